From an optimization exercise on the open Yosys and OpenROAD flow, aimed at small area, a short achievable clock period and few clock cycles per item; shortcuts taken in it are not production practice.
At most, simulation tests tie the RTL to the original design; equivalence was not proved.
The runs stand in the order in which they began. Some may have run side by side, so a run need not build on the results above it, and the first need not be the original design.
Some runs may be left out. An edit can pass the tests and still lose a function that they never use.
Only the layout flow was run in run 2; the RTL was not checked for function there.
Power and IR drop assume default switching activity.

==> flow/design.v <==
module Cfu (
    input               cmd_valid,
    output              cmd_ready,
    input      [9:0]    cmd_payload_function_id,
    input      [31:0]   cmd_payload_inputs_0,
    input      [31:0]   cmd_payload_inputs_1,
    output reg          rsp_valid,
    input               rsp_ready,
    output reg [31:0]   rsp_payload_outputs_0,
    input               reset,
    input               clk
);
    reg [8:0] InputOffset;
    wire signed [15:0] prod_0, prod_1, prod_2, prod_3;
    assign prod_0 =  ($signed(cmd_payload_inputs_0[7 : 0]) + $signed(InputOffset))
                    * $signed(cmd_payload_inputs_1[7 : 0]);
    assign prod_1 =  ($signed(cmd_payload_inputs_0[15: 8]) + $signed(InputOffset))
                    * $signed(cmd_payload_inputs_1[15: 8]);
    assign prod_2 =  ($signed(cmd_payload_inputs_0[23:16]) + $signed(InputOffset))
                    * $signed(cmd_payload_inputs_1[23:16]);
    assign prod_3 =  ($signed(cmd_payload_inputs_0[31:24]) + $signed(InputOffset))
                    * $signed(cmd_payload_inputs_1[31:24]);
    wire signed [31:0] sum_prods;
    assign sum_prods = prod_0 + prod_1 + prod_2 + prod_3;
    assign cmd_ready = ~rsp_valid & ~calculating;
    reg [31:0] exp_input, exp_integer_bits;
    reg exp_input_valid;
    wire exp_finish;
    wire [31:0] exp_result;
    exp EXP (
        .clk(clk),
        .rst(reset),
        .x(exp_input),
        .integer_bits(exp_integer_bits[3:0]),
        .input_valid(exp_input_valid),
        .exp_x(exp_result),
        .output_valid(exp_finish)
    );
    reg [31:0] re_input;
    reg re_input_valid;
    wire [31:0] re_result;
    wire re_finish;
    reciprocal RECIPROCAL (
        .clk(clk),
        .rst(reset),
        .x(re_input),
        .input_valid(re_input_valid),
        .reciprocal(re_result),
        .output_valid(re_finish)
    );
    wire signed [31:0] quantized_result;
    reg [31:0] quantized_multiplier, quantized_shift, quantized_x;
    reg quan_input_valid;
    wire quan_finish;
    MultiplyByQuantizedMultiplier MBQM (
        .clk(clk),
        .x(quantized_x),
        .quantized_multiplier(quantized_multiplier),
        .shift(quantized_shift),
        .reset(reset),
        .result(quantized_result),
        .input_valid(quan_input_valid),
        .output_valid(quan_finish)
    );
    reg calculating;
    always @(posedge clk) begin
        if (reset) begin
            rsp_payload_outputs_0 <= 32'b0;
            rsp_valid <= 1'b0;
            calculating <= 0;
            exp_input <= 0;
            exp_input_valid <= 0;
            re_input <= 0;
            re_input_valid <= 0;
            quan_input_valid <= 0;
            InputOffset <= 0;
        end else if (rsp_valid) begin
            rsp_valid <= ~rsp_ready;
        end else if (cmd_valid && cmd_ready) begin
            if (cmd_payload_function_id[9:3] == 0) begin
                rsp_payload_outputs_0 <= 32'b0;
                InputOffset <= cmd_payload_inputs_0[8:0];
                rsp_valid <= 1'b1;
            end 
            else if (cmd_payload_function_id[9:3] == 1) begin
                rsp_payload_outputs_0 <= rsp_payload_outputs_0 + sum_prods;
                rsp_valid <= 1'b1;
            end 
            else if (cmd_payload_function_id[9:3] == 10) begin
                quantized_x <= cmd_payload_inputs_0;
                quantized_multiplier <= cmd_payload_inputs_1;
                rsp_valid <= 1'b1;
            end
            else if (cmd_payload_function_id[9:3] == 11) begin
                quantized_shift <= cmd_payload_inputs_0;
                quan_input_valid <= 1;
                calculating <= 1;
            end
            else if (cmd_payload_function_id[9:3] == 12) begin
                exp_input <= cmd_payload_inputs_0;
                exp_integer_bits <= cmd_payload_inputs_1;
                exp_input_valid <= 1;
                calculating <= 1;
            end
            else if (cmd_payload_function_id[9:3] == 13) begin
                re_input <= cmd_payload_inputs_0;
                re_input_valid <= 1;
                calculating <= 1;
            end
        end
        else if (exp_input_valid || re_input_valid || quan_input_valid) begin
            exp_input_valid <= 0;
            re_input_valid <= 0;
            quan_input_valid <= 0;
        end
        else if (exp_finish == 1) begin
            calculating <= 0;
            rsp_valid <= 1'b1;
            rsp_payload_outputs_0 <= exp_result;
        end
        else if (re_finish == 1) begin
            calculating <= 0;
            rsp_valid <= 1'b1;
            rsp_payload_outputs_0 <= re_result;
        end
        else if (quan_finish == 1) begin
            calculating <= 0;
            rsp_valid <= 1'b1;
            rsp_payload_outputs_0 <= quantized_result;
        end
    end
endmodule
module exp(
    input wire clk,
    input wire rst,
    input wire [31:0] x,
    input wire [3:0] integer_bits,
    input wire input_valid,
    output reg [31:0] exp_x,
    output reg output_valid
);
    localparam IDLE = 0, CALC = 1, DONE = 2, INIT = 3;
    reg [1:0] state;
    reg [2:0] i;
    reg [36:0] x_extention;
    reg [36:0] temp;  
    reg [73:0] x_power;
    reg [73:0] term;
    reg [15:0] multiplier [0:5];
    always @(posedge clk) begin
        if (rst) begin
            state <= IDLE;
            temp <= 37'd0;
            x_power <= 74'd0;
            term <= 74'd0;
            i <= 0;
            x_extention <= 37'd0;
            output_valid <= 0;
            multiplier[0] <= 16'b1000000000000000;
            multiplier[1] <= 16'b0010101010101010;
            multiplier[2] <= 16'b0000101010101010;
            multiplier[3] <= 16'b0000001000100010;
            multiplier[4] <= 0;
            multiplier[5] <= 0;
        end 
        else begin
            case(state)
                IDLE: begin
                    output_valid <= 0;
                    if (input_valid) begin
                        x_extention <= {6'b0, x[30:0]} << integer_bits;  
                        temp <= 64'd1 << 31;  
                        i <= 1;
                        state <= INIT;
                    end
                end
                INIT: begin
                    x_power <= (x_extention * x_extention) >> 31;
                    term <= x_extention;
                    i <= i + 1;
                    state <= CALC;
                end
                CALC: begin
                    if (i <= 6) begin
                        term <= (x_power * multiplier[i-2]) >> 16;
                        temp <= (i % 2 == 1) ? temp + term : temp - term;
                        x_power <= (x_power * x_extention) >> 31;
                        i <= i + 1;
                    end else begin
                        state <= DONE;
                    end
                end
                DONE: begin
                    state <= IDLE;
                    exp_x <= temp[31] == 1 ? temp[31:0] - 1 : temp[31:0];
                    output_valid <= 1;
                end
            endcase
        end
    end
endmodule
module reciprocal(
    input wire clk,
    input wire rst,
    input wire [31:0] x,
    input wire input_valid,
    output reg [31:0] reciprocal,
    output reg output_valid
);
    localparam [33:0] CONSTANT_48_OVER_17 = 34'b0_10_1101001011010010110100101101001;  
    localparam [33:0] CONSTANT_32_OVER_17 = 34'b0_01_1110000111100001111000011110000;  
    localparam IDLE = 0, INIT = 1, CALC1 = 2, CALC2 = 3, CALC3 = 4, CALC4 = 5, DONE = 6;
    reg [2:0] state; 
    reg [33:0] half_denominator;
    reg [33:0] xi;
    reg [33:0] half_denominator_times_xi;
    reg [33:0] one_minus_half_denominator_times_xi;
    reg [33:0] correction;
    wire [67:0] temp0 = CONSTANT_48_OVER_17 - ((half_denominator * CONSTANT_32_OVER_17) >> 31);
    wire [67:0] temp1 = (half_denominator * xi) >> 31;
    wire [67:0] temp2 = (xi * one_minus_half_denominator_times_xi) >> 31;
    integer iteration_count;
    always @(posedge clk) begin
        if (rst) begin
            state <= IDLE;
            half_denominator <= 0;
            xi <= 0;
            half_denominator_times_xi <= 0;
            one_minus_half_denominator_times_xi <= 0;
            correction <= 0;
            iteration_count <= 0;
            output_valid <= 0;
        end
        else begin
            case (state)
            IDLE: begin
                output_valid <= 0;
                reciprocal <= 0;
                if (input_valid) begin
                    state <= INIT;
                end
                half_denominator <= (x + (34'h1 << 31)) >> 1;
            end
            INIT: begin
                xi <= temp0[33:0];
                iteration_count <= 0;
                state <= CALC1;
            end
            CALC1: begin
                half_denominator_times_xi <= temp1[33:0];
                state <= CALC2;
            end
            CALC2: begin
                if (half_denominator_times_xi > (34'h1 << 31)) begin
                    one_minus_half_denominator_times_xi <= half_denominator_times_xi - (34'h1 << 31);
                end else begin
                    one_minus_half_denominator_times_xi <= (34'h1 << 31) - half_denominator_times_xi;
                end
                state <= CALC3;
            end
            CALC3: begin
                correction <= temp2[33:0];
                state <= CALC4;
            end
            CALC4: begin
                if (half_denominator_times_xi > (34'h1 << 31)) begin
                    xi <= xi - correction;
                end else begin
                    xi <= xi + correction;
                end
                iteration_count <= iteration_count + 1;
                if (iteration_count >= 3) begin
                    state <= DONE;
                end else begin
                    state <= CALC1;   
                end
            end
            DONE: begin
                reciprocal <= {xi[33], xi[31:1]};   
                output_valid <= 1;
                state <= IDLE;
            end
            endcase
        end
    end
endmodule
module MultiplyByQuantizedMultiplier
(
    input clk,
    input reset,
    input [31:0] x,
    input [31:0] quantized_multiplier,
    input [31:0] shift,
    output reg [31:0] result,
    input input_valid,
    output reg output_valid
);
    wire [31:0] left_shifted;
    wire [31:0] right_shift;
    wire [63:0] mul_result;
    assign left_shifted = x << (shift[31] ? 0 : shift);
    assign right_shift = (shift[31] ? -shift : 0);
    assign mul_result = $signed(left_shifted) * $signed(quantized_multiplier);
    reg valid_1;
    reg [63:0] mul_result_reg;
    reg [31:0] left_shifted_reg, right_shift_reg, quantized_multiplier_reg;
    always @(posedge clk) begin
        if (reset) begin
            valid_1 <= 0;
        end
        else if (input_valid) begin
            valid_1 <= 1;
            mul_result_reg <= mul_result;
            left_shifted_reg <= left_shifted;
            right_shift_reg <= right_shift;
            quantized_multiplier_reg <= quantized_multiplier;
        end 
        else begin
            valid_1 <= 0;
        end
    end
    wire [63:0] adjusted_mul_result;
    wire [31:0] nudge;
    wire overflow;
    wire [31:0] mul_high;
    assign overflow = (left_shifted_reg == quantized_multiplier_reg) && (left_shifted_reg == 32'h80000000);
    assign nudge = mul_result_reg[63] ? 32'hbfffffff : 32'h40000000;
    assign adjusted_mul_result = mul_result_reg + nudge;
    assign mul_high = overflow ? 32'h7fffffff : adjusted_mul_result[62:31];
    reg valid_2;
    reg [31:0] right_shift_reg2;
    reg [31:0] mul_high_reg2;
    always @(posedge clk) begin
        if (reset) begin
            valid_2 <= 0;
        end
        else if (valid_1) begin
            valid_2 <= 1;
            right_shift_reg2 <= right_shift_reg;
            mul_high_reg2 <= mul_high;
        end 
        else begin
            valid_2 <= 0;
        end
    end
    wire [31:0] remainder, threshold, mask;
    wire [31:0] x_shifted;
    assign mask = (32'h1 << right_shift_reg2) - 32'h1;
    assign remainder = mul_high_reg2 & mask;
    assign threshold = (mask >> 1) + (mul_high_reg2[31] ? 1 : 0);
    assign x_shifted = $signed(mul_high_reg2) >>> right_shift_reg2;
    reg valid_3;
    reg [31:0] remainder_reg3, threshold_reg3;
    reg [31:0] x_shifted_reg3;
    always @(posedge clk) begin
        if (reset) begin
            valid_3 <= 0;
        end
        else if (valid_2) begin
            valid_3 <= 1;
            remainder_reg3 <= remainder;
            threshold_reg3 <= threshold;
            x_shifted_reg3 <= x_shifted;
        end 
        else begin
            valid_3 <= 0;
        end
    end
    wire [31:0] x_rounded;
    assign x_rounded = x_shifted_reg3 + (remainder_reg3 > threshold_reg3 ? 1 : 0);
    always @(posedge clk) begin
        if (reset) begin
            output_valid <= 0;
        end
        else if (valid_3) begin
            output_valid <= 1;
            result <= x_rounded;
        end 
        else begin
            output_valid <= 0;
        end
    end
endmodule
==> flow/run.sh <==
#!/bin/bash
# synth_recipe.tcl (not shown) runs the flow's synth.tcl, then flattens the netlist and writes it again
# the make line also repeats each setting of config.mk as NAME=value (left out here)
make -C /OpenROAD-flow-scripts/flow DESIGN_CONFIG=/design/flow/config.mk WORK_HOME=/design/flow/orfs CLKGATE_MAP_FILE= SYNTH_SCRIPT=/design/flow/synth_recipe.tcl finish
==> flow/config.mk <==
export PLATFORM = sky130hd
export DESIGN_NAME = Cfu
export DESIGN_NICKNAME = Cfu
export VERILOG_FILES = /design/flow/design.v
export SDC_FILE = /design/flow/constraint.sdc
export NUM_CORES = 4
export LEC_CHECK = 0
export CAP_MARGIN = 20
export CORE_MARGIN = 2
export CORE_UTILIZATION = 45
export PLACE_DENSITY = 0.6
export SLEW_MARGIN = 20
==> flow/constraint.sdc <==
create_clock -name core_clock -period 15.0 [get_ports {clk}]
set_input_delay 3.0000 -clock core_clock [delete_from_list [all_inputs] [get_ports {clk}]]
set_output_delay 3.0000 -clock core_clock [all_outputs]
set_load 0.01 [all_outputs]
==> results of run 1 <==
routing by layer:
| metal | up-vias | global-route usage [%] | routed length, um |
|---|---|---|---|
| met1 | 105000 | 38.30 | 356600 |
| met3 | 1363 | 4.815 | 68310 |
| met4 | 22 | 8.624 | 31400 |
| li1 | 88320 | - | - |
| met5 | - | 0 | 138 |
| met2 | 7179 | 45.00 | 391600 |
final timing paths:
kind / startpoint / endpoint / slack (ns) / cells past startpoint
setup / recovery: cmd_payload_inputs_0[0] / rsp_payload_outputs_0[30] / 1.44 / 46
hold / removal: MBQM.right_shift_reg[11] / MBQM.right_shift_reg2[11] / 0.42 / 0
setup reg to reg: quantized_shift[12] / MBQM.mul_result_reg[63] / 1.88 / 39
hold reg to reg: MBQM.right_shift_reg[11] / MBQM.right_shift_reg2[11] / 0.42 / 0
through the flow:
step	hold slack [ns]	worst slack (ns)	total power (uW)
after global routing	0.4232	0.8728	31120
final	0.4174	1.437	28780
after global placement	0.4024	0.4822	25310
after detailed placement	0.4045	0.6793	25140
after floorplan	0.4003	2.417	18220
after CTS	0.4182	1.558	28710
cells by family (layout without fill, tap and decap cells):
family                   count (synthesis)  after routing
buffers and inverters                 8843           8135
adder cells (fa/ha/maj)               8648           8648
AND/OR/NAND/NOR                       8566           8566
AO/OA/AOI/OAI                         2260           2260
flip-flops                             982            982
XOR/XNOR                               776            776
multiplexers                           271            271
other                                    0             17
layout make-up:
cell class	instances	area share (%)
diodes	17	0.01457
clock buffers	182	1.330
clock inverters	62	0.2095
inverters	7301	9.384
multi-input cells	20520	75.34
flip-flops and latches	982	8.598
well taps	8120	3.479
repair buffers	590	1.640
worst max-delay path, delay by kind of cell:
kind / cells / cell delay (ns)
AO/OA/AOI/OAI: 22 / 4.16
XOR/XNOR: 2 / 0.68
adder cells (fa/ha/maj): 11 / 4.52
buffers and inverters: 5 / 0.67
AND/OR/NAND/NOR: 6 / 1.29
cell usage in the layout, fill, tap and decap left out, types with 201 or more instances in the layout:
| cell type | n |
|---|---|
| fa_1 | 6399 |
| buf_4 | 476 |
| dfxtp_1 | 327 |
| nor2_1 | 792 |
| inv_1 | 7283 |
| and2_1 | 1836 |
| o21ai_0 | 395 |
| nor3_1 | 201 |
| a21o_1 | 218 |
| xnor2_1 | 510 |
| ha_1 | 2248 |
| xor2_1 | 263 |
| a21oi_1 | 810 |
| edfxtp_1 | 516 |
| nand2_1 | 4845 |
| mux2i_1 | 212 |
report_power, final:
part | total (uW) | leakage [uW] | switching, uW | internal, uW
logic | 22100 | 0.130 | 12900 | 9180
registers | 3310 | 0.00854 | 357 | 2950
clock network | 3390 | 0.00217 | 1440 | 1960
==> summary.txt, run 1 <==
Route
  • Initial DRC Count: 14940
  • WL/cell: 22.45 um
  • Vias after detailed routing: 201800
  • Routed WL: 848100 um
  • Via density per instance: 5.343
  • Antenna Nets Post-Route: 0
  • Drt first pass iters: 7
  • Drt drc: 0

Setup path
  • Critical Path Sink Type: flop
  • CP Launch Type: input port
  • Cell repeated most along the worst path: fa_1
  • Data arrival, critical path: 14.37 ns
  • Critical path fanouts, max: 8
  • Worst EP required: 15.80 ns
  • Worst stage delay on the critical path: 0.53 ns
  • CP max-delay cell: fa_1
  • WS Path Type: in2reg

Floorplanning
  • Die ar.: 623500 um^2
  • Die height: 789.6 um
  • Total core area: 615100 um^2
  • # rows: 288
  • I/O pins: 112
  • Die W: 789.6 um
  • Initial Util: 45.15%

Outcome
  • Status: no timing/DRC/antenna violations

Run
  • Max-cap viol count: 0

Pwr
  • P_leak: 0.1405 uW
  • Peak supply drop: 1.071 mV
  • Pwr dens: 98.54 nW/um^2

Global routing
  • First-pass GRT wire length: 1326000 um
  • GRT Resource Usage Total: 27.80%
  • Vias in the first global route: 218600
  • Total grt overflow: 0
  • Initial antenna violation count: 55
  • Pin count of the biggest net entering global routing: 99

Yosys
  • Area contributors post-synth: fa_1 (46%), ha_1 (10%), inv_1 (9.8%), nand2_1 (6.6%), edfxtp_1 (5.6%)
  • Sequential area share after synthesis: 8.937%
  • Mapped Avg Cell Area: 9.153 um^2
  • Synth unique cells: 111
  • Synth area leader: fa_1
  • Top-count cell post-synth: inv_1
  • Asr flop ratio synth: 0%
  • Synthesized net count: 39070
  • Largest family of logic cells by synthesized area: adder cells
  • Post-synthesis mux area share: 1.117%
  • Post-Syn Area: 277800 um^2
  • Simple-Gate Fraction of Synth Area: 14.12%
  • Synth Area in Compound Gates: 5.140%
  • Area share of fa/ha/maj cells after synthesis: 56.25%
  • Post-Synthesis Cells: 30350
  • Most common library cells after synthesis: inv_1 (7283), fa_1 (6399), nand2_1 (4847), ha_1 (2249), and2_1 (1836)
  • Area fraction of the dominant cell type after synthesis: 46.12%
  • Synth Area in XOR/XNOR: 2.459%
  • Post-synth EDFFs: 516
  • Synth Warn #: 5
  • Most used DFF post-synth: edfxtp_1
  • Yosys reg bits: 982

Timing
  • Final Hold Vio Count: 0
  • Finish-stage setup viols: 0
  • RSZ-0062 raised after global routing: no
  • Fin crit share: 90.42%
  • Min cycle time layout: 13.56 ns
  • Maximum clock rate: 73.73 MHz
  • Relative slew margins: 15.57%
  • Final slew viol count: 0
  • Setup TNS: 0 ns
  • Clk_skew: 0.08978 ns
  • Worst-margin pin slew: 1.253 ns

Finish
  • Ratio of cells with drive above 1 in the final layout: 3.576%
  • Final core occ: 47.48%
  • Final Cell Area: 292000 um^2
  • Area of the multi-input gates: 220000 um^2
  • Final Instance Count excl. Fillers: 37780
  • Nets@finish: 38260
  • Fill cell count: 58520
  • Area growth, synth to finish: 5.146%
  • Register Area: 25110 um^2
  • Max reg flops: 64

Placement
  • Placed inst area: 287400 um^2
  • Placed Cells: 37510
  • I/O Buffers: 108
  • Routability Congestion: 0.9368
  • Post-DP HPWL: 664800 um

Clock tree
  • Clk sink count: 982
  • Clk buf depth: 4
  • CTS tree: done
  • Post-CTS sizing: 0
  • Postcts setup bufs: 0
  • Num CTS Buffers: 135
  • CTS Hold Bufs: 0
  • Clock Latency Late Sink: 0.89 ns
  • H-tree depth: 4
  • Clock root cell: clkbuf_16
  • Clk pin slew, worst setup/hold paths: 0.06 ns

Hold path
  • Worst hold path class: reg2reg
Testbench counts, summed over its fixed seeds: cycles 15,804, items 3,342.
==> run 2: too many edits to list; what changed since run 1 <==
flow/design.v: 383 -> 2959 lines; modules unchanged: 0
  Cfu: edited, 132 -> 2959 lines, shown in part
  removed: exp, reciprocal, MultiplyByQuantizedMultiplier
==> module Cfu as of run 2, first 49 of 2959 lines <==
module Cfu (
    input               cmd_valid,
    output              cmd_ready,
    input      [9:0]    cmd_payload_function_id,
    input      [31:0]   cmd_payload_inputs_0,
    input      [31:0]   cmd_payload_inputs_1,
    output              rsp_valid,
    input               rsp_ready,
    output     [31:0]   rsp_payload_outputs_0,
    input               reset,
    input               clk
);
    localparam [4:0] LQ = 5'd4, LE = 5'd10, LR = 5'd20;
    localparam [37:0] C32 = 38'hF0F0F0F0;
    reg        a_v;
    reg [31:0] a_a, a_b;
    reg        a_f0, a_f1, a_f10, a_f11, a_f12, a_f13;
    wire [6:0] fin = cmd_payload_function_id[9:3];
    reg [2:0]  oc;       
    reg [4:0]  cnt;      
    reg        r1_v, r2_v, r2_last;
    wire       ring_free = ~(r2_v & ~r2_last);
    wire a_simple = a_f0 | a_f1 | a_f10;
    wire a_long = a_f11 | a_f12 | a_f13;
    wire a_none = ~(a_simple | a_long);
    wire disp = a_v & ((a_simple & (cnt == 5'd0)) |
                       (a_f11 & (cnt < LQ) & ring_free) |
                       (a_f12 & (cnt < LE) & ring_free) |
                       (a_f13 & (cnt < LR) & ring_free) |
                       a_none);
    wire disp_long = disp & a_long;
    assign cmd_ready = ~oc[2] & (~a_v | disp);
    wire take = cmd_valid & cmd_ready;
    reg        rv;
    wire       ho = rv & rsp_ready;
    always @(posedge clk) begin
        if (cmd_ready) begin
            a_a <= cmd_payload_inputs_0;
            a_b <= cmd_payload_inputs_1;
            a_f0 <= fin == 7'd0;
            a_f1 <= fin == 7'd1;
            a_f10 <= fin == 7'd10;
            a_f11 <= fin == 7'd11;
            a_f12 <= fin == 7'd12;
            a_f13 <= fin == 7'd13;
        end
        if (reset) begin
            a_v <= 1'b0;
            oc <= 3'd0;
==> summary.txt, run 2 <==
Outcome
  • Status: no timing/DRC/antenna violations

Setup path
  • Worst reg2reg setup slack: 5.48 ns
  • WP depth: 27
  • CP max-delay cell: nor4bb_1
  • Critical path fanouts, max: 42
  • CP Launch Type: flop
  • R2R Path Start: r1_pass[0]
  • CP Buf/Inv Count: 7
  • Critical path's top delay family: simple AND/OR/NAND/NOR gates
  • WS Path Type: reg2reg
  • Cell repeated most along the worst path: fa_1
  • Worst stage delay on the critical path: 0.76 ns
  • Setup crit start: r1_pass[0]
  • Reg2reg end: r2_T[31]
  • Data arrival, critical path: 10.10 ns
  • Worst reg2reg path depth: 27
  • Critical Path Sink Type: flop
  • Worst EP required: 15.58 ns

Floorplanning
  • Initial Util: 45.18%
  • Die ar.: 231600 um^2
  • I/O pins: 112
  • Die height: 481.3 um
  • # rows: 175
  • Die W: 481.3 um
  • Total core area: 226800 um^2

Clock tree
  • Clock root cell: clkbuf_16
  • Clk sink count: 801
  • Post-CTS sizing: 0
  • CTS Hold Bufs: 0
  • Clk pin slew, worst setup/hold paths: 0.06 ns
  • Clk buf depth: 3
  • Num CTS Buffers: 95
  • H-tree depth: 3
  • Postcts setup bufs: 0
  • Clock Latency Late Sink: 0.76 ns
  • CTS tree: done

Global routing
  • Total grt overflow: 0
  • GR Layer Usage met3: 10.68%
  • GRT Resource Usage Total: 33.59%
  • Pin count of the biggest net entering global routing: 75
  • First-pass GRT wire length: 578100 um
  • Vias in the first global route: 86990
  • Initial antenna violation count: 23
  • Met2 Resource Use GR: 49.15%
  • Grt peak-use layer: met2
  • Grt met1 use: 45.07%

Finish
  • Most frequent cells in the layout: inv_1 (1757), fa_1 (1365), a22oi_1 (797)
  • Nets@finish: 12920
  • Commonest non-fill, non-tap cell in the layout: inv_1
  • Final Instance Count excl. Fillers: 13990
  • Ratio of cells with drive above 1 in the final layout: 5.789%
  • Area growth, synth to finish: 7.233%

Hold path
  • Hold path endpoint: r2_B[36]
  • Hold Startpoint: r1_B[36]
  • Worst hold path class: reg2reg
  • Hold path depth: 0

Route
  • Vias after detailed routing: 85970
  • Drt first pass iters: 6
  • Via density per instance: 6.146
  • Drt drc: 0
  • Antenna Nets Post-Route: 0
  • Routed WL: 392200 um
  • Initial DRC Count: 10410
  • WL/cell: 28.04 um

Timing
  • Finish-stage setup viols: 0
  • Worst-margin pin slew: 1.288 ns
  • Final slew viol count: 0
  • Final Hold Vio Count: 0
  • Relative slew margins: 13.50%
  • Clk_skew: 0.04153 ns
  • Setup TNS: 0 ns
  • RSZ-0062 raised after global routing: no
  • Min cycle time layout: 9.520 ns
  • Fin crit share: 63.47%
  • Maximum clock rate: 105.0 MHz

Placement
  • I/O Buffers: 108
  • Post-DP HPWL: 275600 um
  • Placed Cells: 13800
  • Routability Congestion: 1.010

Yosys
  • Post-synth EDFFs: 262
  • Top-count cell post-synth: inv_1
  • Yosys reg bits: 801
  • Most used DFF post-synth: dfxtp_1
  • Synth unique cells: 92
  • Synth Warn #: 1
  • Area contributors post-synth: fa_1 (27%), dfxtp_1 (11%), edfxtp_1 (7.7%), ha_1 (7.1%), inv_1 (6.4%)
  • Area fraction of the dominant cell type after synthesis: 26.66%
  • Asr flop ratio synth: 0%
  • Post-Syn Area: 102500 um^2
  • Synth area leader: fa_1
  • Mapped Avg Cell Area: 9.130 um^2
  • Most common library cells after synthesis: inv_1 (1757), fa_1 (1365), a22oi_1 (797), nand2_1 (715), clkbuf_1 (625)
  • Synthesized net count: 13260
  • Post-Synthesis Cells: 11230
  • Sequential area share after synthesis: 18.20%

Run
  • Max-cap viol count: 0
run 2: changes by cell type in the layout (fill, tap and decap cells not counted), sizes merged, moves of 121 or more:
cell	delta
ha	-1664
fa	-5034
inv	-5527
xor2	+342
nand2	-4132
a22oi	+754
and2	-1598
buf	-250
a21oi	-346
and3	-121
edfxtp	-254
nor2	-321
run 2: metrics by stage:
step                setup WS (ns)  hold WS (ns)  util (%)  area [um^2]
global route                4.882        0.4042     48.44       109900
CTS                         5.295        0.3896     48.41       109800
detailed placement          5.313        0.3862     46.97       106500
floorplan                   7.154        0.3393         -       102500
global placement            5.466        0.3798     46.97       106500
finish                      5.480        0.3895     48.45       109900
run 2: cell type report:
class	instances	area, um^2
flip-flops and latches	801	18760
multi-input cells	7880	74620
fillers	21560	116900
inverters	1772	6653
well taps	3009	3765
diodes	9	22.52
clock inverters	59	604.3
repair buffers	340	2828
clock buffers	118	2660
run 2: routing by layer:
layer  vias up  part of all wire, %
met5         -                0.023
met3      1309                   12
met4        14                  5.7
met1     42870                   40
met2      5313                   42
li1      36460                    -
run 2: how the worst max path moves through the flow:
stage,endpoint
final,r2_T[31]
after global routing,r2_T[31]
after CTS,r2_T[31]
after detailed placement,r2_T[31]
after global placement,r2_T[31]
after floorplan,s_val[17]
run 2: cell families after synthesis:
kind of cell	count (synthesis)	synth area share (%)
xor+xnor	1168	9.980
mux	209	2.792
buf+inv	2546	9.379
other cells	1	0.003659
simple gates	2040	9.435
fa+ha+maj	1950	33.80
compound gates	2512	16.41
flops	801	18.20
Power of run 2 is left out: the tool's default activity adds up to more than one toggle a clock period on the data nets, which glitch-free logic cannot reach.
--- run 3: outline of the changes from run 2 ---
flow/design.v: 2959 -> 4480 lines; modules unchanged: 0
  Cfu: edited, 2959 -> 4480 lines, shown in part
==> module Cfu, changes in run 3, first 39 of 2024 lines <==
@@ -17,31 +17,50 @@
     reg        a_f0, a_f1, a_f10, a_f11, a_f12, a_f13;
     wire [6:0] fin = cmd_payload_function_id[9:3];
+    wire       n_f0 = fin == 7'd0, n_f1 = fin == 7'd1, n_f10 = fin == 7'd10;
+    wire       n_f11 = fin == 7'd11, n_f12 = fin == 7'd12, n_f13 = fin == 7'd13;
     reg [2:0]  oc;       
     reg [4:0]  cnt;      
-    reg        r1_v, r2_v, r2_last;
-    wire       ring_free = ~(r2_v & ~r2_last);
+    reg        ok_s, ok_q, ok_e, ok_r;   
+    reg        rdy;      
     wire a_simple = a_f0 | a_f1 | a_f10;
     wire a_long = a_f11 | a_f12 | a_f13;
     wire a_none = ~(a_simple | a_long);
-    wire disp = a_v & ((a_simple & (cnt == 5'd0)) |
-                       (a_f11 & (cnt < LQ) & ring_free) |
-                       (a_f12 & (cnt < LE) & ring_free) |
-                       (a_f13 & (cnt < LR) & ring_free) |
-                       a_none);
+    wire disp = a_v & ((a_simple & ok_s) | (a_f11 & ok_q) | (a_f12 & ok_e) |
+                       (a_f13 & ok_r) | a_none);
     wire disp_long = disp & a_long;
-    assign cmd_ready = ~oc[2] & (~a_v | disp);
-    wire take = cmd_valid & cmd_ready;
+    assign cmd_ready = rdy;
+    wire take = cmd_valid & rdy;
     reg        rv;
     wire       ho = rv & rsp_ready;
+    reg        r1_v, r1_last;
+    wire [4:0] cnt_n = (disp & a_simple) ? 5'd0 :
+                       (disp & a_f11) ? LQ - 5'd1 :
+                       (disp & a_f12) ? LE - 5'd1 :
+                       (disp & a_f13) ? LR - 5'd1 :
+                       (cnt != 5'd0) ? cnt - 5'd1 : 5'd0;
+    wire       rf_n = ~(r1_v & ~r1_last);    
+    wire       ok_s_n = cnt_n == 5'd0;
+    wire       ok_q_n = (cnt_n < LQ) & rf_n;
+    wire       ok_e_n = (cnt_n < LE) & rf_n;
+    wire       ok_r_n = (cnt_n < LR) & rf_n;
--- a/flow/config.mk
+++ b/flow/config.mk
@@ -8,5 +8,5 @@
 export CAP_MARGIN = 20
 export CORE_MARGIN = 2
-export CORE_UTILIZATION = 45
+export CORE_UTILIZATION = 40
 export PLACE_DENSITY = 0.6
 export SLEW_MARGIN = 20
==> summary.txt, run 3 <==
Clock tree
  • CTS tree: done
  • Post-CTS sizing: 0
  • Clock Latency Late Sink: 0.83 ns
  • CTS Hold Bufs: 0
  • Clock root cell: clkbuf_16
  • Clk sink count: 1022
  • Postcts setup bufs: 0
  • Num CTS Buffers: 117
  • Clk pin slew, worst setup/hold paths: 0.07 ns
  • H-tree depth: 3
  • Clk buf depth: 3

Setup path
  • Worst reg2reg path depth: 18
  • Critical Path Sink Type: flop
  • Data arrival, critical path: 6.69 ns
  • R2R Path Start: pr_V[10]
  • Cell repeated most along the worst path: inv_1
  • CP Capture Point: lr[29]
  • CP Buf/Inv Count: 3
  • Critical path fanouts, max: 9
  • Worst EP required: 15.64 ns
  • Crit path cell chain: inv_1 > fa_1 > inv_1 > fa_1 > inv_1 > ha_1 > ha_1 > and3_1 > a221o_1 > a31o_4 > a2111oi_4 > nor4_2 > o31a_1 > or2_1 > a21oi_1 > a21oi_1 > xnor2_1 > o311ai_1
  • CP max-delay cell: dfxtp_1
  • Worst stage delay on the critical path: 0.81 ns
  • Worst reg2reg setup slack: 8.95 ns
  • WS Path Type: reg2reg
  • Setup crit start: pr_V[10]
  • CP Launch Type: flop
  • WP depth: 18
  • Reg2reg end: lr[29]
  • Critical path's top delay family: compound AO/OA/AOI/OAI gates

Finish
  • Fill cell count: 24420
  • Nets@finish: 12300
  • Ratio of cells with drive above 1 in the final layout: 6.303%
  • Area growth, synth to finish: 8.082%
  • Commonest non-fill, non-tap cell in the layout: inv_1
  • Most frequent cells in the layout: inv_1 (1579), fa_1 (1195), a22oi_1 (1007)

Floorplanning
  • # rows: 185
  • Total core area: 254200 um^2
  • Die ar.: 259900 um^2
  • Die W: 509.8 um
  • Initial Util: 40.26%
  • I/O pins: 112
  • Die height: 509.8 um

Yosys
  • Yosys reg bits: 1022
  • Asr flop ratio synth: 0%
  • Post-Syn Area: 102300 um^2
  • Synth Warn #: 1
  • Synth Area in XOR/XNOR: 10.82%
  • Post-synthesis mux area share: 2.478%
  • Most used DFF post-synth: dfxtp_1
  • Area share of fa/ha/maj cells after synthesis: 30.27%
  • Post-Synthesis Cells: 10840
  • Simple-Gate Fraction of Synth Area: 7.245%
  • Most common library cells after synthesis: inv_1 (1582), fa_1 (1195), a22oi_1 (1007), dfxtp_1 (720), clkbuf_1 (669)
  • Top-count cell post-synth: inv_1
  • Synth unique cells: 109
  • Synthesized net count: 12670
  • Mapped Avg Cell Area: 9.441 um^2
  • Sequential area share after synthesis: 22.95%
  • Post-synth EDFFs: 302
  • Synth area leader: fa_1
  • Synth Area in Compound Gates: 17.41%
  • Largest family of logic cells by synthesized area: adder cells
  • Area contributors post-synth: fa_1 (23%), dfxtp_1 (14%), edfxtp_1 (8.9%), a22oi_1 (7.4%), ha_1 (6.9%)
  • Area fraction of the dominant cell type after synthesis: 23.38%

Timing
  • Relative slew margins: 11.03%
  • Final slew viol count: 0
  • Fin crit share: 40.35%
  • Finish-stage setup viols: 0
  • Min cycle time layout: 6.052 ns
  • Clk_skew: 0.08306 ns
  • Final hold slack: 0.2923 ns
  • RSZ-0062 raised after global routing: no
  • Final Hold Vio Count: 0
  • Setup TNS: 0 ns
  • Maximum clock rate: 165.2 MHz
  • Worst-margin pin slew: 1.325 ns

Global routing
  • Met2 Resource Use GR: 44.17%
  • Total grt overflow: 0
  • GR Layer Usage met3: 8.296%
  • Initial antenna violation count: 26
  • GRT Resource Usage Total: 29.60%
  • Grt met1 use: 39.95%
  • Pin count of the biggest net entering global routing: 69
  • Grt peak-use layer: met2
  • First-pass GRT wire length: 570700 um
  • Vias in the first global route: 85170

Run
  • Max-cap viol count: 0

Route
  • Initial DRC Count: 10350
  • Routed WL: 391300 um
  • Via density per instance: 6.023
  • Antenna Nets Post-Route: 0
  • Vias after detailed routing: 83940
  • WL/cell: 28.08 um
  • Drt first pass iters: 9
  • Drt drc: 0

Outcome
  • Status: no timing/DRC/antenna violations

Placement
  • Routability Congestion: 0.9885
  • Post-DP HPWL: 272200 um
  • I/O Buffers: 108

Hold path
  • Worst hold path class: reg2reg
-- run 3: cell families (layout without fill, tap and decap cells) --
logic type,after synthesis,in the layout
adder cells (fa/ha/maj),1759,1759
buffers and inverters,2401,2128
other,1,6
AND/OR/NAND/NOR,1605,1605
multiplexers,183,183
AO/OA/AOI/OAI,2606,2606
XOR/XNOR,1262,1262
flip-flops,1022,1022
-- run 3: area by class of cell --
cell class | instances | area [um^2] | share of cell area, %
inverters | 1600 | 6007 | 5.431
repair buffers | 307 | 2570 | 2.324
well taps | 3366 | 4212 | 3.808
clock buffers | 156 | 3297 | 2.981
flip-flops and latches | 1022 | 23620 | 21.36
diodes | 5 | 12.51 | 0.01131
multi-input cells | 7416 | 69940 | 63.23
clock inverters | 65 | 945.9 | 0.8552
-- run 3: worst min path at each step --
| stage | startpoint | end | slack, ns | cells after the start |
|---|---|---|---|---|
| 3_5_place_dp | r1_pass[0] | r2_pass[0] | 0.31 | 0 |
| 4_1_cts | r1_op[1] | r2_op[1] | 0.31 | 0 |
| 6_report | r1_op[1] | r2_op[1] | 0.29 | 0 |
| 3_3_place_gp | r1_pass[2] | r2_pass[2] | 0.31 | 0 |
| 5_1_grt | r1_op[1] | r2_op[1] | 0.33 | 0 |
| 2_1_floorplan | r1_B[34] | r2_B[34] | 0.31 | 0 |
-- run 3: per-layer routing --
layer / vias up / wire [um]
li1: 35580 / -
met1: 41730 / 156600
met2: 5392 / 166800
met3: 1212 / 47100
met4: 28 / 20400
met5: - / 356
-- run 3: through the flow --
| step | utilization (%) | instance area [um^2] | worst slack, ns | instances |
|---|---|---|---|---|
| finish | 43.52 | 110600 | 8.948 | 13940 |
| global route | 43.52 | 110600 | 8.735 | 13930 |
| floorplan | - | 102300 | 9.230 | 10840 |
| CTS | 43.50 | 110600 | 9.101 | 13930 |
| global placement | 41.81 | 106300 | 9.134 | 13710 |
| detailed placement | 41.83 | 106300 | 9.103 | 13710 |
Testbench counts for the RTL of run 3, summed over its fixed seeds: cycles 6,876, items 3,342.
Power of run 3 is left out for the same reason.
==> inputs of run 4 (changes only) <==
==> flow/flow/run.sh (new file) <==
#!/bin/bash
set -euo pipefail
bash standard.sh synth > synth.log 2>&1
bash standard.sh SETUP_SLACK_MARGIN=10 finish > layout.log 2>&1
==> flow/standard.sh (new file) <==
#!/bin/bash
# synth_recipe.tcl (not shown) runs the flow's synth.tcl, then flattens the netlist and writes it again
# the make line also repeats each setting of config.mk as NAME=value (left out here)
make -C /OpenROAD-flow-scripts/flow DESIGN_CONFIG=/design/flow/config.mk WORK_HOME=/design/flow/orfs CLKGATE_MAP_FILE= SYNTH_SCRIPT=/design/flow/synth_recipe.tcl "${@:-finish}"
removed: flow/run.sh
==> summary.txt, run 4 <==
Setup path
  • Critical Path Sink Type: flop
  • Critical path fanouts, max: 38
  • Setup crit start: r1_A[14]
  • R2R Path Start: r1_A[14]
  • Worst EP required: 15.60 ns
  • CP Launch Type: flop
  • Worst reg2reg setup slack: 9.98 ns
  • Data arrival, critical path: 5.63 ns
  • CP Capture Point: r2_S[32]
  • WS Path Type: reg2reg
  • Worst reg2reg path depth: 12
  • Reg2reg end: r2_S[32]

Yosys
  • Synth unique cells: 109
  • Synth Warn #: 1
  • Post-Synthesis Cells: 10840
  • Yosys reg bits: 1022
  • Area contributors post-synth: fa_1 (23%), dfxtp_1 (14%), edfxtp_1 (8.9%), a22oi_1 (7.4%), ha_1 (6.9%)
  • Post-Syn Area: 102300 um^2
  • Area fraction of the dominant cell type after synthesis: 23.38%
  • Asr flop ratio synth: 0%
  • Mapped Avg Cell Area: 9.441 um^2
  • Top-count cell post-synth: inv_1
  • Sequential area share after synthesis: 22.95%
  • Most common library cells after synthesis: inv_1 (1582), fa_1 (1195), a22oi_1 (1007), dfxtp_1 (720), clkbuf_1 (669)
  • Most used DFF post-synth: dfxtp_1
  • Synthesized net count: 12670
  • Post-synth EDFFs: 302
  • Synth area leader: fa_1

Hold path
  • Worst hold path class: reg2reg

Placement
  • Routability Congestion: 0.9924
  • Post-DP HPWL: 273000 um
  • Placed Cells: 13720
  • I/O Buffers: 108

Timing
  • Clk_skew: 0.1158 ns
  • Finish-stage setup viols: 0
  • Final slew viol count: 0
  • Worst-margin pin slew: 1.203 ns
  • Min cycle time layout: 5.023 ns
  • Relative slew margins: 19.51%
  • RSZ-0062 raised after global routing: yes
  • Fin crit share: 33.49%
  • Setup TNS: 0 ns
  • Final Hold Vio Count: 0
  • Maximum clock rate: 199.1 MHz

Route
  • Via density per instance: 5.975
  • Initial DRC Count: 10100
  • Routed WL: 390200 um
  • Antenna Nets Post-Route: 0
  • WL/cell: 27.76 um
  • Drt drc: 0
  • Drt first pass iters: 7
  • Vias after detailed routing: 84000

Finish
  • Commonest non-fill, non-tap cell in the layout: inv_1
  • Nets@finish: 12420
  • Most frequent cells in the layout: inv_1 (1567), fa_1 (1194), a22oi_1 (998)
  • Ratio of cells with drive above 1 in the final layout: 8.778%
  • Final Instance Count excl. Fillers: 14060
  • Area growth, synth to finish: 10.36%

Floorplanning
  • Die ar.: 259900 um^2
  • Initial Util: 40.26%
  • Die height: 509.8 um
  • Die W: 509.8 um
  • I/O pins: 112
  • Total core area: 254200 um^2
  • # rows: 185

Global routing
  • Vias in the first global route: 85570
  • First-pass GRT wire length: 569500 um
  • Pin count of the biggest net entering global routing: 65
  • Initial antenna violation count: 32
  • Total grt overflow: 0
  • GRT Resource Usage Total: 29.53%

Clock tree
  • Clk pin slew, worst setup/hold paths: 0.07 ns
  • Clk sink count: 1022
  • CTS tree: done
  • CTS Hold Bufs: 0
  • Clock root cell: clkbuf_16
  • Clk buf depth: 3
  • Clock Latency Late Sink: 0.83 ns
  • Num CTS Buffers: 118
  • H-tree depth: 3

Outcome
  • Status: no timing/DRC/antenna violations

Run
  • Max-cap viol count: 0
-- run 4: cell counts after synthesis --
No cell type changed its count.
-- run 4: final cells by class --
cell class | count | area, um^2
Multi-Input combinational cell | 7416 | 70570
Clock buffer | 166 | 3440
Sequential cell | 1022 | 23750
Clock inverter | 59 | 753.2
Antenna cell | 7 | 17.52
Tap cell | 3366 | 4212
Timing Repair Buffer | 423 | 4118
Fill cell | 24290 | 141200
Inverter | 1600 | 6083
-- run 4: repair_timing --
item / 4_1_cts / 5_1_grt
setup endpoints to repair: 185 / 132
buffers inserted: 49 / 52
resized for setup: 251 / 256
pin swaps: 21 / 34
gates cloned: 1 / 2
-- run 4: through the flow --
step                      utilization (%)  cell area (um^2)  setup WS (ns)  hold slack [ns]
final                               44.44            112900          9.977           0.2359
after global routing                44.43            112900          9.833           0.2474
after CTS                           43.88            111500          9.840           0.2330
after detailed placement            41.87            106400          9.026           0.3143
after global placement              41.86            106400          9.040           0.3110
after floorplan                         -            102400          10.01           0.3096
-- run 4: logic make-up after synthesis --
group / count (synthesis) / synth area share [%]
compound gates: 2606 / 17.41
xor+xnor: 1262 / 10.82
fa+ha+maj: 1759 / 30.27
buf+inv: 2401 / 8.821
flops: 1022 / 22.95
mux: 183 / 2.478
other cells: 1 / 0.003664
simple gates: 1605 / 7.245
-- run 4: routing by layer --
layer / vias to the layer above / global-route usage, % / share of wire [%]
met1: 41760 / 39.06 / 40
met3: 1363 / 9.419 / 12
li1: 35800 / - / -
met4: 19 / 14.83 / 6.0
met2: 5058 / 43.28 / 42
met5: - / 0.09137 / 0.039
-- run 4: worst min-delay path by stage --
stage	slack, ns	cells after the start	startpoint	end
floorplan	0.31	0	r1_B[34]	r2_B[34]
global placement	0.31	0	r1_op[0]	r2_op[0]
detailed placement	0.31	0	r1_pass[0]	r2_pass[0]
CTS	0.23	0	r1_op[1]	r2_op[1]
global route	0.25	0	r1_op[1]	r2_op[1]
finish	0.24	0	r1_op[1]	r2_op[1]
-- run 4: worst max-delay path, stage by stage (launching register included) --
cell     delay [ns]
dfxtp_2        0.53
buf_6          0.57
a22oi_1        0.18
xor2_1         0.21
fa_1           0.57
fa_1           0.58
inv_1          0.06
fa_1           0.47
inv_1          0.05
fa_1           0.48
inv_1          0.07
fa_1           0.44
fa_1           0.57
Power of run 4 is left out for the same reason.
==> inputs of run 5 (changes only) <==
--- a/flow/design.v
+++ b/flow/design.v
@@ -4308,6 +4308,11 @@
     reg [31:0] lr;
     always @(posedge clk) begin
-        if (reset) lr_v <= 1'b0;
-        else lr_v <= pr_v;
+        if (reset) begin
+            lr_v <= 1'b0;
+            cv <= 1'b0;
+        end else begin
+            lr_v <= pr_v;
+            cv <= pr_v | (disp & a_simple);
+        end
         lr_dec <= pr_op == 2'd0 & esum[47];
         lr_inc <= pr_op == 2'd1 & qround;
@@ -4450,5 +4455,5 @@
     wire [31:0] simple_res = s_f0 ? 32'd0 : macc;
     wire [31:0] long_res = lr + {{31{lr_dec}}, lr_dec | lr_inc};
-    wire        cv = s_v | lr_v;
+    reg         cv;      
     wire [31:0] cval = s_v ? simple_res : long_res;
     reg [2:0]  q;
==> flow/flow/run.sh (replaced) <==
#!/bin/bash
set -euo pipefail
sed 's/yosys synth -nofsm -noshare {\*}\$args/yosys synth -nofsm -noshare -noabc {*}$args/' \
    synth_recipe.tcl > nabc_synth.tcl
grep -q -- '-noabc' nabc_synth.tcl
bash standard.sh SYNTH_SCRIPT="$PWD/nabc_synth.tcl" synth > synth.log 2>&1
bash standard.sh SYNTH_SCRIPT="$PWD/nabc_synth.tcl" SETUP_SLACK_MARGIN=10 finish > layout.log 2>&1
--- a/flow/config.mk
+++ b/flow/config.mk
@@ -9,4 +9,4 @@
 export CORE_MARGIN = 2
 export CORE_UTILIZATION = 40
-export PLACE_DENSITY = 0.6
+export PLACE_DENSITY = 0.5
 export SLEW_MARGIN = 20
==> summary.txt, run 5 <==
Setup path
  • CP Launch Type: flop
  • Setup crit start: r1_bn[7]
  • Reg2reg end: r2_S[41]
  • Worst EP required: 15.67 ns
  • WS Path Type: reg2reg
  • Critical path fanouts, max: 31
  • Critical Path Sink Type: flop
  • Data arrival, critical path: 5.69 ns
  • Worst reg2reg setup slack: 9.98 ns
  • R2R Path Start: r1_bn[7]
  • Worst reg2reg path depth: 8

Yosys
  • Area fraction of the dominant cell type after synthesis: 24.60%
  • Sequential area share after synthesis: 23.87%
  • Synthesized net count: 11560
  • Most used DFF post-synth: dfxtp_1
  • Synth unique cells: 103
  • Most common library cells after synthesis: fa_1 (1209), xnor2_1 (1056), a22oi_1 (991), dfxtp_1 (720), clkbuf_1 (678)
  • Top-count cell post-synth: fa_1
  • Synth Warn #: 1
  • Post-synth EDFFs: 302
  • Mapped Avg Cell Area: 10.16 um^2
  • Post-Synthesis Cells: 9687
  • Post-Syn Area: 98400 um^2
  • Asr flop ratio synth: 0%
  • Yosys reg bits: 1022
  • Area contributors post-synth: fa_1 (25%), dfxtp_1 (15%), xnor2_1 (9.4%), edfxtp_1 (9.2%), a22oi_1 (7.6%)
  • Synth area leader: fa_1

Timing
  • Final slew viol count: 0
  • Setup TNS: 0 ns
  • Fin crit share: 33.44%
  • Relative slew margins: 17.07%
  • Worst-margin pin slew: 1.238 ns
  • Finish-stage setup viols: 0
  • RSZ-0062 raised after global routing: yes
  • Maximum clock rate: 199.4 MHz
  • Clk_skew: 0.07670 ns
  • Final worst slack: 9.985 ns
  • Min cycle time layout: 5.015 ns
  • Final Hold Vio Count: 0

Clock tree
  • Clock root cell: clkbuf_16
  • CTS tree: done
  • Clk sink count: 1022
  • H-tree depth: 3
  • Clock Latency Late Sink: 0.86 ns
  • Num CTS Buffers: 121
  • CTS Hold Bufs: 0
  • Clk buf depth: 3
  • Clk pin slew, worst setup/hold paths: 0.07 ns

Finish
  • Register Area: 23830 um^2
  • Nets@finish: 11280
  • Most frequent cells in the layout: fa_1 (1208), xnor2_1 (1046), a22oi_1 (979)
  • Ratio of cells with drive above 1 in the final layout: 9.468%
  • Commonest non-fill, non-tap cell in the layout: fa_1
  • Area growth, synth to finish: 10.42%
  • Area of the multi-input gates: 70800 um^2
  • Fill cell count: 23190

Global routing
  • Vias in the first global route: 80690
  • First-pass GRT wire length: 588300 um
  • Initial antenna violation count: 17
  • GRT Resource Usage Total: 32.37%
  • Pin count of the biggest net entering global routing: 76
  • Total grt overflow: 0

Hold path
  • Worst hold path class: reg2reg
  • Hold path endpoint: r2_B[4]
  • Hold path depth: 0
  • Hold Startpoint: r1_B[4]

Placement
  • Routability Congestion: 0.9650
  • Post-place setup slack: 8.788 ns
  • Post-DP HPWL: 279000 um
  • I/O Buffers: 108

Route
  • Via density per instance: 6.276
  • Routed WL: 412600 um
  • Vias after detailed routing: 80040
  • Drt drc: 0
  • Initial DRC Count: 9449
  • Drt first pass iters: 9
  • Antenna Nets Post-Route: 0
  • WL/cell: 32.35 um

Floorplanning
  • Total core area: 245300 um^2
  • Die W: 500.0 um
  • Die height: 500.0 um
  • I/O pins: 112
  • Initial Util: 40.12%
  • # rows: 182
  • Die ar.: 250000 um^2

Run
  • Max-cap viol count: 0

Outcome
  • Status: no timing/DRC/antenna violations
-- run 5: repair_timing --
item | in CTS | in global routing
gates resized for setup | 161 | 191
setup buffers | 37 | 40
endpoints found under the setup margin | 182 | 146
cloned | 3 | 3
pin swaps | 9 | 42
-- run 5: cells by family (layout without fill, tap and decap cells) --
group	Yosys count	after routing	share of synthesized area (%)
fa+ha+maj	1795	1795	32.05
buf+inv	1266	1095	4.884
other cells	0	17	0
simple gates	1669	1669	7.958
flops	1022	1022	23.87
xor+xnor	1213	1213	10.83
compound gates	2535	2535	17.88
mux	187	187	2.530
-- run 5: how the worst max path moves through the flow --
stage | to | slack [ns] | depth (start not counted)
5_1_grt | R[15] | 9.95 | 15
2_1_floorplan | s_p0[15] | 10.07 | 18
4_1_cts | s_p2[15] | 9.82 | 14
3_5_place_dp | s_p0[15] | 8.79 | 17
3_3_place_gp | s_p0[15] | 8.78 | 17
6_report | r2_S[41] | 9.98 | 8
-- run 5: stage by stage --
step	util (%)	hold WS, ns	std cells	instance area [um^2]
2_1_floorplan	-	0.3096	9687	98400
3_3_place_gp	41.73	0.3109	12420	102400
3_5_place_dp	41.74	0.3121	12420	102400
4_1_cts	43.86	0.3175	12690	107600
5_1_grt	44.29	0.3296	12740	108600
6_report	44.30	0.3104	12750	108700
-- run 5: final cells by class --
cell class	count	area share, %
inverter	466	1.635
timing repair inverter	1	0.004606
timing repair buffer	398	3.592
tap	3220	3.708
multi-input combinational	7399	65.16
clock inverter	80	0.8003
sequential	1022	21.93
clock buffer	150	3.135
antenna	17	0.03915
-- run 5: metal layers --
metal	up-vias	wire length [um]	track usage [%]
li1	33500	-	-
met1	40670	177200	45.58
met2	4753	171300	46.38
met3	1108	43250	9.036
met4	16	20530	13.56
met5	-	200	0.3666
-- run 5: worst max-delay path, cell delays in order (launching register included) --
cell and delay, ns:
dfxtp_2 0.85, buf_6 0.57, xnor2_1 0.22, fa_1 0.58, fa_1 0.46, fa_1 0.54
fa_1 0.56, fa_1 0.59, fa_1 0.45
Testbench counts for the RTL of run 5, summed over its fixed seeds: cycles 6,876, items 3,342.
Power of run 5 is left out for the same reason.
==> inputs of run 6 (changes only) <==
--- a/flow/design.v
+++ b/flow/design.v
@@ -607,9 +607,9 @@
     reg [3:0]  r2_pass;
     reg [73:0] r2_S, r2_C;
-    reg [47:0] r2_tS, r2_tC;
+    reg [31:0] r2_tS, r2_tC;
+    reg        r2_tc;        
     reg [37:0] r2_B;
     wire [73:0] V = r2_S + r2_C;
-    wire [47:0] TV = r2_tS + r2_tC;
-    wire [31:0] r2_T = TV[47:16];
+    wire [31:0] r2_T = r2_tS + r2_tC + {31'b0, r2_tc};
     wire [33:0] pv = V[64:31];
     wire        ps = |pv[33:31];
@@ -3387,4 +3387,5 @@
 assign mC = {mt_1714, mt_1712, mt_1710, mt_1708, mt_1706, mt_1704, mt_1702, mt_1700, mt_1698, mt_1696, mt_1694, mt_1692, mt_1690, mt_1688, mt_1686, mt_1684, mt_1682, mt_1680, mt_1678, mt_1676, mt_1674, mt_1672, mt_1670, mt_1668, mt_1666, mt_1664, mt_1662, mt_1660, mt_1658, mt_1656, mt_1654, mt_1652, mt_1650, mt_1648, mt_1646, mt_1644, mt_1642, mt_1640, mt_1638, mt_1636, mt_1634, mt_1632, mt_1630, mt_1628, mt_1626, mt_1624, mt_1622, mt_1620, mt_1618, mt_1616, mt_1614, mt_1612, mt_1610, mt_1608, mt_1606, mt_1604, mt_1602, mt_1600, mt_1598, mt_1596, mt_1594, mt_1592, mt_1590, mt_1588, mt_1586, mt_1584, mt_1582, mt_1580, mt_1578, mt_1576, mt_1574, mt_1572, mt_1570, z3_0};
     wire [47:0] tS, tC;
+    wire [16:0] tlow = {1'b0, tS[15:0]} + {1'b0, tC[15:0]};
 wire ts0_11 = (tp4 & r1_A[0]);
 wire ts0_12 = (tp4 & r1_A[1]);
@@ -4281,6 +4282,7 @@
         r2_S <= mS;
         r2_C <= mC;
-        r2_tS <= tS;
-        r2_tC <= tC;
+        r2_tS <= tS[47:16];
+        r2_tC <= tC[47:16];
+        r2_tc <= tlow[16];
         r2_B <= r1_B;
     end
@@ -4320,5 +4322,8 @@
               (pr_op == 2'd1) ? qsh : {pr_V[33], pr_V[31:1]};
     end
-    reg [31:0] R;
+    reg [3:0]  wp, rp;
+    reg [31:0] e0, e1, e2, e3;
+    wire [31:0] R = ({32{wp[1]}} & e0) | ({32{wp[2]}} & e1) |
+                    ({32{wp[3]}} & e2) | ({32{wp[0]}} & e3);
     wire [31:0] cS, cC;
 wire ct_1 = R[0] ^ s_p0[0];
@@ -4458,10 +4463,7 @@
     wire [31:0] cval = s_v ? simple_res : long_res;
     reg [2:0]  q;
-    reg [3:0]  wp, rp;
-    reg [31:0] e0, e1, e2, e3;
     wire [2:0] qc = q + {2'b0, cv};
     always @(posedge clk) begin
         if (reset) begin
-            R <= 32'd0;
             q <= 3'd0;
             rv <= 1'b0;
@@ -4469,5 +4471,4 @@
             rp <= 4'b0001;
         end else begin
-            if (cv) R <= cval;
             q <= qc - {2'b0, ho};
             rv <= ho ? (qc != 3'd1) : (qc != 3'd0);
@@ -4478,5 +4479,6 @@
         if (cv & wp[1]) e1 <= cval;
         if (cv & wp[2]) e2 <= cval;
-        if (cv & wp[3]) e3 <= cval;
+        if (reset) e3 <= 32'd0;
+        else if (cv & wp[3]) e3 <= cval;
     end
     assign rsp_valid = rv;
==> summary.txt, run 6 <==
Clock tree
  • Clock root cell: clkbuf_16
  • H-tree depth: 3
  • Clock Latency Late Sink: 0.85 ns
  • CTS tree: done
  • Num CTS Buffers: 116
  • Clk sink count: 961
  • Clk buf depth: 3
  • CTS Hold Bufs: 0
  • Clk pin slew, worst setup/hold paths: 0.06 ns

Placement
  • I/O Buffers: 108
  • Placed inst area: 101400 um^2
  • Routability Congestion: 0.9495
  • Post-DP HPWL: 273400 um
  • Post-place setup slack: 8.661 ns

Setup path
  • WP depth: 19
  • WS Path Type: reg2reg
  • CP Buf/Inv Count: 2
  • Worst reg2reg path depth: 19
  • Worst reg2reg setup slack: 9.93 ns
  • Worst EP required: 15.74 ns
  • Crit path cell chain: buf_12 > a22oi_2 > nand2_2 > fa_1 > fa_1 > fa_1 > buf_4 > fa_2 > a211oi_4 > o21a_1 > o21bai_4 > o2111ai_4 > a21oi_4 > o21ai_2 > a31oi_4 > a21o_1 > a31oi_4 > o221ai_4 > a22o_1
  • CP Launch Type: flop
  • Worst stage delay on the critical path: 0.51 ns
  • Reg2reg end: e3[30]
  • Critical path's top delay family: compound AO/OA/AOI/OAI gates
  • Critical path fanouts, max: 7
  • R2R Path Start: wp[0]
  • Cell repeated most along the worst path: fa_1
  • Data arrival, critical path: 5.81 ns
  • CP max-delay cell: fa_1
  • Critical Path Sink Type: flop

Timing
  • Min cycle time layout: 5.073 ns
  • Final slew viol count: 0
  • Finish-stage setup viols: 0
  • Final worst slack: 9.927 ns
  • Fin crit share: 33.82%
  • Clk_skew: 0.07436 ns
  • Final Hold Vio Count: 0
  • RSZ-0062 raised after global routing: yes
  • Worst-margin pin slew: 1.274 ns
  • Setup TNS: 0 ns
  • Relative slew margins: 14.49%
  • Maximum clock rate: 197.1 MHz
  • Final hold slack: 0.3268 ns

Yosys
  • Synth unique cells: 107
  • Post-Syn Area: 97890 um^2
  • Most used DFF post-synth: dfxtp_1
  • Post-synth EDFFs: 270
  • Most common library cells after synthesis: fa_1 (1211), xnor2_1 (1066), a22oi_1 (1058), dfxtp_1 (691), clkbuf_1 (680)
  • Top-count cell post-synth: fa_1
  • Synth area leader: fa_1
  • Sequential area share after synthesis: 22.41%
  • Mapped Avg Cell Area: 10.13 um^2
  • Yosys reg bits: 961
  • Synth Warn #: 1
  • Post-Synthesis Cells: 9664
  • Area contributors post-synth: fa_1 (25%), dfxtp_1 (14%), xnor2_1 (9.5%), edfxtp_1 (8.3%), a22oi_1 (8.1%)
  • Asr flop ratio synth: 0%
  • Area fraction of the dominant cell type after synthesis: 24.77%
  • Synthesized net count: 11540

Floorplanning
  • I/O pins: 112
  • Initial Util: 40.25%
  • # rows: 181
  • Die W: 498.7 um
  • Die height: 498.7 um
  • Total core area: 243200 um^2
  • Die ar.: 248700 um^2

Global routing
  • GRT Resource Usage Total: 31.83%
  • Vias in the first global route: 80950
  • Pin count of the biggest net entering global routing: 67
  • First-pass GRT wire length: 581200 um
  • Total grt overflow: 0
  • Initial antenna violation count: 34

Finish
  • Area growth, synth to finish: 10.26%
  • Nets@finish: 11230
  • Register Area: 22270 um^2
  • Final Cell Area: 107900 um^2
  • Most frequent cells in the layout: fa_1 (1209), xnor2_1 (1058), a22oi_1 (1024)
  • Ratio of cells with drive above 1 in the final layout: 9.966%
  • Commonest non-fill, non-tap cell in the layout: fa_1
  • Area of the multi-input gates: 71880 um^2
  • Fill cell count: 23030

Route
  • Via density per instance: 6.298
  • Routed WL: 408400 um
  • Antenna Nets Post-Route: 0
  • Drt drc: 0
  • WL/cell: 32.23 um
  • Initial DRC Count: 9502
  • Vias after detailed routing: 79800
  • Drt first pass iters: 8

Hold path
  • Hold path depth: 0
  • Hold path endpoint: r2_B[35]
  • Hold Startpoint: r1_B[35]
  • Worst hold path class: reg2reg

Outcome
  • Status: no timing/DRC/antenna violations

Run
  • Max-cap viol count: 0
[run 6: cell count changes after synthesis, moves of 32 or more]
cell      before   now
o21ai_0      303   341
a21oi_1      433   394
nor2_1       410   344
a22oi_1      991  1058
edfxtp_1     302   270
and2_1        74   138
[run 6: how the worst max path moves through the flow]
stage	start	end
after floorplan	wp[3]	e3[30]
after global placement	a_b[2]	s_p0[15]
after detailed placement	a_b[2]	s_p0[15]
after CTS	a_b[2]	s_p0[15]
after global routing	wp[2]	e3[30]
final	wp[0]	e3[30]
[run 6: layer usage]
| layer | up-vias | global-route usage, % | wire [um] |
|---|---|---|---|
| met5 | - | 0 | 37 |
| met3 | 1028 | 8.465 | 43860 |
| met4 | 6 | 12.07 | 18140 |
| met2 | 4689 | 46.65 | 172300 |
| li1 | 33440 | - | - |
| met1 | 40640 | 44.70 | 174100 |
[run 6: stage by stage]
stage          utilization, %  cells
6_report                44.38  12670
5_1_grt                 44.37  12670
4_1_cts                 43.82  12620
3_5_place_dp            41.70  12350
3_3_place_gp            41.70  12350
2_1_floorplan               -   9664
[run 6: layout make-up]
cell class / count / share of cell area [%]
Inverter: 475 / 1.676
Timing Repair Buffer: 383 / 3.508
Clock buffer: 149 / 3.011
Multi-Input combinational cell: 7422 / 66.60
Antenna cell: 7 / 0.01623
Sequential cell: 961 / 20.63
Clock inverter: 72 / 0.8416
Tap cell: 3202 / 3.712
[run 6: cells by family (layout without fill, tap and decap cells)]
| family | Yosys count | in the layout | synth area share, % |
|---|---|---|---|
| compound gates | 2608 | 2608 | 18.55 |
| fa+ha+maj | 1797 | 1797 | 32.25 |
| simple gates | 1598 | 1598 | 7.805 |
| buf+inv | 1281 | 1079 | 5.091 |
| xor+xnor | 1214 | 1214 | 10.88 |
| flops | 961 | 961 | 22.41 |
| mux | 205 | 205 | 3.014 |
| other cells | 0 | 7 | 0 |
[run 6: worst reg2reg max path, cell delays in order (launching register included)]
cell	delay, ns
dfxtp_4	0.38
buf_12	0.15
a22oi_2	0.18
nand2_2	0.11
fa_1	0.46
fa_1	0.51
fa_1	0.43
buf_4	0.16
fa_2	0.41
a211oi_4	0.29
o21a_1	0.22
o21bai_4	0.11
o2111ai_4	0.29
a21oi_4	0.11
o21ai_2	0.22
a31oi_4	0.14
a21o_1	0.23
a31oi_4	0.17
o221ai_4	0.15
a22o_1	0.26
[run 6: what timing repair did]
item / CTS / global route
resized for setup: 253 / 191
setup buffers: 42 / 43
endpoints found under the setup margin: 211 / 127
pin swaps: 33 / 38
gates cloned: 4 / 3
Testbench counts for the RTL of run 6, summed over its fixed seeds: cycles 6,876, items 3,342.
Power of run 6 is left out for the same reason.
==> inputs of run 7 (changes only) <==
--- a/flow/design.v
+++ b/flow/design.v
@@ -11,5 +11,5 @@
     input               clk
 );
-    localparam [4:0] LQ = 5'd4, LE = 5'd10, LR = 5'd20;
+    localparam [4:0] LQ = 5'd4, LE = 5'd10, LR = 5'd19;
     localparam [37:0] C32 = 38'hF0F0F0F0;
     reg        a_v;
@@ -4293,5 +4293,5 @@
     always @(posedge clk) begin
         if (reset) pr_v <= 1'b0;
-        else pr_v <= r2_v & r2_last;
+        else pr_v <= r2_v & r2_last & (r2_op != 2'd2);
         pr_op <= r2_op;
         pr_V <= V[73:31];
@@ -4307,4 +4307,5 @@
     wire        qround = (rsa != 6'd0) & mh[rb] & (~mh[31] | (|(mh & lowm)));
     wire [31:0] qsh = $signed(mh) >>> rsm;
+    wire       rec_done = r2_v & r2_last & (r2_op == 2'd2);
     reg        lr_v, lr_dec, lr_inc;
     reg [31:0] lr;
@@ -4314,11 +4315,11 @@
             cv <= 1'b0;
         end else begin
-            lr_v <= pr_v;
-            cv <= pr_v | (disp & a_simple);
+            lr_v <= pr_v | rec_done;
+            cv <= pr_v | rec_done | (disp & a_simple);
         end
-        lr_dec <= pr_op == 2'd0 & esum[47];
-        lr_inc <= pr_op == 2'd1 & qround;
-        lr <= (pr_op == 2'd0) ? esum[47:16] :
-              (pr_op == 2'd1) ? qsh : {pr_V[33], pr_V[31:1]};
+        lr_dec <= ~rec_done & pr_op == 2'd0 & esum[47];
+        lr_inc <= ~rec_done & pr_op == 2'd1 & qround;
+        lr <= rec_done ? {V[64], V[62:32]} :
+              (pr_op == 2'd0) ? esum[47:16] : qsh;
     end
     reg [3:0]  wp, rp;
==> summary.txt, run 7 <==
Setup path
  • CP max-delay cell: fa_2
  • Reg2reg end: e0[30]
  • WS Path Type: reg2reg
  • Worst reg2reg setup slack: 9.78 ns
  • Setup crit start: wp[1]
  • Critical path fanouts, max: 15
  • CP Launch Type: flop
  • CP Buf/Inv Count: 1
  • R2R Path Start: wp[1]
  • Critical Path Sink Type: flop
  • WP depth: 19
  • Worst stage delay on the critical path: 0.59 ns
  • Data arrival, critical path: 5.71 ns
  • Critical path's top delay family: compound AO/OA/AOI/OAI gates
  • Worst EP required: 15.49 ns
  • Worst reg2reg path depth: 19
  • Crit path cell chain: buf_12 > a22oi_2 > nand2_2 > fa_1 > fa_2 > fa_1 > fa_2 > a21o_1 > a21o_1 > a21oi_4 > o31ai_4 > a21oi_2 > a31o_4 > a2111oi_4 > o21ai_1 > nand2b_1 > a211oi_2 > xor2_1 > o22ai_2
  • CP Capture Point: e0[30]

Finish
  • Fill cell count: 22720
  • Area of the multi-input gates: 71320 um^2
  • Commonest non-fill, non-tap cell in the layout: fa_1
  • Final core occ: 44.41%
  • Ratio of cells with drive above 1 in the final layout: 9.854%
  • Area growth, synth to finish: 10.28%
  • Most frequent cells in the layout: fa_1 (1209), xnor2_1 (1061), a22oi_1 (1029)
  • Register Area: 22270 um^2
  • Nets@finish: 11150

Global routing
  • GR Layer Usage met3: 8.708%
  • Grt met1 use: 45.36%
  • Grt peak-use layer: met2
  • Vias in the first global route: 79780
  • Total grt overflow: 0
  • First-pass GRT wire length: 576000 um
  • Met2 Resource Use GR: 46.47%
  • Pin count of the biggest net entering global routing: 70
  • GRT Resource Usage Total: 32.19%
  • Initial antenna violation count: 52

Clock tree
  • CTS Hold Bufs: 0
  • Clk buf depth: 3
  • Clock Latency Late Sink: 0.81 ns
  • Num CTS Buffers: 116
  • Clk sink count: 961
  • H-tree depth: 3
  • CTS tree: done
  • Clock root cell: clkbuf_16
  • Clk pin slew, worst setup/hold paths: 0.06 ns

Yosys
  • Top-count cell post-synth: fa_1
  • Yosys reg bits: 961
  • Post-Syn Area: 97040 um^2
  • Area contributors post-synth: fa_1 (25%), dfxtp_1 (14%), xnor2_1 (9.8%), edfxtp_1 (8.4%), a22oi_1 (8.2%)
  • Area fraction of the dominant cell type after synthesis: 24.98%
  • Synth Warn #: 1
  • Synthesized net count: 11460
  • Synth unique cells: 105
  • Most used DFF post-synth: dfxtp_1
  • Asr flop ratio synth: 0%
  • Sequential area share after synthesis: 22.61%
  • Most common library cells after synthesis: fa_1 (1211), xnor2_1 (1081), a22oi_1 (1059), dfxtp_1 (691), clkbuf_1 (678)
  • Synth area leader: fa_1
  • Post-synth EDFFs: 270
  • Post-Synthesis Cells: 9587
  • Mapped Avg Cell Area: 10.12 um^2

Timing
  • Final hold slack: 0.3223 ns
  • Setup TNS: 0 ns
  • Relative slew margins: 10.04%
  • Clk_skew: 0.06360 ns
  • Finish-stage setup viols: 0
  • RSZ-0062 raised after global routing: yes
  • Min cycle time layout: 5.219 ns
  • Final Hold Vio Count: 0
  • Maximum clock rate: 191.6 MHz
  • Final slew viol count: 0
  • Worst-margin pin slew: 1.345 ns
  • Fin crit share: 34.80%

Floorplanning
  • Initial Util: 40.27%
  • Total core area: 241000 um^2
  • Die W: 496.5 um
  • Die ar.: 246600 um^2
  • # rows: 180
  • Die height: 496.5 um
  • I/O pins: 112

Route
  • Routed WL: 404500 um
  • Initial DRC Count: 9479
  • Drt drc: 0
  • Drt first pass iters: 10
  • Vias after detailed routing: 79170
  • WL/cell: 32.16 um
  • Antenna Nets Post-Route: 0
  • Via density per instance: 6.295

Placement
  • Post-DP HPWL: 270300 um
  • Routability Congestion: 0.9629
  • I/O Buffers: 108

Outcome
  • Status: no timing/DRC/antenna violations

Run
  • Max-cap viol count: 0

Hold path
  • Worst hold path class: reg2reg
## run 7: logic make-up after synthesis
kind of cell | count (synthesis) | share of synthesized area [%]
AO/OA/AOI/OAI | 2552 | 18.19
adder cells (fa/ha/maj) | 1796 | 32.53
AND/OR/NAND/NOR | 1570 | 7.776
buffers and inverters | 1277 | 4.976
XOR/XNOR | 1224 | 11.07
flip-flops | 961 | 22.61
multiplexers | 207 | 2.851
## run 7: layout make-up
| type | instances | share of cell area (%) |
|---|---|---|
| clock buffers | 164 | 3.199 |
| well taps | 3185 | 3.724 |
| flip-flops and latches | 961 | 20.81 |
| repair buffers | 366 | 3.329 |
| diodes | 14 | 0.03274 |
| multi-input cells | 7349 | 66.64 |
| clock inverters | 56 | 0.5484 |
| inverters | 481 | 1.714 |
## run 7: through the flow
stage                     area, um^2  instances  worst slack, ns
after floorplan                97080       9587            10.00
after global placement        100800      12260            9.001
after detailed placement      100900      12260            8.983
after CTS                     106100      12540            9.817
after global routing          107000      12560            9.631
final                         107000      12580            9.781
## run 7: worst min path at each step
stage | from | endpoint | slack [ns] | depth (start not counted)
4_1_cts | r1_B[34] | r2_B[34] | 0.32 | 0
3_5_place_dp | r1_B[35] | r2_B[35] | 0.31 | 0
5_1_grt | r1_pass[3] | r2_pass[3] | 0.33 | 0
3_3_place_gp | r1_B[37] | r2_B[37] | 0.31 | 0
2_1_floorplan | r1_B[34] | r2_B[34] | 0.31 | 0
6_report | r1_B[34] | r2_B[34] | 0.32 | 0
## run 7: layer usage
layer,routed length (um),vias to the layer above,share of wire (%)
li1,-,33050,-
met1,172000,40320,43
met2,169800,4781,42
met3,43950,1005,11
met4,18650,18,4.6
met5,119,-,0.029
## run 7: timing repair
item / in CTS / in global routing
pin swaps: 44 / 48
buffers inserted: 52 / 22
cloned: 4 / 2
setup endpoints to repair: 212 / 192
gates resized for setup: 198 / 186
Testbench counts for the RTL of run 7, summed over its fixed seeds: cycles 6,824, items 3,342.
Power of run 7 is left out for the same reason.
==> inputs of run 8 (changes only) <==
--- a/flow/config.mk
+++ b/flow/config.mk
@@ -8,5 +8,5 @@
 export CAP_MARGIN = 20
 export CORE_MARGIN = 2
-export CORE_UTILIZATION = 40
-export PLACE_DENSITY = 0.5
+export CORE_UTILIZATION = 45
+export PLACE_DENSITY = 0.65
 export SLEW_MARGIN = 20
==> summary.txt, run 8 <==
Yosys
  • Yosys reg bits: 961
  • Post-synth EDFFs: 270
  • Area contributors post-synth: fa_1 (25%), dfxtp_1 (14%), xnor2_1 (9.8%), edfxtp_1 (8.4%), a22oi_1 (8.2%)
  • Synth unique cells: 105
  • Asr flop ratio synth: 0%
  • Post-Synthesis Cells: 9587
  • Synth Warn #: 1
  • Synthesized net count: 11460
  • Area fraction of the dominant cell type after synthesis: 24.98%
  • Synth area leader: fa_1
  • Most common library cells after synthesis: fa_1 (1211), xnor2_1 (1081), a22oi_1 (1059), dfxtp_1 (691), clkbuf_1 (678)
  • Sequential area share after synthesis: 22.61%
  • Most used DFF post-synth: dfxtp_1
  • Mapped Avg Cell Area: 10.12 um^2
  • Post-Syn Area: 97040 um^2
  • Top-count cell post-synth: fa_1

Finish
  • Area growth, synth to finish: 9.630%
  • Most frequent cells in the layout: fa_1 (1207), xnor2_1 (1072), a22oi_1 (1027)
  • Nets@finish: 11160
  • Fill cell count: 19280
  • Commonest non-fill, non-tap cell in the layout: fa_1
  • Ratio of cells with drive above 1 in the final layout: 9.638%

Timing
  • Final slew viol count: 0
  • Maximum clock rate: 190.7 MHz
  • RSZ-0062 raised after global routing: yes
  • Setup TNS: 0 ns
  • Fin crit share: 34.96%
  • Finish-stage setup viols: 0
  • Clk_skew: 0.1066 ns
  • Worst-margin pin slew: 1.245 ns
  • Final Hold Vio Count: 0
  • Min cycle time layout: 5.245 ns
  • Relative slew margins: 17.02%

Setup path
  • Crit path cell chain: buf_12 > a22oi_2 > nand2_2 > fa_1 > fa_1 > fa_1 > ha_4 > or2_2 > a21oi_2 > a21oi_2 > nor3b_1 > o31a_1 > buf_4 > o21a_1 > o21ai_1 > nand2b_1 > a221oi_2 > xnor2_1 > a31o_2 > a22o_1
  • Reg2reg end: e3[21]
  • CP max-delay cell: fa_1
  • CP Launch Type: flop
  • CP Capture Point: e3[21]
  • CP Buf/Inv Count: 2
  • Worst reg2reg path depth: 20
  • Data arrival, critical path: 5.96 ns
  • Critical path's top delay family: compound AO/OA/AOI/OAI gates
  • Cell repeated most along the worst path: fa_1
  • Critical path fanouts, max: 18
  • Setup crit start: wp[3]
  • Worst stage delay on the critical path: 0.57 ns
  • WS Path Type: reg2reg
  • Critical Path Sink Type: flop
  • WP depth: 20
  • R2R Path Start: wp[3]
  • Worst EP required: 15.72 ns
  • Worst reg2reg setup slack: 9.76 ns

Run
  • Max-cap viol count: 0

Global routing
  • Pin count of the biggest net entering global routing: 68
  • GRT Resource Usage Total: 34.17%
  • Initial antenna violation count: 39
  • Vias in the first global route: 81070
  • Total grt overflow: 0
  • First-pass GRT wire length: 552000 um

Floorplanning
  • # rows: 170
  • I/O pins: 112
  • Die height: 468.4 um
  • Die W: 468.4 um
  • Initial Util: 45.26%
  • Die ar.: 219400 um^2
  • Total core area: 214400 um^2

Clock tree
  • Clock root cell: clkbuf_16
  • CTS Hold Bufs: 0
  • CTS tree: done
  • Num CTS Buffers: 111
  • H-tree depth: 3
  • Clk sink count: 961
  • Clk pin slew, worst setup/hold paths: 0.06 ns
  • Clock Latency Late Sink: 0.83 ns
  • Clk buf depth: 3

Route
  • Vias after detailed routing: 81440
  • Routed WL: 384700 um
  • Drt first pass iters: 10
  • Antenna Nets Post-Route: 0
  • Via density per instance: 6.657
  • WL/cell: 31.44 um
  • Drt drc: 0
  • Initial DRC Count: 11680

Hold path
  • Worst hold path class: reg2reg

Placement
  • I/O Buffers: 108
  • Routability Congestion: 0.9742
  • Post-DP HPWL: 253400 um

Outcome
  • Status: no timing/DRC/antenna violations
## run 8: cell counts after synthesis
No cell type changed its count.
## run 8: per-layer routing
layer	part of all wire (%)	vias to the layer above	global-route usage (%)	wire (um)
met4	6.1	20	16.39	23290
met5	0.063	-	0.7359	241
li1	-	33040	-	-
met2	42	6425	49.51	159800
met3	14	1674	11.26	52420
met1	39	40280	45.84	149000
## run 8: cells by family (layout without fill, tap and decap cells)
kind of cell / Yosys count / in the layout / synth area share, %
mux: 207 / 207 / 2.851
simple gates: 1570 / 1570 / 7.776
flops: 961 / 961 / 22.61
other cells: 0 / 15 / 0
xor+xnor: 1224 / 1224 / 11.07
fa+ha+maj: 1796 / 1796 / 32.53
compound gates: 2552 / 2552 / 18.19
buf+inv: 1277 / 1070 / 4.976
## run 8: through the flow
stage               setup WS, ns  hold WS (ns)  instance area, um^2  util [%]  instances
floorplan                  10.00        0.3096                97080         -       9587
global placement           8.992        0.3110               100400     46.82      11930
detailed placement         8.995        0.3121               100400     46.83      11930
CTS                        9.932        0.3262               105500     49.21      12200
global route               9.637        0.3299               106300     49.60      12220
finish                     9.756        0.3263               106400     49.62      12230
## run 8: final cells by class
| type | count | area [um^2] | area share, % |
|---|---|---|---|
| timing repair buffer | 378 | 3717 | 3.494 |
| antenna | 15 | 37.54 | 0.03528 |
| clock inverter | 73 | 842.1 | 0.7915 |
| inverter | 481 | 1832 | 1.722 |
| multi-input combinational | 7349 | 71140 | 66.87 |
| sequential | 961 | 22170 | 20.84 |
| clock buffer | 138 | 3098 | 2.912 |
| tap | 2838 | 3551 | 3.338 |
## run 8: worst min path at each step
stage / startpoint / end / slack (ns) / depth (start not counted)
floorplan: r1_B[34] / r2_B[34] / 0.31 / 0
global placement: r1_pass[2] / r2_pass[2] / 0.31 / 0
detailed placement: r1_B[34] / r2_B[34] / 0.31 / 0
CTS: r1_B[34] / r2_B[34] / 0.33 / 0
global route: r1_B[37] / r2_B[37] / 0.33 / 0
finish: r1_B[36] / r2_B[36] / 0.33 / 0
## run 8: what timing repair did
item / CTS / global route
resized for setup: 257 / 145
buffers inserted: 48 / 19
cloned: 5 / 1
pin swaps: 52 / 41
endpoints found under the setup margin: 212 / 165
Power of run 8 is left out for the same reason.
==> inputs of run 9 (changes only) <==
--- a/flow/design.v
+++ b/flow/design.v
@@ -4323,8 +4323,5 @@
               (pr_op == 2'd0) ? esum[47:16] : qsh;
     end
-    reg [3:0]  wp, rp;
-    reg [31:0] e0, e1, e2, e3;
-    wire [31:0] R = ({32{wp[1]}} & e0) | ({32{wp[2]}} & e1) |
-                    ({32{wp[3]}} & e2) | ({32{wp[0]}} & e3);
+    reg [31:0] R;        
     wire [31:0] cS, cC;
 wire ct_1 = R[0] ^ s_p0[0];
@@ -4464,4 +4461,6 @@
     wire [31:0] cval = s_v ? simple_res : long_res;
     reg [2:0]  q;
+    reg [3:0]  wp, rp;
+    reg [31:0] e0, e1, e2, e3;
     wire [2:0] qc = q + {2'b0, cv};
     always @(posedge clk) begin
@@ -4469,7 +4468,9 @@
             q <= 3'd0;
             rv <= 1'b0;
+            R <= 32'd0;
             wp <= 4'b0001;
             rp <= 4'b0001;
         end else begin
+            if (cv) R <= cval;
             q <= qc - {2'b0, ho};
             rv <= ho ? (qc != 3'd1) : (qc != 3'd0);
@@ -4480,6 +4481,5 @@
         if (cv & wp[1]) e1 <= cval;
         if (cv & wp[2]) e2 <= cval;
-        if (reset) e3 <= 32'd0;
-        else if (cv & wp[3]) e3 <= cval;
+        if (cv & wp[3]) e3 <= cval;
     end
     assign rsp_valid = rv;
--- a/flow/config.mk
+++ b/flow/config.mk
@@ -8,5 +8,5 @@
 export CAP_MARGIN = 20
 export CORE_MARGIN = 2
-export CORE_UTILIZATION = 45
-export PLACE_DENSITY = 0.65
+export CORE_UTILIZATION = 40
+export PLACE_DENSITY = 0.5
 export SLEW_MARGIN = 20
==> summary.txt, run 9 <==
Finish
  • Ratio of cells with drive above 1 in the final layout: 9.339%
  • Final Cell Area: 107000 um^2
  • Nets@finish: 11130
  • Commonest non-fill, non-tap cell in the layout: fa_1
  • Area growth, synth to finish: 10.26%
  • Most frequent cells in the layout: fa_1 (1210), xnor2_1 (1054), a22oi_1 (979)

Floorplanning
  • Die W: 496.6 um
  • I/O pins: 112
  • Total core area: 241000 um^2
  • Die height: 496.6 um
  • Die ar.: 246600 um^2
  • Initial Util: 40.28%
  • # rows: 180

Timing
  • Setup TNS: 0 ns
  • Finish-stage setup viols: 0
  • Final slew viol count: 0
  • Relative slew margins: 21.06%
  • Final Hold Vio Count: 0
  • Fin crit share: 33.48%
  • Worst-margin pin slew: 1.180 ns
  • Min cycle time layout: 5.022 ns
  • Maximum clock rate: 199.1 MHz
  • Clk_skew: 0.07790 ns
  • RSZ-0062 raised after global routing: yes

Route
  • Drt first pass iters: 7
  • Antenna Nets Post-Route: 0
  • Via density per instance: 6.289
  • Initial DRC Count: 9513
  • WL/cell: 32.21 um
  • Vias after detailed routing: 78970
  • Drt drc: 0
  • Routed WL: 404500 um

Clock tree
  • Clock root cell: clkbuf_16
  • Clk sink count: 993
  • H-tree depth: 3
  • Clk buf depth: 3
  • CTS Hold Bufs: 0
  • Clock Latency Late Sink: 0.83 ns
  • Num CTS Buffers: 117
  • Clk pin slew, worst setup/hold paths: 0.07 ns
  • CTS tree: done

Setup path
  • Cell repeated most along the worst path: fa_1
  • Data arrival, critical path: 5.68 ns
  • Worst reg2reg path depth: 9
  • Crit path cell chain: buf_4 > a22oi_1 > xnor2_1 > fa_1 > fa_1 > fa_1 > fa_1 > fa_1 > fa_1
  • Worst EP required: 15.66 ns
  • R2R Path Start: r1_A[8]
  • Worst stage delay on the critical path: 0.80 ns
  • Critical Path Sink Type: flop
  • CP Launch Type: flop
  • CP max-delay cell: dfxtp_4
  • Setup crit start: r1_A[8]
  • Critical path fanouts, max: 22
  • WS Path Type: reg2reg

Hold path
  • Hold Startpoint: r1_B[9]
  • Worst hold path class: reg2reg
  • Hold path depth: 0

Global routing
  • Pin count of the biggest net entering global routing: 69
  • Vias in the first global route: 79040
  • First-pass GRT wire length: 571100 um
  • Initial antenna violation count: 41
  • Total grt overflow: 0
  • GRT Resource Usage Total: 31.96%

Yosys
  • Synth area leader: fa_1
  • Yosys reg bits: 993
  • Synthesized net count: 11430
  • Asr flop ratio synth: 0%
  • Synth Warn #: 1
  • Mapped Avg Cell Area: 10.16 um^2
  • Post-Synthesis Cells: 9553
  • Synth unique cells: 102
  • Post-synth EDFFs: 302
  • Most common library cells after synthesis: fa_1 (1211), xnor2_1 (1078), a22oi_1 (995), dfxtp_1 (691), clkbuf_1 (663)
  • Sequential area share after synthesis: 23.59%
  • Post-Syn Area: 97070 um^2
  • Area fraction of the dominant cell type after synthesis: 24.97%
  • Area contributors post-synth: fa_1 (25%), dfxtp_1 (14%), xnor2_1 (9.7%), edfxtp_1 (9.3%), a22oi_1 (7.7%)
  • Most used DFF post-synth: dfxtp_1
  • Top-count cell post-synth: fa_1

Outcome
  • Status: no timing/DRC/antenna violations

Run
  • Max-cap viol count: 0

Placement
  • Placed inst area: 101000 um^2
  • Post-DP HPWL: 267300 um
  • Routability Congestion: 0.9833
  • I/O Buffers: 108
## run 9: changes by cell type after synthesis, moves of 25 or more
| cell | previous run | this run |
|---|---|---|
| a22oi_1 | 1059 | 995 |
| edfxtp_1 | 270 | 302 |
| nor2_1 | 329 | 405 |
| a211oi_1 | 58 | 83 |
| a22o_1 | 63 | 25 |
| nand2_1 | 529 | 556 |
| and2_1 | 135 | 71 |
## run 9: area by class of cell
| type | instances | area [um^2] |
|---|---|---|
| fillers | 22730 | 133900 |
| clock buffers | 150 | 3264 |
| inverters | 488 | 1853 |
| diodes | 14 | 35.03 |
| flip-flops and latches | 993 | 23220 |
| repair buffers | 375 | 3692 |
| multi-input cells | 7280 | 70040 |
| clock inverters | 73 | 950.9 |
| well taps | 3185 | 3985 |
## run 9: logic make-up (layout without fill, tap and decap cells)
group | Yosys count | count (layout) | synth area share, %
AO/OA/AOI/OAI | 2497 | 2497 | 17.74
adder cells (fa/ha/maj) | 1797 | 1797 | 32.52
AND/OR/NAND/NOR | 1572 | 1572 | 7.508
buffers and inverters | 1280 | 1086 | 4.989
XOR/XNOR | 1218 | 1218 | 11.02
flip-flops | 993 | 993 | 23.59
multiplexers | 196 | 196 | 2.629
other | 0 | 14 | 0
## run 9: final timing paths
path         endpoint  slack (ns)
max          r2_S[30]        9.98
min           r2_B[9]        0.30
max reg2reg  r2_S[30]        9.98
min reg2reg   r2_B[9]        0.30
## run 9: routing by layer
metal  share of wire (%)  track usage, %  routed length [um]  vias to the layer above
met5               0.055         0.07722                 224                        -
met1                  42           44.15              169000                    40000
met2                  42           45.83              168100                     4884
li1                    -               -                   -                    32870
met4                 5.4           14.53               21840                       28
met3                  11           9.595               45370                     1194
## run 9: per-stage QoR
| stage | utilization [%] | worst slack [ns] | instances | hold slack (ns) |
|---|---|---|---|---|
| after floorplan | - | 10.00 | 9553 | 0.3096 |
| after global placement | 41.87 | 9.134 | 12240 | 0.3105 |
| after detailed placement | 41.89 | 9.149 | 12240 | 0.3136 |
| after CTS | 44.01 | 9.849 | 12520 | 0.3216 |
| after global routing | 44.40 | 9.921 | 12550 | 0.3304 |
| final | 44.42 | 9.978 | 12560 | 0.3013 |
## run 9: worst max-delay path, delay by kind of cell, from the launching register on
kind	cells	cell delay, ns
flip-flops	1	0.80
adder cells (fa/ha/maj)	6	3.06
AO/OA/AOI/OAI	1	0.19
XOR/XNOR	1	0.26
buffers and inverters	1	0.48
## run 9: timing repair
item,CTS,global route
setup endpoints to repair,194,165
pin swaps,16,21
cloned,2,2
setup buffers,51,25
hold endpoints to repair,0,0
resized for setup,194,188
Testbench counts for the RTL of run 9, summed over its fixed seeds: cycles 6,824, items 3,342.
Power of run 9 is left out for the same reason.
==> inputs of run 10 (changes only) <==
==> flow/flow/run.sh (replaced) <==
#!/bin/bash
set -euo pipefail
sed 's/yosys synth -nofsm -noshare {\*}\$args/yosys synth -nofsm -noshare -noabc {*}$args/' \
    synth_recipe.tcl > nabc_synth.tcl
grep -q -- '-noabc' nabc_synth.tcl
bash standard.sh SYNTH_SCRIPT="$PWD/nabc_synth.tcl" synth > synth.log 2>&1
bash standard.sh SYNTH_SCRIPT="$PWD/nabc_synth.tcl" SETUP_SLACK_MARGIN=10.25 finish > layout.log 2>&1
==> summary.txt, run 10 <==
Route
  • Vias after detailed routing: 81040
  • WL/cell: 33.94 um
  • Drt drc: 0
  • Antenna Nets Post-Route: 0
  • Drt first pass iters: 6
  • Routed WL: 430200 um
  • Initial DRC Count: 10320
  • Via density per instance: 6.394

Setup path
  • R2R Path Start: r2_S[20]
  • Worst EP required: 12.00 ns
  • Reg2reg end: r1_A[42]
  • Data arrival, critical path: 1.94 ns
  • WS Path Type: reg2out
  • Critical path's top delay family: buffers and inverters
  • Worst reg2reg setup slack: 10.25 ns
  • Crit path cell chain: buf_12 > buf_12 > a22oi_2 > nand2_1 > buf_2
  • CP Launch Type: flop
  • Cell repeated most along the worst path: buf_12
  • Critical Path Sink Type: output port
  • Critical path fanouts, max: 14
  • Worst stage delay on the critical path: 0.37 ns
  • CP Buf/Inv Count: 3
  • Worst reg2reg path depth: 14
  • CP max-delay cell: dfxtp_4

Finish
  • Commonest non-fill, non-tap cell in the layout: fa_1
  • Most frequent cells in the layout: fa_1 (1203), xnor2_1 (1056), a22oi_1 (941)
  • Area growth, synth to finish: 12.96%
  • Final core occ: 45.50%
  • Ratio of cells with drive above 1 in the final layout: 11.42%
  • Nets@finish: 11230

Global routing
  • GRT Resource Usage Total: 32.88%
  • Vias in the first global route: 79740
  • Pin count of the biggest net entering global routing: 65
  • Total grt overflow: 0
  • Initial antenna violation count: 51
  • First-pass GRT wire length: 583600 um

Clock tree
  • Clk buf depth: 3
  • Clk sink count: 993
  • CTS tree: done
  • Clock Latency Late Sink: 0.87 ns
  • Clk pin slew, worst setup/hold paths: 0.07 ns
  • CTS Hold Bufs: 0
  • H-tree depth: 3
  • Clock root cell: clkbuf_16
  • Num CTS Buffers: 120

Placement
  • Post-place setup slack: 9.178 ns
  • I/O Buffers: 108
  • Post-DP HPWL: 265000 um
  • Routability Congestion: 0.9802

Timing
  • Worst-margin pin slew: 1.306 ns
  • Final hold slack: 0.3096 ns
  • Relative slew margins: 12.33%
  • Fin crit share: 32.94%
  • Final worst slack: 10.06 ns
  • Finish-stage setup viols: 0
  • Setup TNS: 0 ns
  • Maximum clock rate: 202.4 MHz
  • Clk_skew: 0.08891 ns
  • Final slew viol count: 0
  • RSZ-0062 raised after global routing: yes
  • Min cycle time layout: 4.942 ns
  • Final Hold Vio Count: 0

Yosys
  • Post-synthesis mux area share: 2.629%
  • Area contributors post-synth: fa_1 (25%), dfxtp_1 (14%), xnor2_1 (9.7%), edfxtp_1 (9.3%), a22oi_1 (7.7%)
  • Area share of fa/ha/maj cells after synthesis: 32.52%
  • Synth Area in Compound Gates: 17.74%
  • Synthesized net count: 11430
  • Most used DFF post-synth: dfxtp_1
  • Synth unique cells: 102
  • Synth area leader: fa_1
  • Most common library cells after synthesis: fa_1 (1211), xnor2_1 (1078), a22oi_1 (995), dfxtp_1 (691), clkbuf_1 (663)
  • Mapped Avg Cell Area: 10.16 um^2
  • Top-count cell post-synth: fa_1
  • Area fraction of the dominant cell type after synthesis: 24.97%
  • Largest family of logic cells by synthesized area: adder cells
  • Sequential area share after synthesis: 23.59%
  • Yosys reg bits: 993
  • Synth Area in XOR/XNOR: 11.02%
  • Post-Syn Area: 97070 um^2
  • Asr flop ratio synth: 0%
  • Simple-Gate Fraction of Synth Area: 7.508%
  • Post-synth EDFFs: 302
  • Post-Synthesis Cells: 9553
  • Synth Warn #: 1

Floorplanning
  • Die height: 496.6 um
  • # rows: 180
  • Die ar.: 246600 um^2
  • Total core area: 241000 um^2
  • Initial Util: 40.28%
  • I/O pins: 112
  • Die W: 496.6 um

Run
  • Max-cap viol count: 0

Outcome
  • Status: no timing/DRC/antenna violations

Hold path
  • Hold path endpoint: r2_pass[0]
  • Worst hold path class: reg2reg
  • Hold path depth: 0
  • Hold Startpoint: r1_pass[0]
==> run 10: cell counts after synthesis <==
Identical to the previous run, type by type.
==> run 10: worst register-to-register path: stages (launching register included) <==
cell and delay, ns:
dfxtp_1 0.30, ha_1 0.27, o21ai_0 0.13, a211oi_2 0.51
o221ai_1 0.41, a41o_1 0.45, nand3_1 0.21, a21oi_1 0.19
nor4_2 0.48, o21ai_0 0.20, o22ai_2 0.52, a21boi_2 0.28
a21oi_4 0.40, inv_2 0.11, a21o_1 0.17
==> run 10: repair_timing <==
item                                    CTS  global route
cloned                                    7            10
endpoints found under the setup margin  251           207
pin swaps                                47            75
buffers inserted                         78            87
resized for setup                       390           221
==> run 10: logic make-up (layout without fill, tap and decap cells) <==
group,Yosys count,count (layout)
XOR/XNOR,1218,1218
buffers and inverters,1280,1186
adder cells (fa/ha/maj),1797,1797
multiplexers,196,196
AND/OR/NAND/NOR,1572,1572
flip-flops,993,993
AO/OA/AOI/OAI,2497,2497
other,0,31
==> run 10: metrics by stage <==
step	instance area (um^2)	std cells
after floorplan	97120	9553
after global placement	100800	12230
after detailed placement	100900	12230
after CTS	107300	12550
after global routing	109600	12650
final	109700	12680
==> run 10: layout make-up <==
class                      count  area (um^2)
tap                         3185         3985
clock inverter                75        969.7
clock buffer                 152         3307
fill                       22610       131300
antenna                       31        77.57
inverter                     488         1882
sequential                   993        23240
timing repair buffer         471         5597
multi-input combinational   7280        70600
==> run 10: worst max-delay path by stage <==
stage	from	end	slack (ns)	depth (start not counted)
2_1_floorplan	a_b[1]	s_p0[15]	10.25	19
6_report	rp[0]	rsp_payload_outputs_0[24]	10.06	5
3_5_place_dp	pr_T[0]	lr[22]	9.18	17
5_1_grt	rp[2]	rsp_payload_outputs_0[22]	9.99	4
4_1_cts	rp[2]	rsp_payload_outputs_0[27]	9.97	4
3_3_place_gp	a_b[2]	s_p0[15]	9.24	18
==> run 10: metal layers <==
metal  GRT usage [%]  part of all wire, %  vias up
met5               0                0.095        -
met4           15.66                  5.9       35
met3           11.19                   13     1452
met2           46.35                   41     5602
met1           44.98                   40    40840
li1                -                    -    33110
Power of run 10 is left out for the same reason.
==> inputs of run 11 (changes only) <==
==> flow/flow/run.sh (replaced) <==
#!/bin/bash
set -euo pipefail
sed 's/yosys synth -nofsm -noshare {\*}\$args/yosys synth -nofsm -noshare -noabc {*}$args/' \
    synth_recipe.tcl > nabc_synth.tcl
grep -q -- '-noabc' nabc_synth.tcl
bash standard.sh SYNTH_SCRIPT="$PWD/nabc_synth.tcl" synth > synth.log 2>&1
bash standard.sh SYNTH_SCRIPT="$PWD/nabc_synth.tcl" SETUP_SLACK_MARGIN=10.5 finish > layout.log 2>&1
==> summary.txt, run 11 <==
Outcome
  • Status: no timing/DRC/antenna violations

Finish
  • Area of the multi-input gates: 72240 um^2
  • Most frequent cells in the layout: fa_1 (1112), xnor2_1 (1039), a22oi_1 (900)
  • Nets@finish: 11450
  • Ratio of cells with drive above 1 in the final layout: 16.50%
  • Fill cell count: 22190
  • Area growth, synth to finish: 18.38%
  • Commonest non-fill, non-tap cell in the layout: fa_1
  • Register Area: 23310 um^2

Floorplanning
  • Initial Util: 40.28%
  • Die W: 496.6 um
  • I/O pins: 112
  • Total core area: 241000 um^2
  • # rows: 180
  • Die height: 496.6 um
  • Die ar.: 246600 um^2

Clock tree
  • Clock Latency Late Sink: 0.86 ns
  • H-tree depth: 3
  • Clk buf depth: 3
  • Clk pin slew, worst setup/hold paths: 0.06 ns
  • Num CTS Buffers: 117
  • CTS Hold Bufs: 0
  • Clk sink count: 993
  • Clock root cell: clkbuf_16
  • CTS tree: done

Timing
  • Maximum clock rate: 205.3 MHz
  • Final Hold Vio Count: 0
  • Finish-stage setup viols: 0
  • Final hold slack: 0.3075 ns
  • Worst-margin pin slew: 1.393 ns
  • Min cycle time layout: 4.871 ns
  • Clk_skew: 0.1341 ns
  • Final slew viol count: 0
  • Fin crit share: 32.48%
  • RSZ-0062 raised after global routing: yes
  • Setup TNS: 0 ns
  • Relative slew margins: 6.167%

Global routing
  • Pin count of the biggest net entering global routing: 65
  • GRT Resource Usage Total: 33.43%
  • Vias in the first global route: 80360
  • Initial antenna violation count: 42
  • First-pass GRT wire length: 592400 um
  • Total grt overflow: 0

Route
  • Initial DRC Count: 10660
  • Vias after detailed routing: 81490
  • Drt first pass iters: 9
  • Drt drc: 0
  • Via density per instance: 6.326
  • WL/cell: 33.70 um
  • Antenna Nets Post-Route: 0
  • Routed WL: 434100 um

Setup path
  • CP max-delay cell: dfxtp_4
  • R2R Path Start: r1_bo[0]
  • Worst EP required: 12.00 ns
  • Critical path fanouts, max: 6
  • Critical Path Sink Type: output port
  • Data arrival, critical path: 1.87 ns
  • CP Launch Type: flop
  • Worst stage delay on the critical path: 0.41 ns
  • Crit path cell chain: buf_12 > a22oi_2 > nand2_2 > buf_2
  • WS Path Type: reg2out
  • Setup crit start: rp[2]

Yosys
  • Area contributors post-synth: fa_1 (25%), dfxtp_1 (14%), xnor2_1 (9.7%), edfxtp_1 (9.3%), a22oi_1 (7.7%)
  • Post-Synthesis Cells: 9553
  • Synthesized net count: 11430
  • Synth area leader: fa_1
  • Largest family of logic cells by synthesized area: adder cells
  • Most common library cells after synthesis: fa_1 (1211), xnor2_1 (1078), a22oi_1 (995), dfxtp_1 (691), clkbuf_1 (663)
  • Synth Warn #: 1
  • Asr flop ratio synth: 0%
  • Synth Area in Compound Gates: 17.74%
  • Yosys reg bits: 993
  • Post-synth EDFFs: 302
  • Area fraction of the dominant cell type after synthesis: 24.97%
  • Area share of fa/ha/maj cells after synthesis: 32.52%
  • Sequential area share after synthesis: 23.59%
  • Simple-Gate Fraction of Synth Area: 7.508%
  • Mapped Avg Cell Area: 10.16 um^2
  • Post-Syn Area: 97070 um^2
  • Synth Area in XOR/XNOR: 11.02%
  • Top-count cell post-synth: fa_1
  • Synth unique cells: 102
  • Most used DFF post-synth: dfxtp_1
  • Post-synthesis mux area share: 2.629%

Placement
  • I/O Buffers: 108
  • Post-DP HPWL: 269000 um
  • Routability Congestion: 0.9749

Run
  • Max-cap viol count: 0

Hold path
  • Worst hold path class: reg2reg
  • Hold Startpoint: r1_B[29]
run 11: layer usage:
layer  share of wire, %  global-route usage (%)  up-vias
met5               0.10                  0.3861        -
met4                6.8                   18.03       17
met3                 12                   11.27     1371
met2                 41                   46.80     5327
met1                 40                   45.25    41210
li1                   -                       -    33560
run 11: kinds of logic (layout without fill, tap and decap cells):
logic type,after synthesis,after routing
flops,993,993
xor+xnor,1218,1218
buf+inv,1280,1400
simple gates,1572,1572
fa+ha+maj,1797,1797
other cells,0,24
compound gates,2497,2497
mux,196,196
run 11: stage by stage:
stage               util (%)  setup WS (ns)  area (um^2)  instances
floorplan                  -          10.36        97280       9553
global placement       41.95          9.148       101100      12250
detailed placement     41.95          9.137       101100      12250
CTS                    46.04          10.04       110900      12710
global route           47.66          10.07       114900      12860
finish                 47.69          10.13       114900      12880
run 11: final cells by class:
cell class | instances | area share, %
Antenna cell | 24 | 0.05226
Sequential cell | 993 | 20.28
Clock buffer | 146 | 2.807
Multi-Input combinational cell | 7280 | 62.87
Inverter | 488 | 1.639
Clock inverter | 75 | 0.8210
Timing Repair Buffer | 691 | 8.063
Tap cell | 3185 | 3.468
run 11: path summary, 6_finish.rpt:
path / endpoint / slack [ns] / cells after the start
min: r2_B[29] / 0.31 / 0
max reg2reg: r2_S[42] / 10.14 / 11
max: rsp_payload_outputs_0[21] / 10.13 / 4
min reg2reg: r2_B[29] / 0.31 / 0
run 11: what timing repair did:
action,4_1_cts,5_1_grt
setup endpoints to repair,310,243
gates cloned,25,30
pin swaps,207,252
gates resized for setup,780,417
setup buffers,214,114
run 11: worst max-delay path: cells and delay by family, from the launching register on:
family	cells	cell delay, ns
AO/OA/AOI/OAI	1	0.17
buffers and inverters	2	0.31
flip-flops	1	0.41
AND/OR/NAND/NOR	1	0.10
Power of run 11 is left out for the same reason.

[separate check: timing with driven ports]
No port has a modelled driver above. Below, the same layouts with a new extraction and two added sets of constraints. Step 1 assumes that a clkbuf_16 drives the clock port and a buf_2 every other input. Step 2 moves the port delays by t, midway between the first and last clock arrival at a register: inputs arrive t later, outputs are due t later. That takes back most of the time a late clock gives input paths. a / b / c = ideal / step 1 / step 2; a / b = the first two.
| run | shift t [ns] | setup slack, ns | worst setup path after step 2 | worst data-port slew with drivers (ns) |
|---|---|---|---|---|
| run 1 | 0.956 | 1.437 / 1.517 / 0.561 | input to register | 0.12 |
| run 2 | 0.839 | 5.480 / 5.480 / 5.480 | register to register | 0.04 |
| run 3 | 0.877 | 8.948 / 8.948 / 8.948 | register to register | 0.07 |
| run 4 | 0.854 | 9.977 / 9.977 / 9.312 | input to register | 0.06 |
| run 5 | 0.917 | 9.985 / 9.985 / 9.387 | input to register | 0.13 |
| run 6 | 0.899 | 9.927 / 9.927 / 9.315 | input to register | 0.04 |
| run 7 | 0.860 | 9.781 / 9.781 / 9.353 | input to register | 0.05 |
| run 8 | 0.864 | 9.755 / 9.756 / 9.311 | input to register | 0.06 |
| run 9 | 0.891 | 9.978 / 9.889 / 9.345 | input to register | 0.07 |
| run 10 | 0.901 | 10.058 / 9.978 / 9.489 | input to register | 0.09 |
| run 11 | 0.888 | 10.129 / 10.040 / 9.728 | input to register | 0.07 |
After both steps every run listed still meets setup and hold. For run 1, which loses most, drivers alone change the setup slack by +0.080 ns; drivers and shift together by -0.876 ns.
